What follows belongs to an exercise in optimizing a design on an open flow for small area; a production flow would make more cautious choices. Where RTL was checked, it was by simulation tests only, not by an equivalence proof against the original. Order is by start time. A run may have started before the one above it ended, and the first run may already hold edits. Not every run is shown, and edits may drop behaviour that the tests do not exercise. Only the layout flow was run in runs 3 to 6, 8 and 9; the RTL was not checked for function there. No activity file was given, so power comes from the tool's default toggle rates.

$ cat design/flow/design.v
`timescale 1ns / 1ps
module Edge_Detector(
    input clk,
    input rst,
    input pin_in,
    output sig_H2L
);
    reg pin_pre;
    assign sig_H2L = !pin_in & pin_pre;
    always @( posedge clk or posedge rst )
        if( rst )
            pin_pre <= 1'b0;
        else
            pin_pre <= pin_in;
endmodule
`timescale 1ns / 1ps
module Baud_Rate_Generator(
    input clk,
    input rst,
    input band_sig,
    output reg clk_bps
);
    parameter SYS_RATE = 125000000;
    parameter BAND_RATE = 9600;
    parameter CNT_BAND = SYS_RATE / BAND_RATE;
    parameter HALF_CNT_BAND = CNT_BAND / 2;
    reg [13:0] cnt_bps;
    always @( posedge clk or posedge rst )
        if( rst )
        begin
            cnt_bps <= HALF_CNT_BAND;
            clk_bps <= 1'b0;
        end
        else if( !band_sig )
        begin
            cnt_bps <= HALF_CNT_BAND;
            clk_bps <= 1'b0;
        end
        else if( cnt_bps == CNT_BAND )
        begin
            cnt_bps <= 14'd0;
            clk_bps <= 1'b1;
        end
        else
        begin
            cnt_bps <= cnt_bps + 1'b1;
            clk_bps <= 1'b0;
        end
endmodule
`timescale 1ns / 1ps
module UART_Control_Unit (
    input clk,
    input rst,
    input rx_pin_in,
    input rx_pin_H2L,
    output reg rx_band_sig,
    input rx_clk_bps,
    output reg [15:0] out_data,
    output reg rx_done_sig
);
   localparam [2:0] IDLE = 3'b000, BEGIN = 3'b001, DATA=3'b010, END = 3'b011, BFREE = 3'b100 ,FINISH = 3'b101;
    reg [4:0] pos;
    reg [7:0] rx_data;
    reg [2:0] data_bit_count; 
    reg [1:0] count;
    reg [15:0] out_data1;
    always @(posedge clk or posedge rst)
        if (rst) begin
            rx_band_sig <= 1'b0;
            rx_data <= 8'd0;
            pos <= IDLE;
            data_bit_count<=3'd0;
            rx_done_sig <= 1'b0;
            count <= 2'd0;
        end else begin
            case (pos)
                IDLE:
                    if (rx_pin_H2L) begin
                        rx_done_sig <= 1'b0;
                        rx_band_sig <= 1'b1;
                        pos <= BEGIN;
                        rx_data <= 8'd0;
                        data_bit_count<=3'd0;
                    end
                BEGIN:
                    if (rx_clk_bps) begin
                        if (rx_pin_in == 1'b0) begin
                            pos <= DATA;
                        end else begin
                            rx_band_sig <= 1'b0;
                            pos <= IDLE;
                        end
                    end
                DATA: begin
            if (rx_clk_bps) begin
                rx_data[data_bit_count] <= rx_pin_in;
                if (data_bit_count == 3'd7) begin
                    pos <= END;
                end else begin
                    data_bit_count <= data_bit_count + 1'b1;
                end
            end
        end
                END:
                    if (rx_clk_bps) begin
                        rx_band_sig <= 1'b0;
                        pos <= BFREE;                     
                      if (count == 2'd0) begin
                        out_data1 <= {rx_data,out_data1[7:0]};
                      end
                      else if (count == 2'd1) begin
                        out_data1 <= {out_data1[15:8],rx_data};
                      end
                    end
                BFREE:
                    begin
                        if (out_data1[15:8] != 8'h52 && count == 2'd0 ) begin
                                rx_done_sig <= 1'b0;
                                pos <= IDLE;
                                count <= 2'd0;
                        end
                        else  begin
                                rx_done_sig <= 1'b0;
                                pos <= FINISH;
                                count <= count + 2'd1;
                        end
                    end
                FINISH:
                    begin
                        if (count == 2'd2) begin
                            out_data <= out_data1;
                            count <= 2'd0;
                            rx_done_sig <= 1'b1;
                            out_data1 <= 16'd0;
                        end
                        pos <= IDLE;
                    end
            endcase
        end
endmodule
`timescale 1ns / 1ps
module Cmd_Flash_Logic(
    input  wire       sys_clk,        
    input  wire       sys_rst_n,      
    input  wire       rx_done_sig,    
    input  wire [15:0] rx_data,        
    output reg         start_read,
    output reg  [7:0]  addr_offset,
    output reg         write_enable
);
    reg  [7:0] cmd_byte_1, cmd_byte_2;
    reg  [1:0] byte_count;  
    reg  [9:0] count;
    always @(posedge sys_clk or posedge sys_rst_n) begin
        if(sys_rst_n) begin
            byte_count        <= 2'd0;
            cmd_byte_1        <= 8'd0;
            cmd_byte_2        <= 8'd0;
            start_read        <= 1'd0;
            write_enable      <= 1'd0;
            count             <= 10'd0;
        end
        else begin
        if(rx_done_sig) 
        begin
                case(byte_count)
                    2'd0: begin
                        cmd_byte_1 <= rx_data[15:8]; 
                        byte_count <= 2'd1;
                    end
                    2'd1: begin
                        cmd_byte_2 <= rx_data[7:0];
                        byte_count <= 2'd2;
                        write_enable <= 1'd1;
                        if(cmd_byte_1 == 8'h52) begin  
                            if(cmd_byte_2 >= 8'h30 && cmd_byte_2 <= 8'h39) begin
                                addr_offset <= cmd_byte_2 ; 
                            end
                            else if(cmd_byte_2 >= 8'h41 && cmd_byte_2 <= 8'h46) begin
                                addr_offset <= cmd_byte_2 ; 
                            end
                            else begin
                                addr_offset <= 8'b0100_0101;
                            end
                        end
                    end
                    2'd2: begin
                        start_read <= 1'd1;
                        byte_count <= 2'd3;
                        if ( count == 10'd500 ) begin
                            write_enable <= 1'd0;
                            count      <= 10'd0;
                        end
                        else begin
                            count <= count + 1;
                            byte_count <= 2'd2;
                        end
                    end
                    2'd3: begin
                        start_read <= 1'd0;
                        if ( count == 10'd500 ) begin
                            count      <= 10'd0;
                            byte_count <= 2'd0;
                        end
                        else begin
                            count <= count + 1;
                            byte_count <= 2'd3;
                        end  
                    end
                    default: byte_count <= 2'd0;
                endcase
            end
        end
    end
endmodule
module SPI_clock (
    input clk,  
    input rst,    
    input spi_sig,       
    output reg spclk,
    output wire spclk_rise
);
    parameter SYS_RATE = 125000000; 
    parameter BAND_RATE = 1000000; 
    parameter CNT_BAND = 125; 
    parameter HALF_CNT_BAND = 62;    
    reg [31:0] cnt_bps; 
    assign spclk_rise = spi_sig && (cnt_bps == CNT_BAND);
    always @( posedge clk or posedge rst )
        if( rst )
        begin
            cnt_bps <= HALF_CNT_BAND;
            spclk <= 1'b0;
        end
        else if( !spi_sig )
        begin
            cnt_bps <= HALF_CNT_BAND;
            spclk <= 1'b0;
        end
        else if( cnt_bps == CNT_BAND )
        begin
            cnt_bps <= 31'd0;
            spclk <= 1'b1;
        end
        else
        begin
            cnt_bps <= cnt_bps + 1'b1;
            spclk <= 1'b0;
        end
endmodule
module SPI_control_read_only(
    input  wire        sys_clk,
    input  wire        sys_rst_n,    
    input  wire        start_read,
    input  wire [7:0]  addr_offset,          
    input  wire        spclk,
    input  wire        MISO,
    output reg         MOSI,
    output wire        SPI_CLK,
    output reg         CS_n,
    output reg         spi_sig,
    output reg  [7:0]  data_out,
    output reg         read_enable
);
    localparam S_IDLE = 3'd0;
    localparam S_CS   = 3'd1;
    localparam S_CMD  = 3'd2;  
    localparam S_ADDR = 3'd3;  
    localparam S_READ = 3'd4;  
    localparam S_DONE = 3'd5;
    reg [2:0]  current_state, next_state;
    reg [5:0]  bit_cnt;
    reg [7:0]  read_reg;  
    reg [23:0]  addr;
    localparam [7:0] READ_CMD = 8'h03;
    always @(*) begin
    case (addr_offset)
     8'b0011_0000: addr=24'h000000;
     8'b0011_0001: addr=24'h000001;
     8'b0011_0010: addr=24'h000002;
     8'b0011_0011: addr=24'h000003;
     8'b0011_0100: addr=24'h000004;
     8'b0011_0101: addr=24'h000005;
     8'b0011_0110: addr=24'h000006;
     8'b0011_0111: addr=24'h000007;
     8'b0011_1000: addr=24'h000008;
     8'b0011_1001: addr=24'h000009;
     8'b0100_0001: addr=24'h00000A;
     8'b0100_0010: addr=24'h00000B;
     8'b0100_0011: addr=24'h00000C;
     8'b0100_0100: addr=24'h00000D;
     8'b0100_0101: addr=24'h00000E;
     8'b0100_0110: addr=24'h00000F;
     default: addr= 24'h00000E;
    endcase
   end
     always @(posedge sys_clk or posedge sys_rst_n) begin
        if(sys_rst_n) begin
            current_state <= S_IDLE;
            MOSI <= 1'b0;
            read_reg <= 8'd0;
            data_out   <= 8'd0;
            bit_cnt <= 6'd0;
            spi_sig <= 1'b1;
            CS_n <= 1'b1;
            read_enable <= 1'b0;
        end
        else if (spclk) begin
            case(current_state)
                S_IDLE:  begin
                    if (start_read == 1'b1) begin
                        current_state <= S_CS;
                    end
                end
                S_CS : begin
                    CS_n <= 1'b0;
                    current_state <= S_CMD;
                    MOSI <= READ_CMD[7];
                    read_enable <= 1'b1;
                end
                S_CMD:  begin
                    MOSI <= READ_CMD[6 - bit_cnt];
                        if (bit_cnt == 6'd6) begin
                            current_state <= S_ADDR;
                            bit_cnt <= 6'd0;
                            read_enable <= 1'b0;
                        end else begin
                            bit_cnt <= bit_cnt + 1'b1;
                        end
                end
                S_ADDR:  begin
                        MOSI <= addr[23 - bit_cnt];
                            if (bit_cnt == 6'd23) begin
                            current_state <= S_READ;
                            bit_cnt <= 6'd0;
                        end else begin
                            bit_cnt <= bit_cnt + 1'b1;
                        end
                end
                S_READ:   begin
                    MOSI <= 1'b0;
                      if (bit_cnt > 6'd0) begin
                        read_reg[8 - bit_cnt] <= MISO;
                        if (bit_cnt == 6'd8) begin
                                current_state <= S_DONE;
                                bit_cnt <= 6'd0;
                                CS_n <= 1'b1;
                            end 
                        else begin
                            bit_cnt <= bit_cnt + 1'b1;
                        end
                    end
                    else begin
                                bit_cnt <= bit_cnt + 1'b1;
                    end
                end
                S_DONE:  begin
                    data_out <= read_reg;
                    current_state <= S_IDLE;
                end
                default: begin
                     MOSI <= 1'b0;
                     CS_n <= 1'b1;
                end
            endcase
        end
    end
    assign SPI_CLK = spclk;
endmodule
module ASCII_to_7seg(
    input  wire       rst,     
    input  wire [7:0] ASCII,
    output reg  [7:0] seg7_out   
);
    always @(*) begin
        if(rst) begin
            seg7_out = 8'h00; 
        end
        else begin
            case(ASCII)
                8'b0000_0000: seg7_out = 8'b00000011;
                8'b0000_0001: seg7_out = 8'b10011111;
                8'b0000_0010: seg7_out = 8'b00100101;
                8'b0000_0011: seg7_out = 8'b00001101;
                8'b0000_0100: seg7_out = 8'b10011001;
                8'b0000_0101: seg7_out = 8'b01001001;
                8'b0000_0110: seg7_out = 8'b01000001;
                8'b0000_0111: seg7_out = 8'b00011111;
                8'b0000_1000: seg7_out = 8'b00000001;
                8'b0000_1001: seg7_out = 8'b00001001;
                8'b0000_1010: seg7_out = 8'b00010001;
                8'b0000_1011: seg7_out = 8'b11000001;
                8'b0000_1100: seg7_out = 8'b11100101;
                8'b0000_1101: seg7_out = 8'b10000101;
                8'b0000_1110: seg7_out = 8'b01100001;
                8'b0000_1111: seg7_out = 8'b01110001;
                default: seg7_out = 8'b01100001;
            endcase
        end
    end
endmodule
module flip_flop_synch_1bit(
    input wire clk,
    input wire a_ce,            
    input wire a_rst_n,          
    input wire b_ce,           
    input wire b_rst_n,         
    input wire  async_data,   
    output reg  sync_data     
);
    reg  stage1;
    reg  stage2;
    always @(posedge clk or posedge a_rst_n) begin
        if (a_rst_n) begin
            stage1 <= 1'b0;
        end else if (a_ce) begin
            stage1 <= async_data;
        end
    end
    always @(posedge clk or posedge b_rst_n) begin
        if (b_rst_n) begin
            stage2 <= 1'b0;
            sync_data <= 1'b0;
        end else if (b_ce) begin
            stage2 <= stage1;  
            sync_data <= stage2;  
        end
    end
endmodule
module flip_flop_synch(
    input wire clk,
    input wire a_ce,           
    input wire a_rst_n,         
    input wire b_ce,           
    input wire b_rst_n,        
    input wire [3:0] async_data,   
    output reg [3:0] sync_data     
);
    reg [3:0] stage1;
    reg [3:0] stage2;
    always @(posedge clk or posedge a_rst_n) begin
        if (a_rst_n) begin
            stage1 <= 4'b0000;
        end else if (a_ce) begin
            stage1 <= async_data;
        end
    end
    always @(posedge clk or posedge b_rst_n) begin
        if (b_rst_n) begin
            stage2 <= 4'b0000;
            sync_data <= 4'b0000;
        end else if (b_ce) begin
            stage2 <= stage1;  
            sync_data <= stage2;   
        end
    end
endmodule
module fifo_memory (
    input wire [7:0] write_data,
    input wire [3:0] write_addr,
    input wire write_enable,
    input wire write_clk,
    input wire write_rst_n,
    input wire [3:0] read_addr,
    input wire read_enable,
    input wire read_ce,
    input wire read_rst_n,
    output reg [7:0] read_data
);
    reg [7:0] fifo_data[0:7];
    reg [7:0] fifo_data_next[0:7];
    reg [7:0] read_data_comb;
    integer i;
    always @(posedge write_clk or posedge write_rst_n) begin
        if (write_rst_n) begin
            for (i = 0; i < 8; i = i + 1) begin
                fifo_data[i] <= 8'h00;
            end
        end else begin
            for (i = 0; i < 8; i = i + 1) begin
                fifo_data[i] <= fifo_data_next[i];
            end
        end
    end
    always @(posedge write_clk or posedge read_rst_n) begin
        if (read_rst_n) begin
            read_data <= 8'h00;
        end else if (read_ce && read_enable) begin
            read_data <= read_data_comb;
        end
    end
    always @(*) begin
        for (i = 0; i <8; i = i + 1) begin
            fifo_data_next[i] = fifo_data[i];
        end
        if (write_enable) begin
            fifo_data_next[write_addr[2:0]] = write_data;
        end
        if (read_enable) begin
            read_data_comb = fifo_data[read_addr[2:0]];
        end
         else begin
            read_data_comb = read_data;
        end
    end
endmodule
module write_control_logic (
    input wire write_clk,
    input wire write_rst_n,
    input wire write_enable_in,
    input wire [3:0] read_addr_gray_sync,  
    output reg [3:0] write_addr_gray,       
    output reg [3:0] write_addr,            
    output reg write_enable_out,
    output reg fifo_full
);
    reg [3:0] read_addr;
    reg [3:0] write_ptr_next;
    reg full_next;
    always @(posedge write_clk or posedge write_rst_n) begin
        if (write_rst_n) begin
            write_addr <= 4'b0000;
            fifo_full <= 1'b0;
        end else begin
            write_addr <= write_ptr_next;
            fifo_full <= full_next;
        end
    end
    always @(*) begin
        write_ptr_next = write_addr;
        read_addr[3] = read_addr_gray_sync[3];  
        read_addr[2] = read_addr_gray_sync[3] ^ read_addr_gray_sync[2];
        read_addr[1] = read_addr_gray_sync[3] ^ read_addr_gray_sync[2] ^ read_addr_gray_sync[1];
        read_addr[0] = read_addr_gray_sync[3] ^ read_addr_gray_sync[2] ^ read_addr_gray_sync[1] ^ read_addr_gray_sync[0];
        write_addr_gray[3] = write_addr[3];                   
        write_addr_gray[2] = write_addr[3] ^ write_addr[2];     
        write_addr_gray[1] = write_addr[2] ^ write_addr[1];
        write_addr_gray[0] = write_addr[1] ^ write_addr[0];
        if (write_enable_in == 1'b1 && fifo_full == 1'b0) begin
            write_ptr_next = write_addr + 1'b1;  
            write_enable_out = 1'b1;  
        end else begin
            write_enable_out = 1'b0;  
        end
        if ((write_ptr_next[2:0] == read_addr[2:0]) && 
            (write_ptr_next[3] != read_addr[3])) begin
            full_next = 1'b1;  
        end else begin
            full_next = 1'b0;
        end
    end
endmodule
module read_control_logic (
    input wire read_clk,
    input wire read_ce,
    input wire read_rst_n,
    input wire read_enable_in,
    input wire [3:0] write_addr_gray_sync,   
    output reg [3:0] read_addr_gray,         
    output reg [3:0] read_addr,             
    output reg read_enable_out,
    output reg fifo_empty
);
    reg [3:0] read_ptr_next; 
    reg [3:0] write_addr;
    reg empty_next;
    always @(posedge read_clk or posedge read_rst_n) begin
        if (read_rst_n) begin
            read_addr <= 4'b0000;
            fifo_empty <= 1'b1;
        end else if (read_ce) begin
            read_addr <= read_ptr_next;
            fifo_empty <= empty_next;
        end
    end
    always @(*) begin
        read_ptr_next = read_addr;
        write_addr[3] = write_addr_gray_sync[3];  
        write_addr[2] = write_addr_gray_sync[3] ^ write_addr_gray_sync[2];
        write_addr[1] = write_addr_gray_sync[3] ^ write_addr_gray_sync[2] ^ write_addr_gray_sync[1];
        write_addr[0] = write_addr_gray_sync[3] ^ write_addr_gray_sync[2] ^ write_addr_gray_sync[1] ^ write_addr_gray_sync[0];
        read_addr_gray = {read_addr[3], read_addr[3] ^ read_addr[2], 
                               read_addr[2] ^ read_addr[1], read_addr[1] ^ read_addr[0]};
        if (read_enable_in == 1'b1 && fifo_empty == 1'b0) begin
            read_ptr_next = read_addr + 1'b1;  
            read_enable_out = 1'b1;  
        end else begin
            read_enable_out = 1'b0;  
        end
        if (write_addr == read_ptr_next) begin
            empty_next = 1'b1;  
        end else begin
            empty_next = 1'b0;
        end
    end
endmodule
module UART_Data_Processor(
    input clk,
    input rst,
    input rx_pin_in,
    input  wire        MISO,
    output wire        MOSI,
    output wire        SPI_CLK,
    output wire        CS_n,
    output [7:0] seg7
);
    wire       write_enable;
    wire       spclk;
    wire       spclk_rise;
    wire       start_read_spi;
    wire [7:0] read_data;
    wire       read_enable;
    wire rx_pin_H2L;
    Edge_Detector rx_in_detect(
        .clk( clk ),
        .rst( rst ),
        .pin_in( rx_pin_in ),
        .sig_H2L( rx_pin_H2L )
    );
    wire rx_band_sig;
    wire clk_bps;
    Baud_Rate_Generator rx_baud_gen(
        .clk( clk ),
        .rst( rst ),
        .band_sig( rx_band_sig ),
        .clk_bps( clk_bps )
    );
    wire [15:0] rx_data;
    wire       rx_done_sig;
    UART_Control_Unit rx_control(
        .clk( clk ),
        .rst( rst ),
        .rx_pin_in( rx_pin_in ),
        .rx_pin_H2L( rx_pin_H2L ),
        .rx_band_sig( rx_band_sig ),
        .rx_clk_bps( clk_bps ),
        .out_data( rx_data ),
        .rx_done_sig( rx_done_sig )
    );
    wire       start_read;
    wire [7:0]addr_offset;        
    Cmd_Flash_Logic u_cmd_flash_logic (
        .sys_clk         ( clk        ),  
        .sys_rst_n       ( rst       ),  
        .rx_done_sig     ( rx_done_sig),
        .rx_data         ( rx_data    ),
        .start_read      ( start_read ),
        .addr_offset     ( addr_offset ) ,
        .write_enable    ( write_enable )
    );
    wire [7:0] data_out;
    wire       spi_sig;
    SPI_control_read_only u_spi_control (
                .sys_clk    ( clk ),
                .sys_rst_n  ( rst ), 
                .start_read ( start_read_spi ),
                .addr_offset( read_data ),
                .MISO       ( MISO ),
                .MOSI       ( MOSI ),
                .SPI_CLK    ( SPI_CLK ),
                .spclk      ( spclk ),
                .CS_n       ( CS_n ),
                .data_out   ( data_out  ),
                .spi_sig    (spi_sig),
                .read_enable(read_enable)
            );
    SPI_clock u_SPI_clock (
                .clk    ( clk ),
                .spi_sig ( spi_sig ),
                .rst  ( rst ), 
                .spclk ( spclk ),
                .spclk_rise ( spclk_rise )
        );
    ASCII_to_7seg u_ASCII2seg7(
        .rst      ( rst ),  
        .ASCII    ( data_out ),
        .seg7_out ( seg7 )
    );
 flip_flop_synch_1bit flip_flop_synch_1bit(
        .async_data(start_read),      
        .clk(clk),
        .a_ce(1'b1),
        .a_rst_n(rst),          
        .b_ce(spclk_rise),
        .b_rst_n(rst),        
        .sync_data(start_read_spi)  
    );
     wire fifo_full;
     wire fifo_empty;
    wire write_enable_out;
    wire read_enable_out;
    wire [3:0] write_addr;
    wire [3:0] read_addr;
    wire [3:0] write_addr_gray;
    wire [3:0] read_addr_gray;
    wire [3:0] write_addr_gray_sync_1;
    wire [3:0] read_addr_gray_sync_1;
    fifo_memory mem(
        .write_data(addr_offset),
        .write_addr(write_addr),
        .write_enable(write_enable),
        .write_clk(clk),
        .write_rst_n(rst),
        .read_addr(read_addr),
        .read_enable(read_enable),
        .read_ce(spclk_rise),
        .read_rst_n(rst),
        .read_data(read_data)
    );
    write_control_logic wctrl(
        .write_clk(clk),
        .write_rst_n(rst),
        .write_enable_in(write_enable),
        .read_addr_gray_sync(write_addr_gray_sync_1),
        .write_addr_gray(write_addr_gray),
        .write_addr(write_addr),
        .write_enable_out(write_enable_out),
        .fifo_full(fifo_full)
    );
    read_control_logic rctrl(
        .read_clk(clk),
        .read_ce(spclk_rise),
        .read_rst_n(rst),
        .read_enable_in(read_enable),
        .write_addr_gray_sync(read_addr_gray_sync_1),
        .read_addr(read_addr),
        .read_addr_gray(read_addr_gray),
        .read_enable_out(read_enable_out),
        .fifo_empty(fifo_empty)
    );
    flip_flop_synch sync_write(
        .async_data(read_addr_gray),      
        .clk(clk),
        .a_ce(spclk_rise),
        .a_rst_n(rst),           
        .b_ce(1'b1),
        .b_rst_n(rst),         
        .sync_data(write_addr_gray_sync_1)  
    );
    flip_flop_synch sync_read(
        .async_data(write_addr_gray),   
        .clk(clk),
        .a_ce(1'b1),
        .a_rst_n(rst),         
        .b_ce(spclk_rise),
        .b_rst_n(rst),         
        .sync_data(read_addr_gray_sync_1)  
    );
endmodule
$ cat design/flow/run.sh
#!/bin/bash
# synth_recipe.tcl (not shown) runs the flow's synth.tcl, then flattens the netlist and writes it again
# the make line also repeats each setting of config.mk as NAME=value (left out here)
make -C /OpenROAD-flow-scripts/flow DESIGN_CONFIG=/design/flow/config.mk WORK_HOME=/design/flow/orfs CLKGATE_MAP_FILE= SYNTH_SCRIPT=/design/flow/synth_recipe.tcl finish
$ cat design/flow/config.mk
export PLATFORM = sky130hd
export DESIGN_NAME = UART_Data_Processor
export DESIGN_NICKNAME = UART_Data_Processor
export VERILOG_FILES = /design/flow/design.v
export SDC_FILE = /design/flow/constraint.sdc
export NUM_CORES = 4
export LEC_CHECK = 0
export CAP_MARGIN = 20
export CORE_MARGIN = 2
export CORE_UTILIZATION = 40
export SLEW_MARGIN = 20
$ cat design/flow/constraint.sdc
create_clock -name core_clock -period 8.0 [get_ports {clk}]
set_input_delay 1.6000 -clock core_clock [delete_from_list [all_inputs] [get_ports {clk}]]
set_output_delay 1.6000 -clock core_clock [all_outputs]
set_load 0.01 [all_outputs]
==> results of run 1 <==
==> where the power goes <==
group	switching (mW)	total, mW	internal, mW
registers	0.192	1.88	1.69
logic	0.464	0.920	0.456
clock network	0.591	1.45	0.856
==> worst max path at each step <==
| stage | from | cells after the start | end |
|---|---|---|---|
| detailed placement | rst | 4 | seg7[0] |
| global route | rst | 4 | seg7[0] |
| floorplan | rst | 3 | seg7[2] |
| CTS | rst | 4 | seg7[0] |
| global placement | rst | 4 | seg7[0] |
| finish | rst | 4 | seg7[0] |
==> kinds of logic after synthesis <==
group	Yosys count	synth area share (%)
AOI/OAI and AO/OA	182	9.13
xor gates and xnor gates	68	4.40
adders and majority gates	57	5.27
buffers and inverters	75	2.19
DFF	274	52.3
muxes	137	11.5
other	1	0.0277
and+or+nand+nor	391	15.1
==> routing by layer <==
layer	share of wire [%]	up-vias	GRT usage (%)
met4	1.7	0	3.79
met1	50	4344	22.4
li1	-	4309	-
met5	0	-	0
met3	2.8	38	2.30
met2	45	104	24.2
==> placed cells by master (no fill, tap or decap), types with 8 or more instances in the layout <==
master	Yosys	routed
nand2b_1	15	15
nor4_1	16	15
ha_1	57	57
nor3_1	19	18
nand2_1	85	85
a21oi_1	45	45
edfxtp_1	40	40
clkbuf_1	27	8
nor2b_1	10	10
nand4_1	16	16
xnor2_1	44	44
dfstp_2	15	15
or3_1	15	15
nor4b_1	9	9
mux2_2	121	121
and3_1	13	13
nor2_1	86	85
o2111ai_1	8	8
a222oi_1	11	11
clkbuf_16	0	34
and2_1	30	30
xor2_1	24	24
o21ai_0	54	54
nand3_1	43	43
inv_1	39	38
clkdlybuf4s50_1	0	14
dfrtp_1	219	219
==> worst register-to-register path, delay by kind of cell, from the launching register on <==
family | cells | cell delay [ns]
simple gates | 4 | 1.09
compound gates | 2 | 0.82
fa+ha+maj | 2 | 0.75
flops | 1 | 0.68
buf+inv | 2 | 0.57
mux | 1 | 0.34
==> area by class of cell <==
type,instances,share of cell area [%]
Inverter,39,0.986
Multi-Input combinational cell,836,40.5
Sequential cell,274,46.5
Clock buffer,45,6.06
Timing Repair Buffer,21,1.27
Tap cell,448,3.68
Clock inverter,17,0.986
==> stage by stage <==
| stage | util (%) | instance area [sq um] |
|---|---|---|
| after floorplan | - | 13500 |
| after global placement | 42.3 | 14100 |
| after detailed placement | 42.3 | 14100 |
| after CTS | 45.5 | 15200 |
| after global routing | 45.5 | 15200 |
| final | 45.5 | 15200 |
==> metrics.yaml, run 1 <==
status:
  status: "no timing/DRC/antenna violations"
yosys:
  synth_flop_cell: "dfrtp_1"
  seq_area_frac_synth_pct: 52.3
  ys_seq_elements: 274
  synth.most_common_cell: "dfrtp_1"
  syn-num-nets: 1246
  synth_async_sr_flop_share_pct: 85.4
  synth.cell_area_sq_um: 13500
  yosys.area.top_type: "dfrtp_1"
  yosys.area.top_type_share_pct: 40.5
  synth_commonest_cells: "dfrtp_1, mux2_2, nor2_1, nand2_1, ha_1"
  synth_warnings: 14
  synth.avg_cell_area_sq_um: 11.4
  synth.top_cells.by_area: "dfrtp_1, mux2_2, edfxtp_1, ha_1, dfstp_2"
  synthDistinctLibCells: 77
  syn_inst: 1185
  synth_edf_count: 40
die:
  dieHeight_um: 188
  coreArea_sq_um: 33400
  rows: 67
  io_pins: 15
  start_util_pct: 40.4
  die_area_sq_um: 35300
  die_w_um: 188
critical_path:
  critPathLaunchType: "input pin"
  arrival_ns: 3.38
  cp-end-kind: "output pin"
  required_ns: 6.40
  crit_top_cell: "clkdlybuf4s50_1"
  crit_fanout: 42
  worstReg2RegStart: "u_spi_control.bit_cnt[0]"
  r2r_end: "u_spi_control.read_reg[2]"
  crit_path_max_incr_delay_ns: 0.65
  critPathKind: "in2out"
  worst-r2r-cell-count: 11
  path_buf_inv: 4
  cp_slowest_cell: "clkdlybuf4s50_1"
  r2r_slack_ns: 3.62
  cp_top_family: "buffers and inverters"
  path_cells: "clkdlybuf4s50_1 -> clkinvlp_4 -> buf_4 -> clkdlybuf4s50_1"
layout:
  n_antenna_cell: 0
  area_growth_pct: 12.6
  nNetsFinal: 1267
  seq_area_sq_um: 7080
  fin_cells: 1680
  multi_input_area_sq_um: 6170
  fillerInstances: 3105
  largest_register_ffs: 64
  layout-drive-gt1-share_pct: 17.7
global_route:
  grt_pass1_wl_um: 45100
  grt_pass1_vias: 8881
  gr-total-overflow: 0
  grt_max_degree: 73
  track_usage_pct: 15.4
  grt_antenna_before_repair: 0
clock_tree:
  htreeDepth: 2
  cts_tree: "built"
  cts_hold_buf: 0
  clock-sinks: 274
  post_cts_resized: 0
  cts.clk_slew.worst_paths_ns: 0.06
  cts_post_setup_buffers_inserted: 0
  clockBufferDepth: 3
  clkLatencyLatePin_ns: 0.51
  numCtsBuffers: 34
  root_buffer: "clkbuf_16"
routing:
  antenna_left: 0
  num_vias: 8795
  drcViolationCount: 0
  avgViaCountPerCell: 5.24
  drt_iter0_drc: 480
  wl_per_cell_um: 15.7
  wirelength_um: 26300
  firstDrtPassIters: 5
sta:
  rsz0062_at_grt: "no"
  setup_violations: 0
  fin_ws_ns: 3.02
  fmax_mhz: 201
  fin_skew_ns: 0.0187
  worstMarginPinSlew_ns: 1.05
  maxSlewHeadroom_pct: 29.6
  finalSetupTns_ns: 0
  timing.final.crit_share_pct: 62.2
  period_needed_ns: 4.98
  slew_violations: 0
  finalHoldViolCount: 0
  whs_ns: 0.347
min_path:
  hold_path_depth: 0
  hold_end: "sync_write.sync_data[2]"
  hp-start: "sync_write.stage2[2]"
  hp-class: "reg2reg"
power:
  p_per_area_nw_per_um2: 279
  worst_ir_drop_vdd_v: 0.000142
  total_leakage_power_nw: 6.18
  power_mw: 4.25
place:
  dp_cells: 1618
  gp_congestion: 0.786
  hpwl_um: 17700
  port_buffers: 14
  post-place-ws_ns: 2.94
flow_run:
  cap_violations: 0
==> run 2, diff against run 1 <==
==> design/flow/design.v (replaced) <==
module UART_Data_Processor(
    input clk,
    input rst,
    input rx_pin_in,
    input  wire        MISO,
    output wire        MOSI,
    output wire        SPI_CLK,
    output wire        CS_n,
    output [7:0] seg7
);
    reg pin_pre;
    always @(posedge clk or posedge rst)
        if (rst) pin_pre <= 1'b0;
        else     pin_pre <= rx_pin_in;
    wire h2l = ~rx_pin_in & pin_pre;
    reg        band;
    reg [13:0] bcnt;
    reg        bps;
    always @(posedge clk or posedge rst)
        if (rst) begin
            bcnt <= 14'd6510;
            bps  <= 1'b0;
        end else if (!band) begin
            bcnt <= 14'd6510;
            bps  <= 1'b0;
        end else if (bcnt == 14'd13020) begin
            bcnt <= 14'd0;
            bps  <= 1'b1;
        end else begin
            bcnt <= bcnt + 1'b1;
            bps  <= 1'b0;
        end
    localparam [2:0] IDLE = 3'd0, BEGIN = 3'd1, DATA = 3'd2, END = 3'd3,
                     BFREE = 3'd4, FINISH = 3'd5;
    reg [2:0] pos;
    reg [2:0] dbc;
    reg       done;
    reg       cnt1;        
    reg [7:0] rxd;
    always @(posedge clk or posedge rst)
        if (rst) begin
            band <= 1'b0;
            pos  <= IDLE;
            dbc  <= 3'd0;
            done <= 1'b0;
            cnt1 <= 1'b0;
        end else begin
            case (pos)
                IDLE:
                    if (h2l) begin
                        done <= 1'b0;
                        band <= 1'b1;
                        pos  <= BEGIN;
                    end
                BEGIN:
                    if (bps) begin
                        if (!rx_pin_in) pos <= DATA;
                        else begin
                            band <= 1'b0;
                            pos  <= IDLE;
                        end
                    end
                DATA:
                    if (bps) begin
                        dbc <= dbc + 1'b1;
                        if (dbc == 3'd7) pos <= END;
                    end
                END:
                    if (bps) begin
                        band <= 1'b0;
                        pos  <= BFREE;
                    end
                BFREE:
                    if (!cnt1 && rxd != 8'h52) pos <= IDLE;
                    else begin
                        pos  <= FINISH;
                        cnt1 <= ~cnt1;
                    end
                FINISH: begin
                    if (!cnt1) done <= 1'b1;
                    pos <= IDLE;
                end
                default: ;
            endcase
        end
    always @(posedge clk)
        if (pos == DATA && bps) rxd <= {rx_pin_in, rxd[7:1]};
    function [3:0] amap(input [7:0] b);
        if (b >= 8'h30 && b <= 8'h39)      amap = b[3:0];
        else if (b >= 8'h41 && b <= 8'h46) amap = b[3:0] + 4'd9;
        else                               amap = 4'hE;
    endfunction
    reg [1:0] bc;
    reg [9:0] ccnt;
    reg       sr;          
    reg       we;          
    reg [3:0] cb2;         
    reg [3:0] aoff;        
    always @(posedge clk or posedge rst)
        if (rst) begin
            bc   <= 2'd0;
            ccnt <= 10'd0;
            sr   <= 1'b0;
            we   <= 1'b0;
            cb2  <= 4'hE;
        end else if (done) begin
            case (bc)
                2'd0: bc <= 2'd1;
                2'd1: begin
                    cb2 <= amap(rxd);
                    bc  <= 2'd2;
                    we  <= 1'b1;
                end
                2'd2: begin
                    sr <= 1'b1;
                    if (ccnt == 10'd500) begin
                        we   <= 1'b0;
                        ccnt <= 10'd0;
                        bc   <= 2'd3;
                    end else
                        ccnt <= ccnt + 1'b1;
                end
                2'd3: begin
                    sr <= 1'b0;
                    if (ccnt == 10'd500) begin
                        ccnt <= 10'd0;
                        bc   <= 2'd0;
                    end else
                        ccnt <= ccnt + 1'b1;
                end
            endcase
        end
    always @(posedge clk)
        if (done && bc == 2'd1) aoff <= cb2;
    reg [6:0] scnt;
    always @(posedge clk or posedge rst)
        if (rst)                 scnt <= 7'd62;
        else if (scnt == 7'd125) scnt <= 7'd0;
        else                     scnt <= scnt + 1'b1;
    wire spclk = (scnt == 7'd0);
    wire e1    = (scnt == 7'd1);
    wire e124  = (scnt == 7'd124);
    wire e125  = (scnt == 7'd125);
    assign SPI_CLK = spclk;
    reg sra, srb;
    always @(posedge clk or posedge rst)
        if (rst) begin
            sra <= 1'b0;
            srb <= 1'b0;
        end else if (e124) begin
            sra <= sr;
            srb <= sra;
        end
    reg [5:0] p;
    always @(posedge clk or posedge rst)
        if (rst) p <= 6'd0;
        else if (spclk) begin
            if (p == 6'd0) begin
                if (srb) p <= 6'd1;
            end else if (p == 6'd42) p <= 6'd0;
            else p <= p + 1'b1;
        end
    wire re = (p >= 6'd2) && (p <= 6'd8);
    assign CS_n = ~((p >= 6'd2) && (p <= 6'd41));
    reg [3:0] rdat;
    assign MOSI = (p == 6'd8) | (p == 6'd9) |
                  ((p == 6'd30) & rdat[3]) | ((p == 6'd31) & rdat[2]) |
                  ((p == 6'd32) & rdat[1]) | ((p == 6'd33) & rdat[0]);
    reg       hi;
    reg [3:0] lo;
    always @(posedge clk)
        if (spclk) begin
            if (p == 6'd34) hi <= MISO;
            else if (p >= 6'd35 && p <= 6'd37) hi <= hi | MISO;
            if (p >= 6'd38 && p <= 6'd41) lo <= {lo[2:0], MISO};
        end
    reg [3:0] dout;
    always @(posedge clk or posedge rst)
        if (rst) dout <= 4'd0;
        else if (spclk && p == 6'd42) dout <= hi ? 4'hE : lo;
    reg [3:0] mem [0:7];
    reg [3:0] wa, ra, s1, s3, x1, x2;
    reg       full, empty;
    wire [3:0] wnext = (we && !full) ? wa + 1'b1 : wa;
    always @(posedge clk or posedge rst)
        if (rst) begin
            wa   <= 4'd0;
            full <= 1'b0;
        end else begin
            wa   <= wnext;
            full <= (wnext == (s3 ^ 4'b1000));
        end
    always @(posedge clk)
        if (we) mem[wa[2:0]] <= aoff;
    wire [3:0] rnext = (re && !empty) ? ra + 1'b1 : ra;
    always @(posedge clk or posedge rst)
        if (rst) begin
            ra    <= 4'd0;
            empty <= 1'b1;
            s1    <= 4'd0;
            x1    <= 4'd0;
            x2    <= 4'd0;
        end else if (e124) begin
            ra    <= rnext;
            empty <= (x2 == rnext);
            s1    <= ra;
            x1    <= wa;
            x2    <= x1;
        end
    always @(posedge clk or posedge rst)
        if (rst)     s3 <= 4'd0;
        else if (e1) s3 <= s1;
    always @(posedge clk)
        if (e125 && re) rdat <= mem[s1[2:0]];
    reg [7:0] seg;
    always @(*)
        case (dout)
            4'h0: seg = 8'b00000011;
            4'h1: seg = 8'b10011111;
            4'h2: seg = 8'b00100101;
            4'h3: seg = 8'b00001101;
            4'h4: seg = 8'b10011001;
            4'h5: seg = 8'b01001001;
            4'h6: seg = 8'b01000001;
            4'h7: seg = 8'b00011111;
            4'h8: seg = 8'b00000001;
            4'h9: seg = 8'b00001001;
            4'hA: seg = 8'b00010001;
            4'hB: seg = 8'b11000001;
            4'hC: seg = 8'b11100101;
            4'hD: seg = 8'b10000101;
            4'hE: seg = 8'b01100001;
            default: seg = 8'b01110001;
        endcase
    assign seg7 = rst ? 8'h00 : seg;
endmodule
==> metrics.yaml, run 2 <==
status:
  status: "no timing/DRC/antenna violations"  # unchanged
clock_tree:
  cts_hold_buf: 0  # unchanged
  clockBufferDepth: 2  # was 3
  root_buffer: "clkbuf_16"  # unchanged
  cts_post_setup_buffers_inserted: 0  # unchanged
  numCtsBuffers: 17  # was 34
  clock-sinks: 141  # was 274
  cts.clk_slew.worst_paths_ns: 0.06  # about the same
  clkLatencyLatePin_ns: 0.42  # was 0.51 ns
  htreeDepth: 4  # was 2
  cts_tree: "built"  # unchanged
  post_cts_resized: 0  # unchanged
sta:
  timing.final.crit_share_pct: 61.1  # was 62.2%
  fmax_mhz: 204  # was 201 MHz
  rsz0062_at_grt: "no"  # unchanged
  finalSetupTns_ns: 0  # unchanged
  finalHoldViolCount: 0  # unchanged
  maxSlewHeadroom_pct: 37.7  # was 29.6%
  period_needed_ns: 4.89  # was 4.98 ns
  setup_violations: 0  # unchanged
  worstMarginPinSlew_ns: 0.928  # was 1.05 ns
  whs_ns: 0.452  # was 0.347 ns
  fin_skew_ns: 0.00881  # was 0.0187 ns
  slew_violations: 0  # unchanged
yosys:
  synthSimpleGateAreaFrac_pct: 16.7  # was 15.1%
  yosys.area.top_type: "dfrtp_1"  # unchanged
  synth_adder_area_share_pct: 5.71  # was 5.27%
  synth_xor_area_share_pct: 4.95  # was 4.40%
  synth_commonest_cells: "nand2_1, dfrtp_1, edfxtp_1, nor2_1, inv_1"  # was dfrtp_1, mux2_2, nor2_1, nand2_1, ha_1
  synth_async_sr_flop_share_pct: 62.4  # was 85.4%
  synth.cell_area_sq_um: 7010  # was 13500 sq um
  seq_area_frac_synth_pct: 54.4  # was 52.3%
  yosys.area.top_type_share_pct: 25.4  # was 40.5%
  synth.avg_cell_area_sq_um: 11.4  # about the same
  ys_seq_elements: 141  # was 274
  synth.most_common_cell: "nand2_1"  # was dfrtp_1
  muxShareOfSynthArea_pct: 6.09  # was 11.5%
  synth_warnings: 1  # was 14
  synth-compound-area-share_pct: 9.14  # was 9.13%
  synth_top_family_by_area: "simple AND/OR/NAND/NOR gates"  # unchanged
  syn-num-nets: 650  # was 1246
  synthDistinctLibCells: 69  # was 77
  synth.top_cells.by_area: "dfrtp_1, edfxtp_1, dfstp_2, ha_1, nand2_1"  # was dfrtp_1, mux2_2, edfxtp_1, ha_1, dfstp_2
  synth_flop_cell: "dfrtp_1"  # unchanged
  synth_edf_count: 53  # was 40
  syn_inst: 614  # was 1185
routing:
  wirelength_um: 12300  # was 26300 um
  antenna_left: 0  # unchanged
  wl_per_cell_um: 14.2  # was 15.7 um
  drt_iter0_drc: 208  # was 480
  num_vias: 4512  # was 8795
  avgViaCountPerCell: 5.20  # was 5.24
  drcViolationCount: 0  # unchanged
  firstDrtPassIters: 4  # was 5
die:
  coreArea_sq_um: 17200  # was 33400 sq um
  die_w_um: 136  # was 188 um
  io_pins: 15  # unchanged
  die_area_sq_um: 18600  # was 35300 sq um
  dieHeight_um: 136  # was 188 um
  start_util_pct: 40.7  # was 40.4%
  rows: 48  # was 67
critical_path:
  required_ns: 6.40  # about the same
  critPathLaunchType: "input pin"  # unchanged
  crit_fanout: 23  # was 42
  cp-end-kind: "output pin"  # unchanged
  arrival_ns: 3.29  # was 3.38 ns
  critPathKind: "in2out"  # unchanged
layout:
  layout_commonest_cell: "nand2_1"  # was dfrtp_1
  largest_register_ffs: 32  # was 64
  final_cell_mix: "nand2_1, dfrtp_1, edfxtp_1"  # was dfrtp_1, mux2_2, nand2_1, nor2_1, ha_1
  n_antenna_cell: 0  # unchanged
  layout-drive-gt1-share_pct: 14.3  # was 17.7%
  nNetsFinal: 665  # was 1267
  area_growth_pct: 13.1  # was 12.6%
power:
  worst_ir_drop_vdd_v: 0.000170  # was 0.000142 V
  p_sw_share_pct: 26.6  # was 29.4%
  total_leakage_power_nw: 3.19  # was 6.18 nW
  power_switching_uw: 493  # was 1.25 mW
  power_frac_seq_pct: 47.2  # was 44.3%
  p_per_area_nw_per_um2: 234  # was 279 nW/um^2
  clockPowerShare_pct: 40.9  # was 34.1%
  pwr-share-comb_pct: 11.9  # was 21.7%
  p_int_mw: 1.36  # was 3.00 mW
  power_mw: 1.85  # was 4.25 mW
global_route:
  grt_pass1_vias: 4388  # was 8881
  grt_antenna_before_repair: 0  # unchanged
  gr-total-overflow: 0  # unchanged
  grt_max_degree: 70  # was 73
  grt_pass1_wl_um: 21200  # was 45100 um
  track_usage_pct: 14.5  # was 15.4%
place:
  gp_congestion: 0.827  # was 0.786
  port_buffers: 14  # unchanged
  hpwl_um: 8360  # was 17700 um
flow_run:
  cap_violations: 0  # unchanged
min_path:
  hp-class: "reg2reg"  # unchanged
## run 2: critical path: stages
cell and delay, ns:
clkdlybuf4s50_1 0.58, clkinv_2 0.36, and2_1 0.27, clkdlybuf4s50_1 0.47
## run 2: cell type report
| type | instances | area, sq um |
|---|---|---|
| fill | 1551 | 9310 |
| sequential | 141 | 3810 |
| multi-input combinational | 420 | 2980 |
| clock buffer | 20 | 447 |
| tap | 225 | 282 |
| timing repair buffer | 15 | 148 |
| inverter | 34 | 129 |
| clock inverter | 12 | 121 |
## run 2: routing by layer
| layer | GRT usage [%] | part of all wire (%) | wire [um] |
|---|---|---|---|
| met1 | 18.3 | 47 | 5730 |
| met2 | 23.6 | 49 | 6000 |
| met3 | 4.18 | 3.1 | 381 |
| met4 | 5.56 | 1.4 | 166 |
| met5 | 0 | 0 | 0 |
## run 2: cell families after synthesis
family,Yosys count
compound gates,99
flops,141
xor+xnor,38
mux,28
simple gates,223
fa+ha+maj,32
buf+inv,53
## run 2: path summary, 6_finish.rpt
kind | startpoint | to | slack [ns] | cells after the start
min in group asynchronous | rst | srb | 1.61 | 2
worst min register to register | cb2[0] | aoff[0] | 0.45 | 0
max in group asynchronous | rst | bcnt[13] | 5.21 | 3
worst min-delay path | cb2[0] | aoff[0] | 0.45 | 0
worst max register to register | p[1] | rdat[2] | 5.89 | 5
worst max-delay path | rst | seg7[7] | 3.11 | 4
## run 2: power by group through the flow
stage               registers, mW  logic, mW  clock network [mW]
floorplan                   0.861      0.192                   0
global placement            0.883      0.213                   0
finish                      0.874      0.220               0.758
detailed placement          0.886      0.222                   0
global route                0.884      0.249               0.812
CTS                         0.874      0.223               0.776
## run 2: stage by stage
stage	worst slack, ns	instances	area [sq um]	util, %
3_5_place_dp	3.07	835	7360	42.7
2_1_floorplan	2.55	614	7010	-
6_report	3.11	867	7930	46.0
3_3_place_gp	3.07	835	7360	42.7
5_1_grt	2.97	867	7930	46.0
4_1_cts	3.05	867	7930	46.0
==> run 3, diff against run 2 <==
--- a/design/flow/design.v
+++ b/design/flow/design.v
@@ -17,16 +17,13 @@
     reg [13:0] bcnt;
     reg        bps;
-    always @(posedge clk or posedge rst)
-        if (rst) begin
-            bcnt <= 14'd6510;
+    always @(posedge clk)
+        if (!band) begin
+            bcnt <= 14'd15646;
             bps  <= 1'b0;
-        end else if (!band) begin
-            bcnt <= 14'd6510;
-            bps  <= 1'b0;
-        end else if (bcnt == 14'd13020) begin
+        end else if (bcnt == 14'd15665) begin
             bcnt <= 14'd0;
             bps  <= 1'b1;
         end else begin
-            bcnt <= bcnt + 1'b1;
+            bcnt <= {bcnt[12:0], ~(bcnt[0] ^ bcnt[1] ^ bcnt[13])};
             bps  <= 1'b0;
         end
@@ -97,4 +94,6 @@
     reg [3:0] cb2;         
     reg [3:0] aoff;        
+    localparam [9:0] CEND = 10'd611;    
+    wire [9:0] cstep = {ccnt[8:0], ~(ccnt[2] ^ ccnt[9])};
     always @(posedge clk or posedge rst)
         if (rst) begin
@@ -114,18 +113,18 @@
                 2'd2: begin
                     sr <= 1'b1;
-                    if (ccnt == 10'd500) begin
+                    if (ccnt == CEND) begin
                         we   <= 1'b0;
                         ccnt <= 10'd0;
                         bc   <= 2'd3;
                     end else
-                        ccnt <= ccnt + 1'b1;
+                        ccnt <= cstep;
                 end
                 2'd3: begin
                     sr <= 1'b0;
-                    if (ccnt == 10'd500) begin
+                    if (ccnt == CEND) begin
                         ccnt <= 10'd0;
                         bc   <= 2'd0;
                     end else
-                        ccnt <= ccnt + 1'b1;
+                        ccnt <= cstep;
                 end
             endcase
@@ -135,21 +134,18 @@
     reg [6:0] scnt;
     always @(posedge clk or posedge rst)
-        if (rst)                 scnt <= 7'd62;
-        else if (scnt == 7'd125) scnt <= 7'd0;
-        else                     scnt <= scnt + 1'b1;
+        if (rst)                scnt <= 7'd60;
+        else if (scnt == 7'd32) scnt <= 7'd0;
+        else                    scnt <= {scnt[5:0], ~(scnt[5] ^ scnt[6])};
     wire spclk = (scnt == 7'd0);
     wire e1    = (scnt == 7'd1);
-    wire e124  = (scnt == 7'd124);
-    wire e125  = (scnt == 7'd125);
+    wire e124  = (scnt == 7'd80);
+    wire e125  = (scnt == 7'd32);
     assign SPI_CLK = spclk;
     reg sra, srb;
     always @(posedge clk or posedge rst)
-        if (rst) begin
-            sra <= 1'b0;
-            srb <= 1'b0;
-        end else if (e124) begin
-            sra <= sr;
-            srb <= sra;
-        end
+        if (rst)       sra <= 1'b0;
+        else if (e124) sra <= sr;
+    always @(posedge clk)
+        if (e124) srb <= sra;
     reg [5:0] p;
     always @(posedge clk or posedge rst)
@@ -198,5 +194,4 @@
             ra    <= 4'd0;
             empty <= 1'b1;
-            s1    <= 4'd0;
             x1    <= 4'd0;
             x2    <= 4'd0;
@@ -204,8 +199,9 @@
             ra    <= rnext;
             empty <= (x2 == rnext);
-            s1    <= ra;
             x1    <= wa;
             x2    <= x1;
         end
+    always @(posedge clk)
+        if (e124) s1 <= ra;
     always @(posedge clk or posedge rst)
         if (rst)     s3 <= 4'd0;
--- a/design/flow/config.mk
+++ b/design/flow/config.mk
@@ -8,4 +8,7 @@
 export CAP_MARGIN = 20
 export CORE_MARGIN = 2
-export CORE_UTILIZATION = 40
+export CORE_UTILIZATION = 60
+export CTS_BUF_LIST = sky130_fd_sc_hd__clkbuf_4
+export CTS_CLUSTER_DIAMETER = 60
+export CTS_CLUSTER_SIZE = 30
 export SLEW_MARGIN = 20
==> metrics.yaml, run 3 <==
status:
  status: "no timing/DRC/antenna violations"  # unchanged
routing:
  wl_per_cell_um: 15.6  # was 14.2 um
  dr_wl_met3_um: 363  # was 381 um
  avgViaCountPerCell: 5.67  # was 5.20
  firstDrtPassIters: 4  # unchanged
  drt-met1-wl_um: 4820  # was 5730 um
  top_layer_used: "met4"  # unchanged
  drcViolationCount: 0  # unchanged
  drt_iter0_drc: 197  # was 208
  num_vias: 3796  # was 4512
  antenna_left: 0  # unchanged
  wl_met2_um: 5130  # was 6000 um
  wirelength_um: 10500  # was 12300 um
critical_path:
  cp-end-kind: "output pin"  # unchanged
  required_ns: 6.40  # about the same
  critPathLaunchType: "input pin"  # unchanged
  arrival_ns: 3.42  # was 3.29 ns
  crit_fanout: 33  # was 23
  r2r_slack_ns: 5.55  # was 5.89 ns
  critPathKind: "in2out"  # unchanged
clock_tree:
  cts.clk_slew.worst_paths_ns: 0.11  # was 0.06 ns
  clkLatencyLatePin_ns: 0.52  # was 0.42 ns
  cts_hold_buf: 0  # unchanged
  root_buffer: "clkbuf_4"  # was clkbuf_16
  clock-sinks: 141  # unchanged
  cts_tree: "built"  # unchanged
  clockBufferDepth: 2  # unchanged
  post_cts_resized: 0  # unchanged
  numCtsBuffers: 17  # unchanged
  htreeDepth: 4  # unchanged
  cts_post_setup_buffers_inserted: 0  # unchanged
place:
  port_buffers: 14  # unchanged
  gp_congestion: 0.822  # was 0.827
  hpwl_um: 7280  # was 8360 um
die:
  die_area_sq_um: 11400  # was 18600 sq um
  rows: 37  # was 48
  die_w_um: 107  # was 136 um
  coreArea_sq_um: 10300  # was 17200 sq um
  start_util_pct: 61.6  # was 40.7%
  dieHeight_um: 107  # was 136 um
  io_pins: 15  # unchanged
sta:
  fmax_mhz: 199  # was 204 MHz
  maxSlewHeadroom_pct: 32.8  # was 37.7%
  worstMarginPinSlew_ns: 1.00  # was 0.928 ns
  timing.final.crit_share_pct: 62.8  # was 61.1%
  setup_violations: 0  # unchanged
  finalSetupTns_ns: 0  # unchanged
  rsz0062_at_grt: "no"  # unchanged
  slew_violations: 0  # unchanged
  finalHoldViolCount: 0  # unchanged
  fin_skew_ns: 0.0167  # was 0.00881 ns
  period_needed_ns: 5.02  # was 4.89 ns
yosys:
  ys_seq_elements: 141  # unchanged
  synthDistinctLibCells: 59  # was 69
  synth_flop_cell: "dfrtp_1"  # unchanged
  seq_area_frac_synth_pct: 59.3  # was 54.4%
  synth_warnings: 1  # unchanged
  synth_commonest_cells: "dfrtp_1, nand2_1, edfxtp_1, nor2_1, ha_1"  # was nand2_1, dfrtp_1, edfxtp_1, nor2_1, inv_1
  synth_async_sr_flop_share_pct: 48.2  # was 62.4%
  syn_inst: 505  # was 614
  synth.top_cells.by_area: "edfxtp_1, dfrtp_1, ha_1, dfxtp_1, mux2_2"  # was dfrtp_1, edfxtp_1, dfstp_2, ha_1, nand2_1
  synth_edf_count: 58  # was 53
  yosys.area.top_type: "edfxtp_1"  # was dfrtp_1
  synth.avg_cell_area_sq_um: 12.5  # was 11.4 sq um
  syn-num-nets: 534  # was 650
  synth.most_common_cell: "dfrtp_1"  # was nand2_1
  synth.cell_area_sq_um: 6330  # was 7010 sq um
  yosys.area.top_type_share_pct: 27.5  # was 25.4%
layout:
  layout_commonest_cell: "dfrtp_1"  # was nand2_1
  fillerInstances: 768  # was 1551
  nNetsFinal: 550  # was 665
  n_antenna_cell: 0  # unchanged
  final_core_util_pct: 67.3  # was 46.0%
  largest_register_ffs: 32  # unchanged
  area_growth_pct: 9.21  # was 13.1%
  final_cell_mix: "dfrtp_1, nand2_1, edfxtp_1"  # was nand2_1, dfrtp_1, edfxtp_1
  layout-drive-gt1-share_pct: 16.7  # was 14.3%
power:
  power_frac_seq_pct: 55.0  # was 47.2%
  power_switching_uw: 504  # was 493 uW
  p_per_area_nw_per_um2: 260  # was 234 nW/um^2
  p_sw_share_pct: 28.1  # was 26.6%
  pwr-share-comb_pct: 16.6  # was 11.9%
  clockPowerShare_pct: 28.4  # was 40.9%
  p_int_mw: 1.29  # was 1.36 mW
  total_leakage_power_nw: 2.79  # was 3.19 nW
  worst_ir_drop_vdd_v: 0.000214  # was 0.000170 V
global_route:
  grt_pass1_wl_um: 18000  # was 21200 um
  grt_pass1_vias: 3720  # was 4388
  grt_max_degree: 40  # was 70
  gr-total-overflow: 0  # unchanged
  grt_antenna_before_repair: 0  # unchanged
  track_usage_pct: 20.5  # was 14.5%
min_path:
  hp-class: "reg2reg"  # unchanged
flow_run:
  cap_violations: 0  # unchanged
==> run 3: power groups by stage <==
stage	clock network (mW)	registers, mW	logic (mW)
finish	0.510	0.988	0.298
global route	0.551	1.01	0.342
CTS	0.524	0.991	0.303
detailed placement	0	1.00	0.302
global placement	0	0.996	0.290
floorplan	0	0.971	0.251
==> run 3: per-layer routing <==
metal  track usage [%]  vias up
met5                 0        -
met4              6.86        0
met3              5.78       13
met2              32.4       65
met1              27.6     1887
li1                  -     1831
==> run 3: area by class of cell <==
| class | instances | area (sq um) | area share, % |
|---|---|---|---|
| Clock inverter | 13 | 190 | 2.75 |
| Multi-Input combinational cell | 328 | 2440 | 35.3 |
| Timing Repair Buffer | 16 | 155 | 2.24 |
| Clock buffer | 19 | 143 | 2.06 |
| Tap cell | 136 | 170 | 2.46 |
| Sequential cell | 141 | 3750 | 54.3 |
| Inverter | 17 | 63.8 | 0.923 |
==> run 3: path summary, 6_finish.rpt <==
| check | start | endpoint | cells past startpoint |
|---|---|---|---|
| worst max-delay path | rst | seg7[7] | 4 |
| worst min-delay path | scnt[3] | scnt[4] | 0 |
| worst max register to register | scnt[1] | ra[1] | 4 |
| worst min register to register | scnt[3] | scnt[4] | 0 |
| max in group asynchronous | rst | scnt[2] | 3 |
| min in group asynchronous | rst | p[5] | 2 |
==> run 3: logic make-up (layout without fill, tap and decap cells) <==
kind of cell | Yosys count | count (layout) | share of synthesized area, %
AOI/OAI and AO/OA | 74 | 74 | 7.99
and+or+nand+nor | 167 | 167 | 13.7
xor gates and xnor gates | 26 | 26 | 3.60
adders and majority gates | 25 | 25 | 4.94
muxes | 36 | 36 | 8.14
DFF | 141 | 141 | 59.3
buffers and inverters | 36 | 65 | 2.29
==> run 3: critical path: stages <==
cell	delay [ns]
clkdlybuf4s50_1	0.51
inv_2	0.56
and2_1	0.22
clkdlybuf4s50_1	0.53
==> run 3: stage by stage <==
stage	total power [mW]	hold WS [ns]	setup slack, ns	cells	area, sq um
after floorplan	1.22	0.401	2.98	505	6330
after global placement	1.29	0.356	2.92	638	6580
after detailed placement	1.31	0.359	2.90	638	6580
after CTS	1.82	0.375	2.90	670	6910
after global routing	1.90	0.384	2.77	670	6910
final	1.80	0.363	2.98	670	6910
==> run 4, diff against run 3 <==
--- a/design/flow/config.mk
+++ b/design/flow/config.mk
@@ -8,7 +8,7 @@
 export CAP_MARGIN = 20
 export CORE_MARGIN = 2
-export CORE_UTILIZATION = 60
-export CTS_BUF_LIST = sky130_fd_sc_hd__clkbuf_4
-export CTS_CLUSTER_DIAMETER = 60
-export CTS_CLUSTER_SIZE = 30
+export CORE_UTILIZATION = 40
+export CTS_BUF_LIST = sky130_fd_sc_hd__clkbuf_8
+export CTS_CLUSTER_DIAMETER = 100
+export CTS_CLUSTER_SIZE = 40
 export SLEW_MARGIN = 20
==> metrics.yaml, run 4 <==
yosys:
  synth.avg_cell_area_sq_um: 12.5  # unchanged
  synth_async_sr_flop_share_pct: 48.2  # unchanged
  synthDistinctLibCells: 59  # unchanged
  synth.cell_area_sq_um: 6330  # unchanged
  syn-num-nets: 534  # unchanged
  seq_area_frac_synth_pct: 59.3  # unchanged
  synth.most_common_cell: "dfrtp_1"  # unchanged
  synth_commonest_cells: "dfrtp_1, nand2_1, edfxtp_1, nor2_1, ha_1"  # unchanged
  yosys.area.top_type: "edfxtp_1"  # unchanged
  yosys.area.top_type_share_pct: 27.5  # unchanged
  ys_seq_elements: 141  # unchanged
  synth.top_cells.by_area: "edfxtp_1, dfrtp_1, ha_1, dfxtp_1, mux2_2"  # unchanged
  synth_edf_count: 58  # unchanged
  syn_inst: 505  # unchanged
  synth_flop_cell: "dfrtp_1"  # unchanged
  synth_warnings: 1  # unchanged
critical_path:
  cp_slowest_cell: "clkdlybuf4s50_1"  # was inv_2
  crit_fanout: 25  # was 33
  cp-end-kind: "output pin"  # unchanged
  cp_top_family: "buffers and inverters"  # unchanged
  cp-startpoint: "rst"  # unchanged
  critPathLaunchType: "input pin"  # unchanged
  path_cells: "clkdlybuf4s50_1 -> inv_2 -> and2_1 -> clkdlybuf4s50_1"  # unchanged
  worstReg2RegStart: "scnt[1]"  # unchanged
  arrival_ns: 3.28  # was 3.42 ns
  crit_top_cell: "clkdlybuf4s50_1"  # unchanged
  critPathKind: "in2out"  # unchanged
  crit_path_max_incr_delay_ns: 0.53  # was 0.56 ns
  path_buf_inv: 3  # unchanged
  required_ns: 6.40  # about the same
die:
  start_util_pct: 41.3  # was 61.6%
  die_area_sq_um: 16800  # was 11400 sq um
  die_w_um: 130  # was 107 um
  io_pins: 15  # unchanged
  rows: 45  # was 37
  dieHeight_um: 130  # was 107 um
  coreArea_sq_um: 15300  # was 10300 sq um
clock_tree:
  cts_hold_buf: 0  # unchanged
  numCtsBuffers: 17  # unchanged
  post_cts_resized: 0  # unchanged
  root_buffer: "clkbuf_8"  # was clkbuf_4
  htreeDepth: 4  # unchanged
  cts.clk_slew.worst_paths_ns: 0.07  # was 0.11 ns
  clockBufferDepth: 2  # unchanged
  clock-sinks: 141  # unchanged
  clkLatencyLatePin_ns: 0.43  # was 0.52 ns
  cts_tree: "built"  # unchanged
  cts_post_setup_buffers_inserted: 0  # unchanged
layout:
  layout-drive-gt1-share_pct: 16.4  # was 16.7%
  fin_cells: 746  # was 670
  nNetsFinal: 551  # was 550
  final_cell_mix: "dfrtp_1, nand2_1, edfxtp_1"  # unchanged
  area_growth_pct: 13.0  # was 9.21%
  largest_register_ffs: 32  # unchanged
  layout_commonest_cell: "dfrtp_1"  # unchanged
  n_antenna_cell: 0  # unchanged
global_route:
  track_usage_pct: 13.6  # was 20.5%
  grt_antenna_before_repair: 0  # unchanged
  gr-total-overflow: 0  # unchanged
  grt_max_degree: 48  # was 40
  grt_pass1_wl_um: 17700  # was 18000 um
  grt_pass1_vias: 3754  # was 3720
sta:
  fmax_mhz: 205  # was 199 MHz
  setup_violations: 0  # unchanged
  period_needed_ns: 4.88  # was 5.02 ns
  timing.final.crit_share_pct: 61.0  # was 62.8%
  fin_skew_ns: 0.0131  # was 0.0167 ns
  finalHoldViolCount: 0  # unchanged
  fin_ws_ns: 3.12  # was 2.98 ns
  worstMarginPinSlew_ns: 0.992  # was 1.00 ns
  maxSlewHeadroom_pct: 33.4  # was 32.8%
  slew_violations: 0  # unchanged
  finalSetupTns_ns: 0  # unchanged
  rsz0062_at_grt: "no"  # unchanged
routing:
  firstDrtPassIters: 4  # unchanged
  antenna_left: 0  # unchanged
  num_vias: 3726  # was 3796
  avgViaCountPerCell: 4.99  # was 5.67
  drcViolationCount: 0  # unchanged
  wirelength_um: 10300  # was 10500 um
  drt_iter0_drc: 247  # was 197
  wl_per_cell_um: 13.8  # was 15.6 um
power:
  worst_ir_drop_vdd_v: 0.000148  # was 0.000214 V
  power_mw: 1.95  # was 1.80 mW
  total_leakage_power_nw: 2.88  # was 2.79 nW
  p_per_area_nw_per_um2: 273  # was 260 nW/um^2
min_path:
  hp-start: "scnt[2]"  # was scnt[3]
  hp-class: "reg2reg"  # unchanged
place:
  dp_cells: 714  # was 638
  port_buffers: 14  # unchanged
  gp_congestion: 0.760  # was 0.822
  post-place-ws_ns: 3.05  # was 2.90 ns
  hpwl_um: 7100  # was 7280 um
status:
  status: "no timing/DRC/antenna violations"  # unchanged
flow_run:
  cap_violations: 0  # unchanged
## run 4: cell counts after synthesis
Identical to the previous run, type by type.
## run 4: per-layer routing
layer,track usage (%),up-vias,routed length (um)
li1,-,1837,-
met1,17.0,1841,4770
met2,22.5,40,5150
met3,4.84,8,338
met4,3.92,0,80
met5,0,-,0
## run 4: report_power, final
group	internal [mW]	leakage (nW)	switching [mW]
clock	0.408	0.251	0.259
sequential	0.905	1.47	0.0786
combinational	0.135	1.16	0.168
total	1.45	2.88	0.506
## run 4: cell families after synthesis
group / synth area share [%]
multiplexers: 8.14
AO/OA/AOI/OAI: 7.99
flip-flops: 59.3
XOR/XNOR: 3.60
AND/OR/NAND/NOR: 13.7
adder cells (fa/ha/maj): 4.94
buffers and inverters: 2.29
## run 4: final cells by class
class                      instances  area [sq um]
fill                            1406          8160
sequential                       141          3750
multi-input combinational        328          2440
tap                              211           264
clock buffer                      18           248
clock inverter                    14           223
timing repair buffer              17           163
inverter                          17          63.8
## run 4: per-stage QoR
step                util (%)  hold WS (ns)  area [sq um]
floorplan                  -         0.401          6330
finish                  46.7         0.366          7150
global route            46.7         0.375          7150
detailed placement      43.6         0.357          6680
CTS                     46.7         0.367          7150
global placement        43.6         0.358          6680
## run 4: final timing paths
check                      slack, ns  cells after the start       to
hold reg to reg                 0.37                      0  scnt[3]
min in group asynchronous       1.66                      2  dout[2]
setup / recovery                3.12                      4  seg7[7]
setup reg to reg                5.56                      4    ra[1]
hold / removal                  0.37                      0  scnt[3]
max in group asynchronous       5.37                      3   pos[0]
==> run 5, diff against run 4 <==
--- a/design/flow/design.v
+++ b/design/flow/design.v
@@ -9,4 +9,13 @@
     output [7:0] seg7
 );
+    function [2:0] inc3(input [2:0] x);
+        inc3 = x ^ {&x[1:0], x[0], 1'b1};
+    endfunction
+    function [5:0] inc6(input [5:0] x);
+        inc6 = x ^ {&x[4:0], &x[3:0], &x[2:0], &x[1:0], x[0], 1'b1};
+    endfunction
+    function [3:0] inc4(input [3:0] x);
+        inc4 = x ^ {&x[2:0], &x[1:0], x[0], 1'b1};
+    endfunction
     reg pin_pre;
     always @(posedge clk or posedge rst)
@@ -28,8 +37,7 @@
             bps  <= 1'b0;
         end
-    localparam [2:0] IDLE = 3'd0, BEGIN = 3'd1, DATA = 3'd2, END = 3'd3,
-                     BFREE = 3'd4, FINISH = 3'd5;
-    reg [2:0] pos;
-    reg [2:0] dbc;
+    localparam [3:0] IDLE = 4'd0, BEGIN = 4'd1, END = 4'd2, BFREE = 4'd3,
+                     FINISH = 4'd4, DATA0 = 4'd8;
+    reg [3:0] pos;
     reg       done;
     reg       cnt1;        
@@ -39,10 +47,11 @@
             band <= 1'b0;
             pos  <= IDLE;
-            dbc  <= 3'd0;
             done <= 1'b0;
             cnt1 <= 1'b0;
+        end else if (pos[3]) begin
+            if (bps) pos <= (pos[2:0] == 3'd7) ? END : {1'b1, inc3(pos[2:0])};
         end else begin
-            case (pos)
-                IDLE:
+            case (pos[2:0])
+                IDLE[2:0]:
                     if (h2l) begin
                         done <= 1'b0;
@@ -50,7 +59,7 @@
                         pos  <= BEGIN;
                     end
-                BEGIN:
+                BEGIN[2:0]:
                     if (bps) begin
-                        if (!rx_pin_in) pos <= DATA;
+                        if (!rx_pin_in) pos <= DATA0;
                         else begin
                             band <= 1'b0;
@@ -58,15 +67,10 @@
                         end
                     end
-                DATA:
-                    if (bps) begin
-                        dbc <= dbc + 1'b1;
-                        if (dbc == 3'd7) pos <= END;
-                    end
-                END:
+                END[2:0]:
                     if (bps) begin
                         band <= 1'b0;
                         pos  <= BFREE;
                     end
-                BFREE:
+                BFREE[2:0]:
                     if (!cnt1 && rxd != 8'h52) pos <= IDLE;
                     else begin
@@ -74,5 +78,5 @@
                         cnt1 <= ~cnt1;
                     end
-                FINISH: begin
+                FINISH[2:0]: begin
                     if (!cnt1) done <= 1'b1;
                     pos <= IDLE;
@@ -82,16 +86,26 @@
         end
     always @(posedge clk)
-        if (pos == DATA && bps) rxd <= {rx_pin_in, rxd[7:1]};
+        if (pos[3] && bps) rxd <= {rx_pin_in, rxd[7:1]};
     function [3:0] amap(input [7:0] b);
-        if (b >= 8'h30 && b <= 8'h39)      amap = b[3:0];
-        else if (b >= 8'h41 && b <= 8'h46) amap = b[3:0] + 4'd9;
-        else                               amap = 4'hE;
+        case (b[7:4])
+            4'h3: amap = (b[3] & (b[2] | b[1])) ? 4'hE : b[3:0];
+            4'h4:
+                case (b[3:0])
+                    4'h1: amap = 4'hA;
+                    4'h2: amap = 4'hB;
+                    4'h3: amap = 4'hC;
+                    4'h4: amap = 4'hD;
+                    4'h6: amap = 4'hF;
+                    default: amap = 4'hE;
+                endcase
+            default: amap = 4'hE;
+        endcase
     endfunction
     reg [1:0] bc;
     reg [9:0] ccnt;
     reg       sr;          
-    reg       we;          
     reg [3:0] cb2;         
     reg [3:0] aoff;        
+    wire      we = (bc == 2'd2);    
     localparam [9:0] CEND = 10'd611;    
     wire [9:0] cstep = {ccnt[8:0], ~(ccnt[2] ^ ccnt[9])};
@@ -101,5 +115,4 @@
             ccnt <= 10'd0;
             sr   <= 1'b0;
-            we   <= 1'b0;
             cb2  <= 4'hE;
         end else if (done) begin
@@ -109,10 +122,8 @@
                     cb2 <= amap(rxd);
                     bc  <= 2'd2;
-                    we  <= 1'b1;
                 end
                 2'd2: begin
                     sr <= 1'b1;
                     if (ccnt == CEND) begin
-                        we   <= 1'b0;
                         ccnt <= 10'd0;
                         bc   <= 2'd3;
@@ -149,4 +160,24 @@
         if (e124) srb <= sra;
     reg [5:0] p;
+    reg re_d, cs_d, mosi_d, hi_first, hi_en, lo_en, p_last;
+    always @(*) begin
+        re_d = 1'b0; cs_d = 1'b0; mosi_d = 1'b0;
+        hi_first = 1'b0; hi_en = 1'b0; lo_en = 1'b0; p_last = 1'b0;
+        case (p)
+            6'd2, 6'd3, 6'd4, 6'd5, 6'd6, 6'd7: begin re_d = 1'b1; cs_d = 1'b1; end
+            6'd8: begin re_d = 1'b1; cs_d = 1'b1; mosi_d = 1'b1; end
+            6'd9: begin cs_d = 1'b1; mosi_d = 1'b1; end
+            6'd30: begin cs_d = 1'b1; mosi_d = rdat[3]; end
+            6'd31: begin cs_d = 1'b1; mosi_d = rdat[2]; end
+            6'd32: begin cs_d = 1'b1; mosi_d = rdat[1]; end
+            6'd33: begin cs_d = 1'b1; mosi_d = rdat[0]; end
+            6'd34: begin cs_d = 1'b1; hi_first = 1'b1; end
+            6'd35, 6'd36, 6'd37: begin cs_d = 1'b1; hi_en = 1'b1; end
+            6'd38, 6'd39, 6'd40, 6'd41: begin cs_d = 1'b1; lo_en = 1'b1; end
+            6'd42: p_last = 1'b1;
+            6'd0, 6'd1: ;
+            default: cs_d = 1'b1;    
+        endcase
+    end
     always @(posedge clk or posedge rst)
         if (rst) p <= 6'd0;
@@ -154,29 +185,27 @@
             if (p == 6'd0) begin
                 if (srb) p <= 6'd1;
-            end else if (p == 6'd42) p <= 6'd0;
-            else p <= p + 1'b1;
-        end
-    wire re = (p >= 6'd2) && (p <= 6'd8);
-    assign CS_n = ~((p >= 6'd2) && (p <= 6'd41));
+            end else if (p_last) p <= 6'd0;
+            else p <= inc6(p);
+        end
+    wire re = re_d;
+    assign CS_n = ~cs_d;
     reg [3:0] rdat;
-    assign MOSI = (p == 6'd8) | (p == 6'd9) |
-                  ((p == 6'd30) & rdat[3]) | ((p == 6'd31) & rdat[2]) |
-                  ((p == 6'd32) & rdat[1]) | ((p == 6'd33) & rdat[0]);
+    assign MOSI = mosi_d;
     reg       hi;
     reg [3:0] lo;
     always @(posedge clk)
         if (spclk) begin
-            if (p == 6'd34) hi <= MISO;
-            else if (p >= 6'd35 && p <= 6'd37) hi <= hi | MISO;
-            if (p >= 6'd38 && p <= 6'd41) lo <= {lo[2:0], MISO};
+            if (hi_first) hi <= MISO;
+            else if (hi_en) hi <= hi | MISO;
+            if (lo_en) lo <= {lo[2:0], MISO};
         end
     reg [3:0] dout;
     always @(posedge clk or posedge rst)
         if (rst) dout <= 4'd0;
-        else if (spclk && p == 6'd42) dout <= hi ? 4'hE : lo;
+        else if (spclk && p_last) dout <= hi ? 4'hE : lo;
     reg [3:0] mem [0:7];
     reg [3:0] wa, ra, s1, s3, x1, x2;
     reg       full, empty;
-    wire [3:0] wnext = (we && !full) ? wa + 1'b1 : wa;
+    wire [3:0] wnext = (we && !full) ? inc4(wa) : wa;
     always @(posedge clk or posedge rst)
         if (rst) begin
@@ -189,5 +218,5 @@
     always @(posedge clk)
         if (we) mem[wa[2:0]] <= aoff;
-    wire [3:0] rnext = (re && !empty) ? ra + 1'b1 : ra;
+    wire [3:0] rnext = (re && !empty) ? inc4(ra) : ra;
     always @(posedge clk or posedge rst)
         if (rst) begin
==> design/flow/flow/run.sh (new file) <==
#!/bin/bash
# Standard ORFS layout with tuned clock-tree and port-buffer options.
set -euo pipefail
export CTS_ARGS="-sink_clustering_enable -repair_clock_nets -dont_use_dummy_load -buf_list {sky130_fd_sc_hd__clkbuf_4} -sink_clustering_size 20 -sink_clustering_max_diameter 60"
export BUFFER_PORTS_ARGS="-buffer_cell sky130_fd_sc_hd__buf_1"
bash standard.sh > standard.log 2>&1
==> design/flow/standard.sh (new file) <==
#!/bin/bash
# synth_recipe.tcl (not shown) runs the flow's synth.tcl, then flattens the netlist and writes it again
# the make line also repeats each setting of config.mk as NAME=value (left out here)
make -C /OpenROAD-flow-scripts/flow DESIGN_CONFIG=/design/flow/config.mk WORK_HOME=/design/flow/orfs CLKGATE_MAP_FILE= SYNTH_SCRIPT=/design/flow/synth_recipe.tcl "${@:-finish}"
--- a/design/flow/config.mk
+++ b/design/flow/config.mk
@@ -9,6 +9,3 @@
 export CORE_MARGIN = 2
 export CORE_UTILIZATION = 40
-export CTS_BUF_LIST = sky130_fd_sc_hd__clkbuf_8
-export CTS_CLUSTER_DIAMETER = 100
-export CTS_CLUSTER_SIZE = 40
 export SLEW_MARGIN = 20
removed: design/flow/run.sh
==> metrics.yaml, run 5 <==
status:
  status: "no timing/DRC/antenna violations"  # unchanged
yosys:
  syn-num-nets: 527  # was 534
  synth_top_family_by_area: "simple AND/OR/NAND/NOR gates"  # unchanged
  synth_commonest_cells: "edfxtp_1, dfrtp_1, nand2_1, nor2_1, ha_1"  # was dfrtp_1, nand2_1, edfxtp_1, nor2_1, ha_1
  synth.top_cells.by_area: "edfxtp_1, dfrtp_1, ha_1, mux2_2, dfxtp_1"  # was edfxtp_1, dfrtp_1, ha_1, dfxtp_1, mux2_2
  synth.cell_area_sq_um: 6130  # was 6330 sq um
  synth.avg_cell_area_sq_um: 12.4  # was 12.5 sq um
  yosys.area.top_type: "edfxtp_1"  # unchanged
  synth_warnings: 1  # unchanged
  ys_seq_elements: 138  # was 141
  synthDistinctLibCells: 52  # was 59
  muxShareOfSynthArea_pct: 9.08  # was 8.14%
  synth_edf_count: 58  # unchanged
  synthSimpleGateAreaFrac_pct: 12.8  # was 13.7%
  synth.most_common_cell: "edfxtp_1"  # was dfrtp_1
  syn_inst: 495  # was 505
  synth_adder_area_share_pct: 5.71  # was 4.94%
  synth-compound-area-share_pct: 7.29  # was 7.99%
  synth_xor_area_share_pct: 2.57  # was 3.60%
  synth_flop_cell: "edfxtp_1"  # was dfrtp_1
  yosys.area.top_type_share_pct: 28.4  # was 27.5%
  seq_area_frac_synth_pct: 60.0  # was 59.3%
  synth_async_sr_flop_share_pct: 47.1  # was 48.2%
critical_path:
  path_cells: "buf_1 -> inv_2 -> buf_4 -> and2_1 -> buf_1"  # was clkdlybuf4s50_1 -> inv_2 -> and2_1 -> clkdlybuf4s50_1
  r2r_slack_ns: 5.52  # was 5.56 ns
  crit_path_max_incr_delay_ns: 0.63  # was 0.53 ns
  crit_fanout: 67  # was 25
  critPathLaunchType: "input pin"  # unchanged
  arrival_ns: 2.83  # was 3.28 ns
  cp_slowest_cell: "buf_4"  # was clkdlybuf4s50_1
  crit_top_cell: "buf_1"  # was clkdlybuf4s50_1
  cp-end-kind: "output pin"  # unchanged
  critPathKind: "in2out"  # unchanged
  required_ns: 6.40  # about the same
  path_buf_inv: 4  # was 3
  cp_top_family: "buffers and inverters"  # unchanged
layout:
  final_cell_mix: "edfxtp_1, dfrtp_1, nand2_1"  # was dfrtp_1, nand2_1, edfxtp_1
  largest_register_ffs: 32  # unchanged
  fillerInstances: 1424  # was 1406
  n_antenna_cell: 0  # unchanged
  final_core_util_pct: 42.9  # was 46.7%
  seq_area_sq_um: 3680  # was 3750 sq um
  fin_cells: 694  # was 746
  nNetsFinal: 540  # was 551
  area_growth_pct: 5.55  # was 13.0%
  layout_commonest_cell: "edfxtp_1"  # was dfrtp_1
  multi_input_area_sq_um: 2290  # was 2440 sq um
  layout-drive-gt1-share_pct: 13.0  # was 16.4%
die:
  die_w_um: 128  # was 130 um
  coreArea_sq_um: 15100  # was 15300 sq um
  start_util_pct: 40.6  # was 41.3%
  io_pins: 15  # unchanged
  rows: 45  # unchanged
  die_area_sq_um: 16300  # was 16800 sq um
  dieHeight_um: 128  # was 130 um
routing:
  drcViolationCount: 0  # unchanged
  wl_per_cell_um: 14.8  # was 13.8 um
  antenna_left: 0  # unchanged
  avgViaCountPerCell: 5.23  # was 4.99
  drt_iter0_drc: 132  # was 247
  firstDrtPassIters: 4  # unchanged
  num_vias: 3629  # was 3726
  wirelength_um: 10300  # about the same
place:
  port_buffers: 14  # unchanged
  dp_cells: 677  # was 714
  hpwl_um: 7030  # was 7100 um
  post-place-ws_ns: 3.46  # was 3.05 ns
  gp_congestion: 0.811  # was 0.760
sta:
  slew_violations: 0  # unchanged
  maxSlewHeadroom_pct: 40.6  # was 33.4%
  finalHoldViolCount: 0  # unchanged
  period_needed_ns: 4.43  # was 4.88 ns
  fin_ws_ns: 3.57  # was 3.12 ns
  finalSetupTns_ns: 0  # unchanged
  fin_skew_ns: 0.0483  # was 0.0131 ns
  fmax_mhz: 226  # was 205 MHz
  timing.final.crit_share_pct: 55.4  # was 61.0%
  rsz0062_at_grt: "no"  # unchanged
  worstMarginPinSlew_ns: 0.885  # was 0.992 ns
  setup_violations: 0  # unchanged
clock_tree:
  htreeDepth: 4  # unchanged
  clockBufferDepth: 2  # unchanged
  cts_post_setup_buffers_inserted: 0  # unchanged
  cts_hold_buf: 0  # unchanged
  numCtsBuffers: 17  # unchanged
  cts.clk_slew.worst_paths_ns: 0.09  # was 0.07 ns
  cts_tree: "built"  # unchanged
  root_buffer: "clkbuf_4"  # was clkbuf_8
  post_cts_resized: 0  # unchanged
  clkLatencyLatePin_ns: 0.54  # was 0.43 ns
  clock-sinks: 138  # was 141
global_route:
  grt_antenna_before_repair: 0  # unchanged
  grt_pass1_wl_um: 17900  # was 17700 um
  grt_pass1_vias: 3748  # was 3754
  grt_max_degree: 68  # was 48
  gr-total-overflow: 0  # unchanged
  track_usage_pct: 13.8  # was 13.6%
flow_run:
  cap_violations: 0  # unchanged
min_path:
  hp-class: "reg2reg"  # unchanged
## run 5: cell families after synthesis
family          Yosys count
buf+inv                  41
compound gates           71
flops                   138
fa+ha+maj                28
simple gates            158
xor+xnor                 18
mux                      41
## run 5: per-layer routing
| metal | global-route usage (%) | wire length, um |
|---|---|---|
| met1 | 17.5 | 4740 |
| met4 | 5.62 | 161 |
| met5 | 0 | 0 |
| met2 | 22.9 | 5090 |
| met3 | 3.38 | 275 |
## run 5: final cells by class
| class | count | share of cell area, % |
|---|---|---|
| repair buffers | 15 | 0.928 |
| flip-flops and latches | 138 | 56.8 |
| clock buffers | 17 | 1.97 |
| inverters | 20 | 1.16 |
| multi-input cells | 316 | 35.5 |
| well taps | 188 | 3.63 |
## run 5: stage by stage
stage                     area, sq um  hold slack [ns]
after floorplan                  6130            0.402
after global placement           6340            0.365
after detailed placement         6340            0.367
after CTS                        6470            0.375
after global routing             6470            0.382
final                            6470            0.378
## run 5: path summary, 6_finish.rpt
path | from | end | cells after the start
worst max-delay path | rst | seg7[7] | 5
worst min-delay path | scnt[2] | scnt[3] | 0
worst max register to register | p[0] | empty | 8
worst min register to register | scnt[2] | scnt[3] | 0
max in group asynchronous | rst | cb2[0] | 3
min in group asynchronous | rst | p[4] | 3
## run 5: worst reg2reg max path, stage by stage (launching register included)
cell	delay, ns
dfrtp_1	0.44
inv_1	0.13
ha_1	0.27
o22a_1	0.17
nor3_1	0.06
or3_1	0.47
or3_1	0.41
a221o_1	0.32
o2bb2ai_1	0.12
Power of run 5 is not shown: the default activity estimate is doubtful for this run.
==> run 6, diff against run 5 <==
==> design/flow/flow/run.sh (replaced) <==
#!/bin/bash
# Standard ORFS layout with tuned clock-tree and port-buffer options.
set -euo pipefail
export CTS_ARGS="-sink_clustering_enable -repair_clock_nets -dont_use_dummy_load -buf_list {sky130_fd_sc_hd__clkbuf_8} -sink_clustering_size 30 -sink_clustering_max_diameter 80"
export BUFFER_PORTS_ARGS="-buffer_cell sky130_fd_sc_hd__buf_1"
bash standard.sh > standard.log 2>&1
==> metrics.yaml, run 6 <==
status:
  status: "no timing/DRC/antenna violations"  # unchanged
die:
  die_area_sq_um: 16300  # unchanged
  coreArea_sq_um: 15100  # unchanged
  die_w_um: 128  # unchanged
  io_pins: 15  # unchanged
  dieHeight_um: 128  # unchanged
  rows: 45  # unchanged
  start_util_pct: 40.6  # unchanged
global_route:
  grt_antenna_before_repair: 0  # unchanged
  grt_pass1_vias: 3743  # was 3748
  grt_pass1_wl_um: 17900  # about the same
  track_usage_pct: 13.8  # about the same
  grt_max_degree: 68  # unchanged
  gr-total-overflow: 0  # unchanged
layout:
  layout_commonest_cell: "edfxtp_1"  # unchanged
  area_growth_pct: 7.29  # was 5.55%
  layout-drive-gt1-share_pct: 13.0  # unchanged
  nNetsFinal: 540  # unchanged
  largest_register_ffs: 32  # unchanged
  n_antenna_cell: 0  # unchanged
  stdcell_area_sq_um: 6580  # was 6470 sq um
  final_cell_mix: "edfxtp_1, dfrtp_1, nand2_1"  # unchanged
routing:
  avgViaCountPerCell: 5.23  # unchanged
  num_vias: 3629  # unchanged
  wl_per_cell_um: 14.8  # about the same
  antenna_left: 0  # unchanged
  firstDrtPassIters: 4  # unchanged
  wirelength_um: 10300  # about the same
  drcViolationCount: 0  # unchanged
  drt_iter0_drc: 138  # was 132
critical_path:
  path_buf_inv: 4  # unchanged
  arrival_ns: 2.84  # was 2.83 ns
  worst-r2r-cell-count: 8  # unchanged
  critPathLaunchType: "input pin"  # unchanged
  cp_top_family: "buffers and inverters"  # unchanged
  path_cells: "buf_1 -> inv_2 -> buf_4 -> and2_1 -> buf_1"  # unchanged
  path_depth: 5  # unchanged
  crit_path_max_incr_delay_ns: 0.63  # about the same
  cp-end-kind: "output pin"  # unchanged
  crit_fanout: 67  # unchanged
  critPathKind: "in2out"  # unchanged
  crit_top_cell: "buf_1"  # unchanged
  required_ns: 6.40  # about the same
  cp_slowest_cell: "buf_4"  # unchanged
place:
  port_buffers: 14  # unchanged
  gp_congestion: 0.811  # unchanged
  hpwl_um: 7030  # unchanged
  post_dp_cell_area_sq_um: 6340  # unchanged
sta:
  fin_skew_ns: 0.0280  # was 0.0483 ns
  slew_violations: 0  # unchanged
  finalHoldViolCount: 0  # unchanged
  worstMarginPinSlew_ns: 0.879  # was 0.885 ns
  setup_violations: 0  # unchanged
  rsz0062_at_grt: "no"  # unchanged
  maxSlewHeadroom_pct: 41.0  # was 40.6%
  finalSetupTns_ns: 0  # unchanged
  whs_ns: 0.375  # was 0.378 ns
  period_needed_ns: 4.44  # was 4.43 ns
  timing.final.crit_share_pct: 55.4  # about the same
  fmax_mhz: 225  # was 226 MHz
clock_tree:
  cts_post_setup_buffers_inserted: 0  # unchanged
  post_cts_resized: 0  # unchanged
  numCtsBuffers: 17  # unchanged
  cts_tree: "built"  # unchanged
  clkLatencyLatePin_ns: 0.43  # was 0.54 ns
  cts.clk_slew.worst_paths_ns: 0.06  # was 0.09 ns
  root_buffer: "clkbuf_8"  # was clkbuf_4
  clock-sinks: 138  # unchanged
  clockBufferDepth: 2  # unchanged
  htreeDepth: 4  # unchanged
  cts_hold_buf: 0  # unchanged
yosys:
  synth_warnings: 1  # unchanged
  synth_async_sr_flop_share_pct: 47.1  # unchanged
  syn-num-nets: 527  # unchanged
  synth_flop_cell: "edfxtp_1"  # unchanged
  synth_commonest_cells: "edfxtp_1, dfrtp_1, nand2_1, nor2_1, ha_1"  # unchanged
  yosys.area.top_type_share_pct: 28.4  # unchanged
  synth.avg_cell_area_sq_um: 12.4  # unchanged
  syn_inst: 495  # unchanged
  ys_seq_elements: 138  # unchanged
  synth_edf_count: 58  # unchanged
  seq_area_frac_synth_pct: 60.0  # unchanged
  synth.most_common_cell: "edfxtp_1"  # unchanged
  yosys.area.top_type: "edfxtp_1"  # unchanged
  synth.cell_area_sq_um: 6130  # unchanged
  synth.top_cells.by_area: "edfxtp_1, dfrtp_1, ha_1, mux2_2, dfxtp_1"  # unchanged
  synthDistinctLibCells: 52  # unchanged
min_path:
  hp-class: "reg2reg"  # unchanged
  hold_path_depth: 0  # unchanged
flow_run:
  cap_violations: 0  # unchanged
## run 6: cell counts after synthesis
Identical to the previous run, type by type.
## run 6: stage by stage
| stage | cells | worst slack, ns | util [%] |
|---|---|---|---|
| after floorplan | 495 | 3.06 | - |
| after global placement | 677 | 3.50 | 42.0 |
| after detailed placement | 677 | 3.46 | 42.0 |
| after CTS | 694 | 3.47 | 43.6 |
| after global routing | 694 | 3.34 | 43.6 |
| final | 694 | 3.56 | 43.6 |
## run 6: per-layer routing
metal | track usage (%) | up-vias | share of wire (%)
li1 | - | 1791 | -
met1 | 17.5 | 1789 | 46
met2 | 23.0 | 41 | 50
met3 | 4.01 | 8 | 2.9
met4 | 3.88 | 0 | 0.85
met5 | 0 | - | 0
## run 6: layout make-up
| class | count | area, sq um |
|---|---|---|
| inverter | 20 | 75.1 |
| timing repair buffer | 15 | 60.1 |
| multi-input combinational | 316 | 2290 |
| clock buffer | 17 | 234 |
| fill | 1418 | 8510 |
| tap | 188 | 235 |
| sequential | 138 | 3680 |
## run 6: worst paths after layout
path                       endpoint  startpoint  slack, ns
hold reg to reg             scnt[5]     scnt[4]       0.38
setup / recovery            seg7[7]         rst       3.56
min in group asynchronous   dout[2]         rst       1.53
setup reg to reg              empty        p[0]       5.55
max in group asynchronous    pos[2]         rst       5.93
hold / removal              scnt[5]     scnt[4]       0.38
## run 6: logic make-up after synthesis
group                    Yosys count  synth area share [%]
AND/OR/NAND/NOR                  158                  12.8
flip-flops                       138                  60.0
AO/OA/AOI/OAI                     71                  7.29
buffers and inverters             41                  2.57
multiplexers                      41                  9.08
adder cells (fa/ha/maj)           28                  5.71
XOR/XNOR                          18                  2.57
## run 6: worst reg2reg max path, cell delays in order (launching register included)
cell,delay [ns]
dfrtp_1,0.43
inv_1,0.13
ha_1,0.27
o22a_1,0.17
nor3_1,0.06
or3_1,0.47
or3_1,0.41
a221o_1,0.32
o2bb2ai_1,0.12
Power of run 6 is not shown: the default activity estimate is doubtful for this run.
==> run 7, diff against run 6 <==
--- a/design/flow/design.v
+++ b/design/flow/design.v
@@ -23,5 +23,11 @@
         else     pin_pre <= rx_pin_in;
     wire h2l = ~rx_pin_in & pin_pre;
-    reg        band;
+    localparam [3:0] IDLE = 4'd0, DONE = 4'd1, BFREE = 4'd2, FINISH = 4'd3,
+                     END = 4'd6, BEGIN = 4'd7, DATA0 = 4'd8;
+    reg [3:0] pos;
+    reg       cnt1;        
+    reg [7:0] rxd;
+    wire band = pos[3] | (pos[2:1] == 2'b11);
+    wire done = (pos == DONE);
     reg [13:0] bcnt;
     reg        bps;
@@ -37,15 +43,7 @@
             bps  <= 1'b0;
         end
-    localparam [3:0] IDLE = 4'd0, BEGIN = 4'd1, END = 4'd2, BFREE = 4'd3,
-                     FINISH = 4'd4, DATA0 = 4'd8;
-    reg [3:0] pos;
-    reg       done;
-    reg       cnt1;        
-    reg [7:0] rxd;
-    always @(posedge clk or posedge rst)
-        if (rst) begin
-            band <= 1'b0;
+    always @(posedge clk or posedge rst)
+        if (rst) begin
             pos  <= IDLE;
-            done <= 1'b0;
             cnt1 <= 1'b0;
         end else if (pos[3]) begin
@@ -53,23 +51,10 @@
         end else begin
             case (pos[2:0])
-                IDLE[2:0]:
-                    if (h2l) begin
-                        done <= 1'b0;
-                        band <= 1'b1;
-                        pos  <= BEGIN;
-                    end
+                IDLE[2:0], DONE[2:0]:
+                    if (h2l) pos <= BEGIN;
                 BEGIN[2:0]:
-                    if (bps) begin
-                        if (!rx_pin_in) pos <= DATA0;
-                        else begin
-                            band <= 1'b0;
-                            pos  <= IDLE;
-                        end
-                    end
+                    if (bps) pos <= rx_pin_in ? IDLE : DATA0;
                 END[2:0]:
-                    if (bps) begin
-                        band <= 1'b0;
-                        pos  <= BFREE;
-                    end
+                    if (bps) pos <= BFREE;
                 BFREE[2:0]:
                     if (!cnt1 && rxd != 8'h52) pos <= IDLE;
@@ -78,8 +63,6 @@
                         cnt1 <= ~cnt1;
                     end
-                FINISH[2:0]: begin
-                    if (!cnt1) done <= 1'b1;
-                    pos <= IDLE;
-                end
+                FINISH[2:0]:
+                    pos <= cnt1 ? IDLE : DONE;
                 default: ;
             endcase
@@ -205,5 +188,6 @@
         else if (spclk && p_last) dout <= hi ? 4'hE : lo;
     reg [3:0] mem [0:7];
-    reg [3:0] wa, ra, s1, s3, x1, x2;
+    reg [3:0] wa, ra, s3, x1, x2;
+    reg       rinc;        
     reg       full, empty;
     wire [3:0] wnext = (we && !full) ? inc4(wa) : wa;
@@ -218,24 +202,28 @@
     always @(posedge clk)
         if (we) mem[wa[2:0]] <= aoff;
-    wire [3:0] rnext = (re && !empty) ? inc4(ra) : ra;
-    always @(posedge clk or posedge rst)
-        if (rst) begin
-            ra    <= 4'd0;
+    wire [3:0] ra1  = inc4(ra);
+    wire       rgo  = re && !empty;
+    always @(posedge clk or posedge rst)
+        if (rst) begin
             empty <= 1'b1;
             x1    <= 4'd0;
             x2    <= 4'd0;
         end else if (e124) begin
-            ra    <= rnext;
-            empty <= (x2 == rnext);
+            empty <= (x2 == (rgo ? ra1 : ra));
             x1    <= wa;
             x2    <= x1;
         end
     always @(posedge clk)
-        if (e124) s1 <= ra;
-    always @(posedge clk or posedge rst)
-        if (rst)     s3 <= 4'd0;
-        else if (e1) s3 <= s1;
-    always @(posedge clk)
-        if (e125 && re) rdat <= mem[s1[2:0]];
+        if (e124) rinc <= rgo;
+    always @(posedge clk or posedge rst)
+        if (rst) begin
+            ra <= 4'd0;
+            s3 <= 4'd0;
+        end else if (e1) begin
+            s3 <= ra;
+            if (rinc) ra <= ra1;
+        end
+    always @(posedge clk)
+        if (e125 && re) rdat <= mem[ra[2:0]];
     reg [7:0] seg;
     always @(*)
==> metrics.yaml, run 7 <==
yosys:
  ys_seq_elements: 133  # was 138
  synth_flop_cell: "edfxtp_1"  # unchanged
  synth_edf_count: 55  # was 58
  synth.avg_cell_area_sq_um: 12.4  # about the same
  synth_commonest_cells: "dfrtp_1, edfxtp_1, nand2_1, nor2_1, ha_1"  # was edfxtp_1, dfrtp_1, nand2_1, nor2_1, ha_1
  synth_async_sr_flop_share_pct: 47.4  # was 47.1%
  syn-num-nets: 513  # was 527
  synth.top_cells.by_area: "edfxtp_1, dfrtp_1, ha_1, dfxtp_1, mux2_2"  # was edfxtp_1, dfrtp_1, ha_1, mux2_2, dfxtp_1
  syn_inst: 484  # was 495
  yosys.area.top_type_share_pct: 27.5  # was 28.4%
  synth.cell_area_sq_um: 6010  # was 6130 sq um
  yosys.area.top_type: "edfxtp_1"  # unchanged
  seq_area_frac_synth_pct: 58.9  # was 60.0%
  synthDistinctLibCells: 58  # was 52
  synth_warnings: 1  # unchanged
layout:
  largest_register_ffs: 32  # unchanged
  final_cell_mix: "edfxtp_1, dfrtp_1, nand2_1"  # unchanged
  fillerInstances: 1333  # was 1418
  area_growth_pct: 7.31  # was 7.29%
  layout-drive-gt1-share_pct: 15.0  # was 13.0%
  nNetsFinal: 525  # was 540
  n_antenna_cell: 0  # unchanged
sta:
  maxSlewHeadroom_pct: 45.6  # was 41.0%
  finalHoldViolCount: 0  # unchanged
  slew_violations: 0  # unchanged
  worstMarginPinSlew_ns: 0.815  # was 0.879 ns
  timing.final.crit_share_pct: 47.3  # was 55.4%
  period_needed_ns: 3.78  # was 4.44 ns
  rsz0062_at_grt: "no"  # unchanged
  setup_violations: 0  # unchanged
  finalSetupTns_ns: 0  # unchanged
  fin_skew_ns: 0.0273  # was 0.0280 ns
  fmax_mhz: 264  # was 225 MHz
routing:
  drt_iter0_drc: 151  # was 138
  antenna_left: 0  # unchanged
  firstDrtPassIters: 4  # unchanged
  wl_per_cell_um: 14.5  # was 14.8 um
  avgViaCountPerCell: 5.23  # about the same
  num_vias: 3544  # was 3629
  drcViolationCount: 0  # unchanged
  wirelength_um: 9800  # was 10300 um
die:
  rows: 44  # was 45
  die_w_um: 127  # was 128 um
  coreArea_sq_um: 14600  # was 15100 sq um
  start_util_pct: 41.2  # was 40.6%
  dieHeight_um: 127  # was 128 um
  io_pins: 15  # unchanged
  die_area_sq_um: 16000  # was 16300 sq um
global_route:
  gr-total-overflow: 0  # unchanged
  grt_antenna_before_repair: 0  # unchanged
  grt_pass1_vias: 3489  # was 3743
  track_usage_pct: 13.1  # was 13.8%
  grt_pass1_wl_um: 16800  # was 17900 um
  grt_max_degree: 64  # was 68
clock_tree:
  post_cts_resized: 0  # unchanged
  clkLatencyLatePin_ns: 0.44  # was 0.43 ns
  numCtsBuffers: 17  # unchanged
  cts.clk_slew.worst_paths_ns: 0.06  # about the same
  cts_tree: "built"  # unchanged
  root_buffer: "clkbuf_8"  # unchanged
  htreeDepth: 4  # unchanged
  clockBufferDepth: 2  # unchanged
  cts_hold_buf: 0  # unchanged
  cts_post_setup_buffers_inserted: 0  # unchanged
  clock-sinks: 133  # was 138
place:
  gp_congestion: 0.839  # was 0.811
  hpwl_um: 6760  # was 7030 um
  port_buffers: 14  # unchanged
status:
  status: "no timing/DRC/antenna violations"  # unchanged
min_path:
  hp-class: "reg2reg"  # unchanged
  hp-start: "scnt[4]"  # unchanged
critical_path:
  required_ns: 6.40  # about the same
  worstReg2RegStart: "scnt[1]"  # was p[0]
  cp-startpoint: "rst"  # unchanged
  critPathKind: "in2out"  # unchanged
  cp-end-kind: "output pin"  # unchanged
  crit_fanout: 8  # was 67
  critPathLaunchType: "input pin"  # unchanged
  arrival_ns: 2.18  # was 2.84 ns
flow_run:
  cap_violations: 0  # unchanged
run 7: cell types whose count changed in the layout (fill, tap and decap cells not counted), sizes merged, moves of 6 or more:
| cell | delta |
|---|---|
| o21ai | -10 |
| a21o | +6 |
| nand3b | -6 |
| nand3 | +8 |
| nand2b | -8 |
run 7: worst max-delay path, cell delays in order:
cell	delay [ns]
buf_1	0.17
a311oi_1	0.24
buf_1	0.18
run 7: per-stage QoR:
stage	utilization, %	setup slack, ns	hold WS, ns	cell area, sq um	instances
floorplan	-	3.27	0.417	6010	484
finish	44.2	4.22	0.363	6450	678
detailed placement	42.6	4.22	0.357	6210	661
CTS	44.2	4.22	0.365	6450	678
global route	44.2	4.15	0.364	6450	678
global placement	42.6	4.24	0.357	6210	661
run 7: final cells by class:
type / count / area [sq um] / share of cell area [%]
clock buffers: 17 / 234 / 3.63
inverters: 17 / 63.8 / 0.990
multi-input cells: 311 / 2310 / 35.9
flip-flops and latches: 133 / 3540 / 54.9
well taps: 184 / 230 / 3.57
repair buffers: 16 / 67.6 / 1.05
run 7: layer usage:
metal	share of wire, %	up-vias	routed length (um)	track usage, %
li1	-	1757	-	-
met3	3.2	16	311	4.09
met4	1.7	0	162	5.37
met5	0	-	0	0
met2	47	43	4640	20.4
met1	48	1728	4680	17.1
run 7: path summary, 6_finish.rpt:
check | to | slack, ns | cells past startpoint
max | seg7[7] | 4.22 | 3
max reg2reg | rdat[2] | 5.74 | 3
min reg2reg | scnt[5] | 0.36 | 0
min | scnt[5] | 0.36 | 0
max in group asynchronous | x2[3] | 5.88 | 3
min in group asynchronous | p[3] | 1.56 | 3
run 7: kinds of logic (layout without fill, tap and decap cells):
group                    Yosys count  count (layout)  synth area share [%]
buffers and inverters             40              50                  2.60
adder cells (fa/ha/maj)           25              25                  5.21
AO/OA/AOI/OAI                     82              82                  9.41
XOR/XNOR                          17              17                  2.48
AND/OR/NAND/NOR                  152             152                  13.5
multiplexers                      35              35                  7.97
flip-flops                       133             133                  58.9
Power of run 7 is not shown: the default activity estimate is doubtful for this run.
==> run 8, diff against run 7 <==
--- a/design/flow/design.v
+++ b/design/flow/design.v
@@ -32,15 +32,10 @@
     reg [13:0] bcnt;
     reg        bps;
-    always @(posedge clk)
-        if (!band) begin
-            bcnt <= 14'd15646;
-            bps  <= 1'b0;
-        end else if (bcnt == 14'd15665) begin
-            bcnt <= 14'd0;
-            bps  <= 1'b1;
-        end else begin
-            bcnt <= {bcnt[12:0], ~(bcnt[0] ^ bcnt[1] ^ bcnt[13])};
-            bps  <= 1'b0;
-        end
+    wire       bend = (bcnt == 14'd13817);
+    always @(posedge clk) begin
+        if (!band) bcnt <= 14'd12864;
+        else       bcnt <= {bcnt[12:0], ~(bcnt[0] ^ bcnt[1] ^ bcnt[13]) ^ bend};
+        bps <= band & bend;
+    end
     always @(posedge clk or posedge rst)
         if (rst) begin
@@ -91,10 +86,9 @@
     reg [3:0] aoff;        
     wire      we = (bc == 2'd2);    
-    localparam [9:0] CEND = 10'd611;    
-    wire [9:0] cstep = {ccnt[8:0], ~(ccnt[2] ^ ccnt[9])};
+    localparam [9:0] CEND = 10'd832;    
+    wire       cend = (ccnt == CEND);
     always @(posedge clk or posedge rst)
         if (rst) begin
             bc   <= 2'd0;
-            ccnt <= 10'd0;
             sr   <= 1'b0;
             cb2  <= 4'hE;
@@ -108,31 +102,25 @@
                 2'd2: begin
                     sr <= 1'b1;
-                    if (ccnt == CEND) begin
-                        ccnt <= 10'd0;
-                        bc   <= 2'd3;
-                    end else
-                        ccnt <= cstep;
+                    if (cend) bc <= 2'd3;
                 end
                 2'd3: begin
                     sr <= 1'b0;
-                    if (ccnt == CEND) begin
-                        ccnt <= 10'd0;
-                        bc   <= 2'd0;
-                    end else
-                        ccnt <= cstep;
+                    if (cend) bc <= 2'd0;
                 end
             endcase
         end
+    always @(posedge clk or posedge rst)
+        if (rst) ccnt <= 10'd641;
+        else if (done && bc[1]) ccnt <= {ccnt[8:0], ~(ccnt[2] ^ ccnt[9]) ^ cend};
     always @(posedge clk)
         if (done && bc == 2'd1) aoff <= cb2;
     reg [6:0] scnt;
-    always @(posedge clk or posedge rst)
-        if (rst)                scnt <= 7'd60;
-        else if (scnt == 7'd32) scnt <= 7'd0;
-        else                    scnt <= {scnt[5:0], ~(scnt[5] ^ scnt[6])};
-    wire spclk = (scnt == 7'd0);
-    wire e1    = (scnt == 7'd1);
-    wire e124  = (scnt == 7'd80);
-    wire e125  = (scnt == 7'd32);
+    wire spclk = (scnt == 7'd1);
+    wire e1    = (scnt == 7'd3);
+    wire e124  = (scnt == 7'd32);
+    wire e125  = (scnt == 7'd64);
+    always @(posedge clk or posedge rst)
+        if (rst) scnt <= 7'd120;
+        else     scnt <= {scnt[5:0], ~(scnt[5] ^ scnt[6]) ^ e125};
     assign SPI_CLK = spclk;
     reg sra, srb;
==> design/flow/flow/run.sh (replaced) <==
#!/bin/bash
# Standard ORFS layout with tuned clock-tree and port-buffer options.
set -euo pipefail
export CTS_ARGS="-sink_clustering_enable -repair_clock_nets -dont_use_dummy_load -buf_list {sky130_fd_sc_hd__clkbuf_4} -sink_clustering_size 20 -sink_clustering_max_diameter 40"
export BUFFER_PORTS_ARGS="-buffer_cell sky130_fd_sc_hd__buf_1"
bash standard.sh > standard.log 2>&1
--- a/design/flow/config.mk
+++ b/design/flow/config.mk
@@ -8,4 +8,5 @@
 export CAP_MARGIN = 20
 export CORE_MARGIN = 2
-export CORE_UTILIZATION = 40
+export CORE_UTILIZATION = 65
+export PLACE_DENSITY = 0.75
 export SLEW_MARGIN = 20
==> metrics.yaml, run 8 <==
status:
  status: "no timing/DRC/antenna violations"  # unchanged
layout:
  layout_commonest_cell: "nand2_1"
  largest_register_ffs: 32  # unchanged
  nNetsFinal: 546  # was 525
  layout-drive-gt1-share_pct: 14.4  # was 15.0%
  final_cell_mix: "nand2_1, edfxtp_1, dfrtp_1"  # was edfxtp_1, dfrtp_1, nand2_1
  multi_input_area_sq_um: 2320  # was 2310 sq um
  area_growth_pct: 4.49  # was 7.31%
  fillerInstances: 658  # was 1333
  seq_area_sq_um: 3540  # about the same
yosys:
  synth_warnings: 1  # unchanged
  synth.cell_area_sq_um: 5990  # was 6010 sq um
  synth_async_sr_flop_share_pct: 47.4  # unchanged
  yosys.area.top_type_share_pct: 27.6  # was 27.5%
  yosys.area.top_type: "edfxtp_1"  # unchanged
  syn-num-nets: 527  # was 513
  ys_seq_elements: 133  # unchanged
  synth.avg_cell_area_sq_um: 12.0  # was 12.4 sq um
  synth.most_common_cell: "nand2_1"
  synthDistinctLibCells: 57  # was 58
  syn_inst: 497  # was 484
  synth_flop_cell: "edfxtp_1"  # unchanged
  synth_commonest_cells: "nand2_1, edfxtp_1, dfrtp_1, nor2_1, ha_1"  # was dfrtp_1, edfxtp_1, nand2_1, nor2_1, ha_1
  synth.top_cells.by_area: "edfxtp_1, dfrtp_1, ha_1, dfxtp_1, dfstp_2"  # was edfxtp_1, dfrtp_1, ha_1, dfxtp_1, mux2_2
  synth_edf_count: 55  # unchanged
  seq_area_frac_synth_pct: 59.2  # was 58.9%
flow_run:
  cap_violations: 0  # unchanged
min_path:
  hold_path_depth: 0  # unchanged
  hold_end: "scnt[5]"  # unchanged
  hp-start: "scnt[4]"  # unchanged
  hp-class: "reg2reg"  # unchanged
critical_path:
  arrival_ns: 2.71  # was 2.18 ns
  crit_fanout: 64  # was 8
  crit_path_max_incr_delay_ns: 0.60  # was 0.24 ns
  cp_top_family: "buffers and inverters"  # unchanged
  cp_slowest_cell: "buf_4"  # was a311oi_1
  r2r_end: "empty"  # was rdat[2]
  cp-end-kind: "output pin"  # unchanged
  required_ns: 6.40  # about the same
  critPathLaunchType: "input pin"  # unchanged
  critPathKind: "in2out"  # unchanged
  worst-r2r-cell-count: 7  # was 3
  path_buf_inv: 4  # was 2
  worstReg2RegStart: "p[0]"  # was scnt[1]
  crit_top_cell: "buf_1"  # unchanged
  r2r_slack_ns: 5.76  # was 5.74 ns
  path_cells: "buf_1 -> inv_2 -> buf_4 -> buf_1"  # was buf_1 -> a311oi_1 -> buf_1
place:
  post-place-ws_ns: 3.66  # was 4.22 ns
  gp_congestion: 0.877  # was 0.839
  hpwl_um: 6740  # was 6760 um
  port_buffers: 14  # unchanged
routing:
  wl_per_cell_um: 15.4  # was 14.5 um
  drcViolationCount: 0  # unchanged
  firstDrtPassIters: 4  # unchanged
  num_vias: 3673  # was 3544
  avgViaCountPerCell: 5.87  # was 5.23
  antenna_left: 0  # unchanged
  wirelength_um: 9630  # was 9800 um
  drt_iter0_drc: 160  # was 151
die:
  start_util_pct: 66.0  # was 41.2%
  die_area_sq_um: 9990  # was 16000 sq um
  rows: 35  # was 44
  coreArea_sq_um: 9060  # was 14600 sq um
  io_pins: 15  # unchanged
  die_w_um: 100  # was 127 um
  dieHeight_um: 100  # was 127 um
sta:
  finalHoldViolCount: 0  # unchanged
  fmax_mhz: 232  # was 264 MHz
  fin_skew_ns: 0.0428  # was 0.0273 ns
  finalSetupTns_ns: 0  # unchanged
  slew_violations: 0  # unchanged
  period_needed_ns: 4.31  # was 3.78 ns
  fin_ws_ns: 3.69  # was 4.22 ns
  worstMarginPinSlew_ns: 0.902  # was 0.815 ns
  maxSlewHeadroom_pct: 39.8  # was 45.6%
  rsz0062_at_grt: "no"  # unchanged
  timing.final.crit_share_pct: 53.8  # was 47.3%
  setup_violations: 0  # unchanged
clock_tree:
  htreeDepth: 4  # unchanged
  cts_hold_buf: 0  # unchanged
  numCtsBuffers: 17  # unchanged
  clkLatencyLatePin_ns: 0.51  # was 0.44 ns
  root_buffer: "clkbuf_4"  # was clkbuf_8
  clock-sinks: 133  # unchanged
  cts_tree: "built"  # unchanged
  clockBufferDepth: 2  # unchanged
  cts_post_setup_buffers_inserted: 0  # unchanged
  cts.clk_slew.worst_paths_ns: 0.10  # was 0.06 ns
  post_cts_resized: 0  # unchanged
global_route:
  grt_max_degree: 65  # was 64
  gr-total-overflow: 0  # unchanged
  grt_pass1_wl_um: 17000  # was 16800 um
  grt_antenna_before_repair: 1  # was 0
  grt_pass1_vias: 3651  # was 3489
  track_usage_pct: 22.0  # was 13.1%
power:
  p_per_area_nw_per_um2: 218
  pwr-share-comb_pct: 17.2
  worst_ir_drop_vdd_v: 0.000144
  total_leakage_power_nw: 2.47
  p_int_uw: 992
  power_switching_uw: 375
  power_frac_seq_pct: 61.8
  clockPowerShare_pct: 21.0
  p_sw_share_pct: 27.4
run 8: changes by cell type in the layout (fill, tap and decap cells not counted), sizes merged, moves of 4 or more:
cell    change
a21o        -5
a21oi       +4
a22o        -7
a31oi       -4
and2        -7
nand2      +28
nand2b      +7
nor2b       +6
o21ai       +5
xor2        -4
run 8: worst reg2reg max path: stages (launching register included):
cell and delay (ns):
dfrtp_1 0.42, inv_1 0.14, ha_1 0.29, o22ai_1 0.20
a221oi_4 0.50, mux2i_1 0.27, xnor2_1 0.09, o31ai_1 0.23
run 8: final cells by class:
type	count	share of cell area, %
sequential	133	56.6
timing repair buffer	15	0.960
multi-input combinational	331	37.0
tap	111	2.22
inverter	18	1.08
clock buffer	17	2.04
antenna	1	0.0400
run 8: kinds of logic (layout without fill, tap and decap cells):
group	Yosys count	after routing	synth area share, %
mux	37	37	8.36
xor+xnor	16	16	2.34
simple gates	178	178	14.6
compound gates	74	74	8.00
flops	133	133	59.2
buf+inv	33	50	2.13
other cells	0	1	0
fa+ha+maj	26	26	5.43
run 8: metrics by stage:
step                      cells  power [mW]  hold WS [ns]  util [%]  cell area [sq um]
after global routing        626        1.45         0.361      69.0               6260
final                       626        1.37         0.362      69.0               6260
after CTS                   625        1.38         0.361      69.0               6250
after floorplan             497        1.04         0.359         -               5990
after global placement      608        1.08         0.361      67.6               6130
after detailed placement    608        1.09         0.369      67.6               6130
run 8: per-layer routing:
metal / vias up / wire length [um] / track usage (%)
li1: 1801 / - / -
met1: 1800 / 4520 / 29.2
met2: 60 / 4700 / 35.5
met3: 12 / 276 / 6.06
met4: 0 / 139 / 7.69
met5: - / 0 / 0
run 8: how the worst max path moves through the flow:
stage | startpoint | to | cells past startpoint | slack [ns]
4_1_cts | rst | seg7[0] | 4 | 3.66
5_1_grt | rst | seg7[0] | 4 | 3.53
2_1_floorplan | rst | seg7[0] | 2 | 3.28
3_3_place_gp | rst | seg7[0] | 4 | 3.67
6_report | rst | seg7[0] | 4 | 3.69
3_5_place_dp | rst | seg7[0] | 4 | 3.66
run 8: power groups by stage:
stage | logic [mW] | registers, mW | clock network [mW]
floorplan | 0.204 | 0.833 | 0
global placement | 0.226 | 0.856 | 0
detailed placement | 0.235 | 0.860 | 0
CTS | 0.236 | 0.845 | 0.300
global route | 0.267 | 0.857 | 0.325
finish | 0.235 | 0.845 | 0.287
==> run 9, diff against run 8 <==
==> design/flow/flow/run.sh (replaced) <==
#!/bin/bash
# Standard ORFS layout with tuned clock-tree and port-buffer options.
set -euo pipefail
export CTS_ARGS="-sink_clustering_enable -repair_clock_nets -dont_use_dummy_load -buf_list {sky130_fd_sc_hd__clkbuf_4} -sink_clustering_size 20 -sink_clustering_max_diameter 60"
export BUFFER_PORTS_ARGS="-buffer_cell sky130_fd_sc_hd__buf_1"
bash standard.sh > standard.log 2>&1
--- a/design/flow/config.mk
+++ b/design/flow/config.mk
@@ -9,4 +9,3 @@
 export CORE_MARGIN = 2
 export CORE_UTILIZATION = 65
-export PLACE_DENSITY = 0.75
 export SLEW_MARGIN = 20
==> metrics.yaml, run 9 <==
layout:
  n_antenna_cell: 0  # was 1
  nNetsFinal: 546  # unchanged
  layout-drive-gt1-share_pct: 14.4  # unchanged
  largest_register_ffs: 32  # unchanged
  layout_commonest_cell: "nand2_1"  # unchanged
  fin_cells: 625  # was 626
  final_cell_mix: "nand2_1, edfxtp_1, dfrtp_1"  # unchanged
  final_core_util_pct: 69.0  # about the same
  stdcell_area_sq_um: 6250  # was 6260 sq um
  fillerInstances: 687  # was 658
  area_growth_pct: 4.45  # was 4.49%
clock_tree:
  cts_post_setup_buffers_inserted: 0  # unchanged
  clkLatencyLatePin_ns: 0.48  # was 0.51 ns
  numCtsBuffers: 17  # unchanged
  cts_tree: "built"  # unchanged
  htreeDepth: 4  # unchanged
  clock-sinks: 133  # unchanged
  cts_hold_buf: 0  # unchanged
  root_buffer: "clkbuf_4"  # unchanged
  cts.clk_slew.worst_paths_ns: 0.11  # was 0.10 ns
  clockBufferDepth: 2  # unchanged
  post_cts_resized: 0  # unchanged
routing:
  drcViolationCount: 0  # unchanged
  num_vias: 3627  # was 3673
  wirelength_um: 9760  # was 9630 um
  firstDrtPassIters: 4  # unchanged
  drt_iter0_drc: 167  # was 160
  antenna_left: 0  # unchanged
  avgViaCountPerCell: 5.80  # was 5.87
  wl_per_cell_um: 15.6  # was 15.4 um
sta:
  fmax_mhz: 232  # about the same
  maxSlewHeadroom_pct: 30.9  # was 39.8%
  worstMarginPinSlew_ns: 1.04  # was 0.902 ns
  rsz0062_at_grt: "no"  # unchanged
  period_needed_ns: 4.32  # was 4.31 ns
  timing.final.crit_share_pct: 54.0  # was 53.8%
  slew_violations: 0  # unchanged
  finalHoldViolCount: 0  # unchanged
  setup_violations: 0  # unchanged
  finalSetupTns_ns: 0  # unchanged
  fin_skew_ns: 0.0484  # was 0.0428 ns
power:
  total_leakage_power_nw: 2.47  # about the same
  power_switching_uw: 378  # was 375 uW
  power_frac_seq_pct: 61.8  # about the same
  clockPowerShare_pct: 20.9  # was 21.0%
  p_sw_share_pct: 27.6  # was 27.4%
  pwr-share-comb_pct: 17.3  # was 17.2%
  p_int_uw: 991  # was 992 uW
  p_per_area_nw_per_um2: 219  # was 218 nW/um^2
  worst_ir_drop_vdd_v: 0.000154  # was 0.000144 V
global_route:
  grt_pass1_vias: 3489  # was 3651
  grt_pass1_wl_um: 17000  # about the same
  track_usage_pct: 21.9  # was 22.0%
  gr-total-overflow: 0  # unchanged
  grt_antenna_before_repair: 0  # was 1
  grt_max_degree: 65  # unchanged
place:
  hpwl_um: 6970  # was 6740 um
  post_dp_cell_area_sq_um: 6130  # unchanged
  port_buffers: 14  # unchanged
  dp_cells: 608  # unchanged
  gp_congestion: 0.863  # was 0.877
min_path:
  hp-class: "reg2reg"  # unchanged
  hold_path_depth: 0  # unchanged
  hold_end: "scnt[5]"  # unchanged
  hp-start: "scnt[4]"  # unchanged
yosys:
  yosys.area.top_type_share_pct: 27.6  # unchanged
  synth.top_cells.by_area: "edfxtp_1, dfrtp_1, ha_1, dfxtp_1, dfstp_2"  # unchanged
  synth.cell_area_sq_um: 5990  # unchanged
  seq_area_frac_synth_pct: 59.2  # unchanged
  syn_inst: 497  # unchanged
  ys_seq_elements: 133  # unchanged
  synth_async_sr_flop_share_pct: 47.4  # unchanged
  synthDistinctLibCells: 57  # unchanged
  yosys.area.top_type: "edfxtp_1"  # unchanged
  synth_commonest_cells: "nand2_1, edfxtp_1, dfrtp_1, nor2_1, ha_1"  # unchanged
  synth_warnings: 1  # unchanged
  synth_edf_count: 55  # unchanged
  synth_flop_cell: "edfxtp_1"  # unchanged
  synth.most_common_cell: "nand2_1"  # unchanged
  syn-num-nets: 527  # unchanged
  synth.avg_cell_area_sq_um: 12.0  # unchanged
critical_path:
  path_cells: "buf_1 -> inv_2 -> buf_4 -> buf_1"  # unchanged
  worstReg2RegStart: "p[0]"  # unchanged
  crit_top_cell: "buf_1"  # unchanged
  critPathKind: "in2out"  # unchanged
  path_buf_inv: 4  # unchanged
  crit_path_max_incr_delay_ns: 0.61  # was 0.60 ns
  r2r_slack_ns: 5.77  # was 5.76 ns
  cp_top_family: "buffers and inverters"  # unchanged
  required_ns: 6.40  # about the same
  r2r_end: "empty"  # unchanged
  cp-end-kind: "output pin"  # unchanged
  critPathLaunchType: "input pin"  # unchanged
  arrival_ns: 2.72  # was 2.71 ns
  cp_slowest_cell: "buf_4"  # unchanged
  crit_fanout: 64  # unchanged
  worst-r2r-cell-count: 7  # unchanged
die:
  rows: 35  # unchanged
  die_w_um: 100  # unchanged
  die_area_sq_um: 9990  # unchanged
  coreArea_sq_um: 9060  # unchanged
  dieHeight_um: 100  # unchanged
  start_util_pct: 66.0  # unchanged
  io_pins: 15  # unchanged
flow_run:
  cap_violations: 0  # unchanged
status:
  status: "no timing/DRC/antenna violations"  # unchanged
[run 9: final cells by class]
type | instances | area [sq um] | area share [%]
Sequential cell | 133 | 3540 | 56.6
Tap cell | 111 | 139 | 2.22
Timing Repair Buffer | 15 | 60.1 | 0.960
Clock buffer | 17 | 128 | 2.04
Multi-Input combinational cell | 331 | 2320 | 37.1
Inverter | 18 | 67.6 | 1.08
[run 9: cell families after synthesis]
family | after synthesis | synth area share, %
AO/OA/AOI/OAI | 74 | 8.00
XOR/XNOR | 16 | 2.34
adder cells (fa/ha/maj) | 26 | 5.43
buffers and inverters | 33 | 2.13
flip-flops | 133 | 59.2
multiplexers | 37 | 8.36
AND/OR/NAND/NOR | 178 | 14.6
[run 9: how the worst max path moves through the flow]
stage | endpoint | depth (start not counted) | from
after detailed placement | seg7[0] | 4 | rst
after CTS | seg7[0] | 4 | rst
after global routing | seg7[0] | 4 | rst
after floorplan | seg7[0] | 2 | rst
after global placement | seg7[0] | 4 | rst
final | seg7[0] | 4 | rst
[run 9: routing by layer]
metal | wire length [um] | track usage, % | up-vias
met1 | 4530 | 30.1 | 1755
met3 | 302 | 5.57 | 11
met5 | 0 | 0 | -
met4 | 98 | 7.38 | 0
met2 | 4830 | 34.4 | 50
li1 | - | - | 1811
[run 9: power groups by stage]
| stage | logic [mW] | registers (mW) | clock network [mW] |
|---|---|---|---|
| final | 0.237 | 0.846 | 0.287 |
| after global routing | 0.273 | 0.857 | 0.328 |
| after floorplan | 0.204 | 0.833 | 0 |
| after detailed placement | 0.238 | 0.861 | 0 |
| after global placement | 0.227 | 0.858 | 0 |
| after CTS | 0.239 | 0.847 | 0.298 |
[run 9: metrics by stage]
| stage | hold slack, ns | setup slack (ns) | power [mW] |
|---|---|---|---|
| finish | 0.378 | 3.68 | 1.37 |
| CTS | 0.381 | 3.65 | 1.38 |
| floorplan | 0.359 | 3.28 | 1.04 |
| global placement | 0.361 | 3.69 | 1.08 |
| global route | 0.389 | 3.51 | 1.46 |
| detailed placement | 0.365 | 3.65 | 1.10 |

[what the ideal ports hide]
The results above use ideal ports. As a check the final layouts listed here were re-extracted and re-timed, cells and wires unchanged. Step 1, drivers: a clkbuf_16 drives clk and a buf_2 each remaining input, both assumed. Step 2 moves the port delays by t, midway between the first and last clock arrival at a register: inputs arrive t later, outputs are due t later. That takes back most of the time a late clock gives input paths. Three values: no drivers, after step 1, after step 2; two values: the first two.
run	t (ns)	slack for setup (ns)	slew at the worst register clock pin (ns)	cell pins on the clock port's net
run 1	0.547	3.021 / 2.997 / 2.997	0.06 / 0.06	1
run 2	0.457	3.110 / 3.086 / 3.086	0.06 / 0.06	1
run 3	0.540	2.979 / 2.956 / 2.956	0.13 / 0.13	1
run 4	0.463	3.121 / 3.096 / 3.096	0.09 / 0.09	1
run 5	0.545	3.569 / 3.549 / 3.549	0.13 / 0.13	1
run 6	0.450	3.565 / 3.544 / 3.544	0.08 / 0.08	1
run 7	0.459	4.218 / 4.198 / 4.198	0.08 / 0.08	1
run 8	0.520	3.694 / 3.674 / 3.674	0.12 / 0.12	1
run 9	0.497	3.681 / 3.661 / 3.661	0.13 / 0.13	1
After both steps setup and hold are still met in every run listed. For run 4, which loses most, drivers alone change the setup slack by -0.025 ns; drivers and shift together by -0.025 ns.
